Context: an optimization exercise on an open-source flow, tuned for small area, a short achievable clock period and few clock cycles per item. The choices shown serve that exercise and are no tape-out recipe. Where RTL was checked, it was by simulation tests only, not by an equivalence proof against the original. The runs stand in the order in which they began. Some may have run side by side, so a run need not build on the results above it, and the first need not be the original design. The series may have gaps, and a smaller design here may also do less where the tests do not look. Function not checked in runs 2 to 9: the RTL went through the layout flow alone. Power and IR drop assume default switching activity.

`flow/run.sh`:
```
#!/bin/bash
# synth_recipe.tcl (not shown) runs the flow's synth.tcl, then flattens the netlist and writes it again
# the make line also repeats each setting of config.mk as NAME=value (left out here)
make -C /OpenROAD-flow-scripts/flow DESIGN_CONFIG=/design/flow/config.mk WORK_HOME=/design/flow/orfs CLKGATE_MAP_FILE= SYNTH_SCRIPT=/design/flow/synth_recipe.tcl finish
```
`flow/config.mk`:
```
export PLATFORM = sky130hd
export DESIGN_NAME = dcs_tx
export DESIGN_NICKNAME = dcs_tx
export VERILOG_FILES = /design/flow/design.v
export SDC_FILE = /design/flow/constraint.sdc
export NUM_CORES = 4
export LEC_CHECK = 0
export CAP_MARGIN = 20
export CORE_MARGIN = 2
export CORE_UTILIZATION = 40
export PLACE_DENSITY = 0.6
export SLEW_MARGIN = 20
```
`flow/constraint.sdc`:
```
create_clock -name core_clock -period 5.0 [get_ports {clk}]
set_input_delay 1.0000 -clock core_clock [delete_from_list [all_inputs] [get_ports {clk}]]
set_output_delay 1.0000 -clock core_clock [all_outputs]
set_load 0.01 [all_outputs]
```
`flow/design.v`:
```
module dcs_tx (
  input         clk,
  input         rst,
  input         start,
  input  [31:0] msg,
  output        ready,
  output        done,
  output [15:0] crc,
  output [95:0] frame
);
  reg [31:0] data;
  reg        done_r;
  always @(posedge clk)
    begin
      if (start)
        data <= msg;
      if (rst)
        done_r <= 1'b0;
      else if (start)
        done_r <= 1'b1;
    end
  function [15:0] crc16(input [31:0] m);
    reg [15:0] r;
    reg        fb;
    integer    k;
    begin
      r = 16'hFFFF;
      for (k = 31; k >= 0; k = k - 1)
        begin
          fb = r[15] ^ m[k];
          r  = {r[14:0], 1'b0} ^ (fb ? 16'h8005 : 16'h0000);
        end
      crc16 = r;
    end
  endfunction
  function [95:0] conv(input [47:0] s);
    reg [95:0] f;
    integer    n;
    reg        x0, x1, x2, x3;
    begin
      for (n = 0; n < 48; n = n + 1)
        begin
          x0 = s[47-n];
          x1 = (n >= 1) ? s[48-n] : 1'b0;
          x2 = (n >= 2) ? s[49-n] : 1'b0;
          x3 = (n >= 3) ? s[50-n] : 1'b0;
          f[2*(47-n)+1] = x0 ^ x2 ^ x3;
          f[2*(47-n)]   = x0 ^ x1 ^ x2 ^ x3;
        end
      conv = f;
    end
  endfunction
  function [95:0] ilv(input [95:0] f);
    reg [95:0] o;
    integer    g, j;
    begin
      for (g = 0; g < 3; g = g + 1)
        for (j = 0; j < 4; j = j + 1)
          o[32*g+8*j +: 8] = {f[32*g+24+2*j +: 2], f[32*g+16+2*j +: 2],
                              f[32*g+8+2*j +: 2],  f[32*g+2*j +: 2]};
      ilv = o;
    end
  endfunction
  wire [15:0] c = crc16(data);
  assign crc   = c;
  assign frame = ilv(conv({data, c}));
  assign ready = 1'b1;
  assign done  = done_r;
endmodule
```
==> results of run 1 <==
cell type report:
| class | count | area share |
|---|---|---|
| Clock buffer | 6 | 0.01531 |
| Sequential cell | 33 | 0.2069 |
| Multi-Input combinational cell | 205 | 0.4336 |
| Timing Repair Buffer | 149 | 0.3135 |
| Clock inverter | 2 | 0.002111 |
| Inverter | 2 | 0.001584 |
| Tap cell | 102 | 0.02692 |
flip-flops by register name (all words and copies together), names as in the netlist:
register,cells
done_r,1
data,32
Yosys cell counts (2+ instances only):
cell type | n | area [sq um]
sky130_fd_sc_hd__nor2_1 | 2 | 7.510
sky130_fd_sc_hd__xor2_2 | 4 | 65.06
sky130_fd_sc_hd__buf_4 | 6 | 45.04
sky130_fd_sc_hd__edfxtp_1 | 32 | 960.9
sky130_fd_sc_hd__buf_2 | 14 | 70.07
sky130_fd_sc_hd__inv_1 | 2 | 7.510
sky130_fd_sc_hd__xnor3_2 | 2 | 47.55
sky130_fd_sc_hd__xor3_2 | 2 | 50.05
sky130_fd_sc_hd__clkbuf_1 | 10 | 37.54
sky130_fd_sc_hd__xnor2_1 | 127 | 1112
sky130_fd_sc_hd__xnor3_1 | 9 | 202.7
sky130_fd_sc_hd__xor2_1 | 54 | 473.0
power by group through the flow:
stage	combinational [W]	sequential [W]	clock (W)
after floorplan	0.00151	0.000343	0
final	0.00296	0.000381	0.000197
after detailed placement	0.00298	0.000388	0
after global routing	0.00315	0.000386	0.000216
after CTS	0.00299	0.000382	0.000203
after global placement	0.00298	0.000387	0
how the worst max path moves through the flow:
stage,startpoint,end,slack (ps),depth (start not counted)
finish,data[25],frame[14],590,6
global route,data[25],frame[31],390,6
CTS,data[22],frame[15],580,6
detailed placement,data[25],frame[15],900,6
global placement,data[31],crc[15],970,6
floorplan,data[31],crc[15],1530,6
layer usage:
layer | GRT usage | up-vias | routed length (um)
met5 | 0 | - | 0
met4 | 0.04289 | 0 | 93
met3 | 0.04432 | 7 | 565
met2 | 0.3147 | 87 | 3951
met1 | 0.2636 | 1022 | 3817
li1 | - | 1077 | -
through the flow:
step                      total power [W]  hold slack (ps)  worst slack (ps)  std cells  utilization
final                            0.003541            486.8             592.2        499       0.6135
after detailed placement         0.003364            471.8             897.8        491       0.6028
after CTS                        0.003575            493.5             581.3        499       0.6135
after floorplan                  0.001856            502.8              1532        270            -
after global placement           0.003367            451.9             966.1        491       0.6028
after global routing             0.003755            532.8             386.8        499       0.6135
worst max-delay path: cells and delay by family (launching register included):
kind | cells | cell delay, ps
buffers and inverters | 1 | 550
DFF | 1 | 530
xor gates and xnor gates | 5 | 2040
logic make-up (layout without fill, tap and decap cells):
| kind of cell | Yosys count | after routing | synth area share |
|---|---|---|---|
| and+or+nand+nor | 2 | 2 | 0.002349 |
| other | 1 | 1 | 0.001173 |
| buffers and inverters | 32 | 159 | 0.05010 |
| xor gates and xnor gates | 202 | 202 | 0.6395 |
| DFF | 33 | 33 | 0.3068 |
==> flow_summary.json, run 1 <==
{
  "status": "no timing/DRC/antenna violations",
  "place_area_sq_um": 4658,
  "min_delay_path_class": "reg2reg",
  "grt.overflow.total": 0,
  "syn-num-nets": 305,
  "final-setup-viol-count": 0,
  "cts_setup_buffers": 0,
  "num-fill-cells": 650,
  "crit_path_start_kind": "register",
  "postRouteAntennaNets": 0,
  "layout.cells.most_common_list": "147 x sky130_fd_sc_hd__clkdlybuf4s50_1, 127 x sky130_fd_sc_hd__xnor2_1, 54 x sky130_fd_sc_hd__xor2_1, 32 x sky130_fd_sc_hd__edfxtp_1, 9 x sky130_fd_sc_hd__xnor3_1",
  "leakage_nw": 1.735,
  "critical_path.slowest_cell": "sky130_fd_sc_hd__xnor3_4",
  "count_of_max_cap_constraint_violations": 0,
  "layout-drive-gt1-share": 0.05038,
  "capture_point_of_the_worst_reg_to_reg_path": "done_r",
  "drt_first_pass_iters": 4,
  "worstPathCellList": "xnor2_1 -> xnor3_1 -> xor2_1 -> xnor3_4 -> xor2_1 -> clkdlybuf4s50_1",
  "worst-r2r-setup-slack_ps": 4440,
  "internal-power_w": 0.002189,
  "cts.sinks": 33,
  "total_negative_slack_for_setup_checks_ps": 0,
  "cts_made_buffers": 5,
  "r2r.worst_path.cells": 2,
  "port-buffer-count": 147,
  "cts-resized-gates": 0,
  "ys_seq_elements": 33,
  "max-slew-margin-rel": 0.5197,
  "worst_setup_path_end_kind": "output pin",
  "remaining_drc_errors": 0,
  "finish.instance_area_sq_um": 4741,
  "core_area_sq_um": 7727,
  "path_class": "reg2out",
  "combinationalPowerShare": 0.837,
  "via_per_inst": 4.395,
  "estimated_wirelength_of_the_detail_placed_design_um": 6856,
  "worst_skew_pair_later_pin_latency_ps": 280,
  "grt_max_degree": 34,
  "reg2reg_from": "done_r",
  "timing.hold.worst.start": "done_r",
  "antenna_cell_count": 0,
  "final.period_utilization": 0.8816,
  "synthesized_instance_count": 270,
  "yosys_warnings": 1,
  "register_area_sq_um": 980.9,
  "route.detailed.wl_per_inst_um": 16.89,
  "timing.clock.skew_ps": 0,
  "cp.arrival_ps": 3410,
  "p_seq_frac": 0.108,
  "critPathMaxStageDelay_ps": 560,
  "power.net_switching_w": 0.001352,
  "global_route_wire_length_before_repair_um": 12610,
  "grt_setup_unrepaired": "false",
  "grt_total_usage": 0.1936,
  "gp_congestion": 0.8150,
  "pin_count": 149,
  "min_delay_worst_endpoint": "done_r",
  "floorplan.die.height_um": 93.40,
  "post_synth.cell_area_avg_sq_um": 11.84,
  "cp_max_fo": 5,
  "worst_path_most_repeated_cell": "sky130_fd_sc_hd__xor2_1",
  "synth_top_flop_cell": "sky130_fd_sc_hd__edfxtp_1",
  "cellPowerDensity_nw_per_um2": 746.8,
  "vias": 2193,
  "design.die.area_sq_um": 8724,
  "holdBufCountCts": 0,
  "final_period_minus_worst_setup_slack_ps": 4408,
  "h-tree-depth": 2,
  "max_slew_violation_count": 0,
  "ys_seq_area_frac": 0.3068,
  "fp.dieW_um": 93.40,
  "dr.first_iter.drc_count": 55,
  "fmax_mhz": 226.9,
  "min_delay_path_depth": 2,
  "peakVddDrop_mv": 0.3394,
  "initial_utilization": 0.4137,
  "initial_antenna_violation_count": 0,
  "multi_input_area_sq_um": 2056,
  "power.share.switching": 0.3818,
  "hold_viol_final": 0,
  "synth_enable_flop_cells": 32,
  "first_global_vias": 2198,
  "synth_cell_types": 18,
  "wl_um": 8427,
  "ys_async_sr_fraction": 0,
  "cp_data_required_time_ps": 4000,
  "max_slew.worst_pin.slew_ps": 715.3,
  "row_count": 32,
  "cts_tree": "yes",
  "clk_path_buf_depth": 2,
  "power.share.clock": 0.056,
  "nets": 431,
  "clock-root-buffer": "sky130_fd_sc_hd__clkbuf_8",
  "clkSlewWorstSetupHoldPaths_ps": 70,
  "layout.cells.most_common": "sky130_fd_sc_hd__clkdlybuf4s50_1",
  "synthesis.area_sq_um": 3197,
  "area_added_between_synthesis_and_finish_pct": 48.30
}
Testbench counts, summed over its fixed seeds: cycles 512, items 512.
==> run 2: changes to the inputs <==
--- a/flow/design.v
+++ b/flow/design.v
@@ -11,2 +11,3 @@
   reg [31:0] data;
+  reg [15:0] crc_r;
   reg        done_r;
@@ -15,3 +16,6 @@
       if (start)
-        data <= msg;
+        begin
+          data  <= msg;
+          crc_r <= crc16(msg);
+        end
       if (rst)
@@ -63,5 +67,4 @@
   endfunction
-  wire [15:0] c = crc16(data);
-  assign crc   = c;
-  assign frame = ilv(conv({data, c}));
+  assign crc   = crc_r;
+  assign frame = ilv(conv({data, crc_r}));
   assign ready = 1'b1;
==> flow/flow/run.sh (new file) <==
#!/bin/bash
# Standard layout, but with the port buffers made from sky130_fd_sc_hd__buf_1
# instead of the buffer buffer_ports picks on its own.
set -euo pipefail
export BUFFER_PORTS_ARGS="-buffer_cell sky130_fd_sc_hd__buf_1"
bash standard.sh > standard.log 2>&1
==> flow/standard.sh (new file) <==
#!/bin/bash
# synth_recipe.tcl (not shown) runs the flow's synth.tcl, then flattens the netlist and writes it again
# the make line also repeats each setting of config.mk as NAME=value (left out here)
make -C /OpenROAD-flow-scripts/flow DESIGN_CONFIG=/design/flow/config.mk WORK_HOME=/design/flow/orfs CLKGATE_MAP_FILE= SYNTH_SCRIPT=/design/flow/synth_recipe.tcl "${@:-finish}"
removed: flow/run.sh
==> flow_summary.json, run 2 <==
{
  "status": "no timing/DRC/antenna violations",
  "antenna_cell_count": 0,
  "p_seq_frac": 0.329,
  "estimated_wirelength_of_the_detail_placed_design_um": 5932,
  "holdBufCountCts": 0,
  "initial_antenna_violation_count": 0,
  "design.die.area_sq_um": 9226,
  "layout.cells.most_common_list": "146 x sky130_fd_sc_hd__buf_1, 121 x sky130_fd_sc_hd__xnor2_1, 57 x sky130_fd_sc_hd__xor2_1, 48 x sky130_fd_sc_hd__edfxtp_1, 6 x sky130_fd_sc_hd__xnor3_1",
  "ys_seq_elements": 49,
  "total_negative_slack_for_setup_checks_ps": 0,
  "max_slew.worst_pin.slew_ps": 617.8,
  "floorplan.die.height_um": 96.05,
  "h-tree-depth": 2,
  "register_ranked_first_by_flip_flop_count": "data",
  "cts.sinks": 49,
  "synth_enable_flop_cells": 48,
  "grt_max_degree": 50,
  "max-slew-margin-rel": 0.5881,
  "total_power_w": 0.001893,
  "post_synth.cell_area_avg_sq_um": 13.61,
  "min_delay_path_class": "reg2reg",
  "reg_top3": "data x32, crc_r x16, done_r x1",
  "synthesis.area_sq_um": 3390,
  "worst-r2r-setup-slack_ps": 4440,
  "internal-power_w": 0.001117,
  "synth_cell_types": 14,
  "power.share.switching": 0.4098,
  "worst_skew_pair_later_pin_latency_ps": 290,
  "clk_path_buf_depth": 2,
  "synth_most_common_cell": "sky130_fd_sc_hd__xnor2_1",
  "power.share.clock": 0.118,
  "clkSlewWorstSetupHoldPaths_ps": 90,
  "crit_path_start_kind": "input pin",
  "yosys_warnings": 1,
  "fmax_mhz": 371.5,
  "route.detailed.wl_per_inst_um": 14.00,
  "core_area_sq_um": 8217,
  "first_global_vias": 1990,
  "worst_setup_path_end_kind": "register",
  "most_frequent_cells_after_synthesis": "121 x sky130_fd_sc_hd__xnor2_1, 57 x sky130_fd_sc_hd__xor2_1, 48 x sky130_fd_sc_hd__edfxtp_1",
  "register_area_sq_um": 1461,
  "leakage_nw": 1.406,
  "power.net_switching_w": 0.0007759,
  "dp_worst_setup_slack_ps": 1980,
  "yosys.area.top_type": "sky130_fd_sc_hd__edfxtp_1",
  "timing.clock.skew_ps": 0,
  "ys_seq_area_frac": 0.4312,
  "cp_data_required_time_ps": 5050,
  "netlist_top_cells_area": "sky130_fd_sc_hd__edfxtp_1 43%, sky130_fd_sc_hd__xnor2_1 31%, sky130_fd_sc_hd__xor2_1 15%",
  "drt_first_pass_iters": 4,
  "hold_viol_final": 0,
  "synthesized_instance_count": 249,
  "nets": 435,
  "grt.overflow.total": 0,
  "wl_um": 7083,
  "place_area_sq_um": 4051,
  "peakVddDrop_mv": 0.1757,
  "grt_setup_unrepaired": "false",
  "finish.instance_area_sq_um": 4135,
  "cts_tree": "yes",
  "via_per_inst": 4.417,
  "layout-drive-gt1-share": 0.03491,
  "synth_top_flop_cell": "sky130_fd_sc_hd__edfxtp_1",
  "postRouteAntennaNets": 0,
  "largest_reg_flops": 32,
  "final-setup-viol-count": 0,
  "layout.cells.most_common": "sky130_fd_sc_hd__buf_1",
  "dr.first_iter.drc_count": 62,
  "cellPowerDensity_nw_per_um2": 457.8,
  "synth_top_cell_area_share": 0.4252,
  "global_route_wire_length_before_repair_um": 10580,
  "gp_congestion": 0.7737,
  "pin_count": 149,
  "final_period_minus_worst_setup_slack_ps": 2692,
  "row_count": 33,
  "remaining_drc_errors": 0,
  "multi_input_area_sq_um": 1894,
  "area_added_between_synthesis_and_finish_pct": 22.00,
  "path_class": "in2reg",
  "vias": 2235,
  "combinationalPowerShare": 0.552,
  "cts_setup_buffers": 0,
  "final.period_utilization": 0.5384,
  "clock-root-buffer": "sky130_fd_sc_hd__clkbuf_8",
  "cts-resized-gates": 0,
  "port-buffer-count": 147,
  "initial_utilization": 0.4125,
  "cts_made_buffers": 5,
  "cp.arrival_ps": 2740,
  "num-fill-cells": 773,
  "cp_max_fo": 4,
  "max_slew_violation_count": 0,
  "syn-num-nets": 284,
  "timing.final.ws_setup_ps": 2308,
  "grt_total_usage": 0.1543,
  "ys_async_sr_fraction": 0,
  "fp.dieW_um": 96.05,
  "count_of_max_cap_constraint_violations": 0
}
-- run 2: power groups by stage --
stage | Clock [W] | Combinational, W | Sequential [W]
finish | 0.000224 | 0.00105 | 0.000623
global route | 0.000245 | 0.00117 | 0.000636
CTS | 0.000229 | 0.00107 | 0.000627
detailed placement | 0 | 0.00107 | 0.000635
global placement | 0 | 0.00106 | 0.000635
floorplan | 0 | 0.000727 | 0.000630
-- run 2: stage by stage --
step,cells,hold WS [ps],util
CTS,506,488.0,0.5033
detailed placement,498,468.1,0.4931
global placement,498,452.1,0.4931
finish,506,478.8,0.5033
floorplan,249,502.8,-
global route,506,532.6,0.5033
-- run 2: final timing paths --
| path | start | cells after the start | endpoint |
|---|---|---|---|
| hold reg to reg | done_r | 2 | done_r |
| hold / removal | done_r | 2 | done_r |
| setup reg to reg | done_r | 2 | done_r |
| setup / recovery | msg[19] | 5 | crc_r[0] |
-- run 2: metal layers --
layer	wire (um)	up-vias	track usage	part of all wire
met5	0	-	0	0
met4	57	0	0.04048	0.0080
met2	3603	73	0.2558	0.51
met3	382	7	0.02193	0.054
li1	-	1102	-	-
met1	3039	1053	0.2123	0.43
-- run 2: kinds of logic (layout without fill, tap and decap cells) --
logic type	after synthesis	in the layout	synth area share
xor gates and xnor gates	192	192	0.5556
DFF	49	49	0.4312
buffers and inverters	5	157	0.009966
and+or+nand+nor	2	2	0.002216
other	1	1	0.001106
-- run 2: cell type report --
type,instances,share of cell area
well taps,105,0.03177
inverters,1,0.0009077
repair buffers,148,0.1356
clock buffers,7,0.01846
flip-flops and latches,49,0.3534
multi-input cells,195,0.4581
clock inverters,1,0.001815
-- run 2: critical path, stage by stage --
cell                      delay (ps)
sky130_fd_sc_hd__buf_1           200
sky130_fd_sc_hd__xor3_2          510
sky130_fd_sc_hd__xnor3_1         350
sky130_fd_sc_hd__xnor3_2         260
sky130_fd_sc_hd__xor3_1          410
==> run 3: changes to the inputs <==
==> flow/run.sh (new file) <==
#!/bin/bash
# synth_recipe.tcl (not shown) runs the flow's synth.tcl, then flattens the netlist and writes it again
# the make line also repeats each setting of config.mk as NAME=value (left out here)
make -C /OpenROAD-flow-scripts/flow DESIGN_CONFIG=/design/flow/config.mk WORK_HOME=/design/flow/orfs CLKGATE_MAP_FILE= SYNTH_SCRIPT=/design/flow/synth_recipe.tcl finish
removed: flow/flow/run.sh
removed: flow/standard.sh
==> flow_summary.json, run 3 <==
{
  "holdBufCountCts": 0,
  "grt_total_usage": 0.1659,
  "vias": 2201,
  "initial_antenna_violation_count": 0,
  "clk_path_buf_depth": 2,
  "ys_async_sr_fraction": 0,
  "reg_top3": "data x32, crc_r x16, done_r x1",
  "layout-drive-gt1-share": 0.03250,
  "cts_tree": "yes",
  "h-tree-depth": 2,
  "dr.first_iter.drc_count": 66,
  "status": "no timing/DRC/antenna violations",
  "remaining_drc_errors": 0,
  "synthesized_instance_count": 249,
  "post_synth.cell_area_avg_sq_um": 13.61,
  "synth_most_common_cell": "sky130_fd_sc_hd__xnor2_1",
  "largest_reg_flops": 32,
  "max-slew-margin-rel": 0.2810,
  "cts_made_buffers": 5,
  "worst-r2r-setup-slack_ps": 4430,
  "netlist_top_cells_area": "sky130_fd_sc_hd__edfxtp_1 43%, sky130_fd_sc_hd__xnor2_1 31%, sky130_fd_sc_hd__xor2_1 15%",
  "fmax_mhz": 329.0,
  "layout.cells.most_common": "sky130_fd_sc_hd__clkdlybuf4s50_1",
  "layout.cells.most_common_list": "146 x sky130_fd_sc_hd__clkdlybuf4s50_1, 121 x sky130_fd_sc_hd__xnor2_1, 57 x sky130_fd_sc_hd__xor2_1, 48 x sky130_fd_sc_hd__edfxtp_1, 6 x sky130_fd_sc_hd__xnor3_1",
  "most_frequent_cells_after_synthesis": "121 x sky130_fd_sc_hd__xnor2_1, 57 x sky130_fd_sc_hd__xor2_1, 48 x sky130_fd_sc_hd__edfxtp_1",
  "synth_enable_flop_cells": 48,
  "clock-root-buffer": "sky130_fd_sc_hd__clkbuf_8",
  "cp_data_required_time_ps": 5050,
  "register_ranked_first_by_flip_flop_count": "data",
  "port-buffer-count": 147,
  "yosys.area.top_type": "sky130_fd_sc_hd__edfxtp_1",
  "total_negative_slack_for_setup_checks_ps": 0,
  "global_route_wire_length_before_repair_um": 11450,
  "peakVddDrop_mv": 0.2851,
  "worst_setup_path_end_kind": "register",
  "drt_first_pass_iters": 4,
  "syn-num-nets": 284,
  "synth_top_cell_area_share": 0.4252,
  "count_of_max_cap_constraint_violations": 0,
  "timing.clock.skew_ps": 0,
  "yosys_warnings": 1,
  "synthesis.area_sq_um": 3390,
  "estimated_wirelength_of_the_detail_placed_design_um": 6374,
  "pin_count": 149,
  "gp_congestion": 0.7353,
  "cp.arrival_ps": 3090,
  "row_count": 33,
  "floorplan.die.height_um": 96.05,
  "antenna_cell_count": 0,
  "ys_seq_area_frac": 0.4312,
  "core_area_sq_um": 8217,
  "crit_path_start_kind": "input pin",
  "via_per_inst": 4.358,
  "clkSlewWorstSetupHoldPaths_ps": 90,
  "fp.dieW_um": 96.05,
  "leakage_nw": 1.814,
  "synth_cell_types": 14,
  "hold_viol_final": 0,
  "final-setup-viol-count": 0,
  "path_class": "in2reg",
  "grt_max_degree": 50,
  "design.die.area_sq_um": 9226,
  "synth_top_flop_cell": "sky130_fd_sc_hd__edfxtp_1",
  "cp_max_fo": 4,
  "max_slew.worst_pin.slew_ps": 1078,
  "initial_utilization": 0.4125,
  "grt_setup_unrepaired": "false",
  "nets": 434,
  "wl_um": 7689,
  "postRouteAntennaNets": 0,
  "first_global_vias": 2169,
  "cellPowerDensity_nw_per_um2": 476.4,
  "final.period_utilization": 0.6080,
  "ys_seq_elements": 49,
  "cts_setup_buffers": 0,
  "max_slew_violation_count": 0,
  "worst_skew_pair_later_pin_latency_ps": 300,
  "cts-resized-gates": 0,
  "min_delay_path_class": "reg2reg",
  "area_added_between_synthesis_and_finish_pct": 49.39,
  "final_period_minus_worst_setup_slack_ps": 3040,
  "route.detailed.wl_per_inst_um": 15.23,
  "holdWs_ps": 488.5,
  "cts.sinks": 49,
  "grt.overflow.total": 0
}
-- run 3: per-layer routing --
metal,routed length (um),vias to the layer above,global-route usage
met5,0,-,0
met4,63,0,0.03571
met3,325,8,0.02271
met2,3796,66,0.2836
met1,3502,1020,0.2250
li1,-,1107,-
-- run 3: final timing paths --
path	start	end	cells past startpoint
min reg2reg	done_r	done_r	2
max	msg[19]	crc_r[0]	5
min	done_r	done_r	2
max reg2reg	done_r	done_r	2
-- run 3: kinds of logic (layout without fill, tap and decap cells) --
family / after synthesis / in the layout / share of synthesized area
xor+xnor: 192 / 192 / 0.5556
flops: 49 / 49 / 0.4312
buf+inv: 5 / 156 / 0.009966
simple gates: 2 / 2 / 0.002216
other cells: 1 / 1 / 0.001106
-- run 3: critical path, stage by stage --
cell and delay (ps):
sky130_fd_sc_hd__clkdlybuf4s50_1 560, sky130_fd_sc_hd__xor3_2 500, sky130_fd_sc_hd__xnor3_1 360, sky130_fd_sc_hd__xnor3_2 270, sky130_fd_sc_hd__xor3_1 410
-- run 3: per-stage QoR --
stage	power, W	util	area (sq um)	cells	setup slack, ps
floorplan	0.001357	-	3390	249	2311
detailed placement	0.002165	0.6033	4957	497	1644
finish	0.002412	0.6163	5064	505	1960
global route	0.002560	0.6163	5064	505	1884
global placement	0.002163	0.6033	4957	497	1670
CTS	0.002445	0.6163	5064	505	1954
-- run 3: layout make-up --
| class | count | area (sq um) |
|---|---|---|
| clock buffers | 6 | 72.57 |
| flip-flops and latches | 49 | 1461 |
| well taps | 105 | 131.4 |
| multi-input cells | 195 | 1894 |
| fillers | 695 | 3153 |
| inverters | 1 | 3.754 |
| clock inverters | 2 | 33.78 |
| repair buffers | 147 | 1466 |
-- run 3: report_power, final --
part / total (W) / switching, W / internal [W] / leakage [nW]
combinational: 0.00151 / 0.000579 / 0.000933 / 1.28
clock: 0.000276 / 0.000128 / 0.000148 / 0.0528
sequential: 0.000626 / 0.0000905 / 0.000535 / 0.478
total: 0.00241 / 0.000797 / 0.00162 / 1.81
==> run 4: changes to the inputs <==
==> flow/flow/run.sh (new file) <==
#!/bin/bash
# Standard layout, but with the port buffers made from sky130_fd_sc_hd__buf_1
# instead of the buffer buffer_ports picks on its own.
set -euo pipefail
export BUFFER_PORTS_ARGS="-buffer_cell sky130_fd_sc_hd__buf_1"
bash standard.sh > standard.log 2>&1
==> flow/standard.sh (new file) <==
#!/bin/bash
# synth_recipe.tcl (not shown) runs the flow's synth.tcl, then flattens the netlist and writes it again
# the make line also repeats each setting of config.mk as NAME=value (left out here)
make -C /OpenROAD-flow-scripts/flow DESIGN_CONFIG=/design/flow/config.mk WORK_HOME=/design/flow/orfs CLKGATE_MAP_FILE= SYNTH_SCRIPT=/design/flow/synth_recipe.tcl "${@:-finish}"
--- a/flow/config.mk
+++ b/flow/config.mk
@@ -7,2 +7,3 @@
 export LEC_CHECK = 0
+export ABC_AREA = 1
 export CAP_MARGIN = 20
removed: flow/run.sh
==> flow_summary.json, run 4 <==
{
  "synth-compound-area-share": 0,
  "synth_most_common_cell": "sky130_fd_sc_hd__xnor2_1",
  "cts-resized-gates": 0,
  "h-tree-depth": 2,
  "min_delay_path_class": "reg2reg",
  "reg_top3": "data x32, crc_r x16, done_r x1",
  "drt_first_pass_iters": 4,
  "ys_seq_area_frac": 0.3748,
  "synth_top_cell_area_share": 0.3697,
  "dp.cells": 676,
  "status": "no timing/DRC/antenna violations",
  "max-slew-margin-rel": 0.5720,
  "count_of_max_cap_constraint_violations": 0,
  "layout-drive-gt1-share": 0.07260,
  "synth_top_flop_cell": "sky130_fd_sc_hd__edfxtp_1",
  "clk_path_buf_depth": 2,
  "cp.arrival_ps": 4030,
  "largest_family_of_logic_cells_by_synthesized_area": "XOR/XNOR gates",
  "core_area_sq_um": 9594,
  "cellPowerDensity_nw_per_um2": 543.7,
  "place_area_sq_um": 4592,
  "register_ranked_first_by_flip_flop_count": "data",
  "total_power_w": 0.002542,
  "antenna_cell_count": 0,
  "worst_skew_pair_later_pin_latency_ps": 300,
  "synth_xor_xnor_area_share": 0.4169,
  "max_slew.worst_pin.slew_ps": 642.0,
  "via_per_inst": 4.474,
  "cts_setup_buffers": 0,
  "cts_made_buffers": 5,
  "worst-r2r-setup-slack_ps": 4440,
  "leakage_nw": 1.826,
  "vias": 3060,
  "row_count": 36,
  "grt_setup_unrepaired": "false",
  "layout.cells.most_common": "sky130_fd_sc_hd__buf_1",
  "dr.first_iter.drc_count": 101,
  "grt.overflow.total": 0,
  "num-fill-cells": 966,
  "synth_cell_types": 19,
  "finish.instance_area_sq_um": 4676,
  "most_frequent_cells_after_synthesis": "105 x sky130_fd_sc_hd__xnor2_1, 75 x sky130_fd_sc_hd__xor2_1, 74 x sky130_fd_sc_hd__nand2_1",
  "internal-power_w": 0.001316,
  "grt_total_usage": 0.1591,
  "final-setup-viol-count": 0,
  "postRouteAntennaNets": 0,
  "gp_congestion": 0.8742,
  "p_seq_frac": 0.277,
  "combinationalPowerShare": 0.633,
  "yosys.area_share.adder": 0,
  "port-buffer-count": 147,
  "capture_point_of_the_worst_reg_to_reg_path": "done_r",
  "layout.cells.most_common_list": "146 x sky130_fd_sc_hd__buf_1, 105 x sky130_fd_sc_hd__xnor2_1, 75 x sky130_fd_sc_hd__xor2_1, 74 x sky130_fd_sc_hd__nand2_1, 48 x sky130_fd_sc_hd__edfxtp_1",
  "worst_setup_path_end_kind": "register",
  "floorplan.die.height_um": 102.7,
  "r2r.worst_path.cells": 2,
  "crit_path_start_kind": "input pin",
  "layout.cells.non_filler": 684,
  "nets": 585,
  "syn-num-nets": 435,
  "grt_max_degree": 50,
  "postLayoutCoreUtil": 0.4874,
  "route.detailed.wl_per_inst_um": 12.62,
  "clock-root-buffer": "sky130_fd_sc_hd__clkbuf_8",
  "wl_um": 8629,
  "cts.sinks": 49,
  "reg2reg_from": "done_r",
  "max_slew_violation_count": 0,
  "yosys_warnings": 1,
  "ys_async_sr_fraction": 0,
  "multiplexer_share_of_the_synthesized_area": 0,
  "initial_utilization": 0.4064,
  "synthesized_instance_count": 400,
  "cp_data_required_time_ps": 5070,
  "fp.dieW_um": 102.7,
  "design.die.area_sq_um": 10550,
  "cts_tree": "yes",
  "timing.clock.skew_ps": 0,
  "netlist_top_cells_area": "sky130_fd_sc_hd__edfxtp_1 37%, sky130_fd_sc_hd__xnor2_1 24%, sky130_fd_sc_hd__xor2_1 17%",
  "post_synth.cell_area_avg_sq_um": 9.747,
  "remaining_drc_errors": 0,
  "largest_reg_flops": 32,
  "ys_seq_elements": 49,
  "power.net_switching_w": 0.001226,
  "estimated_wirelength_of_the_detail_placed_design_um": 7248,
  "power.share.switching": 0.4824,
  "first_global_vias": 2635,
  "hold_viol_final": 0,
  "synth_enable_flop_cells": 48,
  "area_fraction_in_and_or_nand_and_nor_cells_after_synthesis": 0.1640,
  "pin_count": 149,
  "fmax_mhz": 252.3,
  "timing.hold.worst.start": "done_r",
  "yosys.area.top_type": "sky130_fd_sc_hd__edfxtp_1",
  "initial_antenna_violation_count": 0,
  "final_period_minus_worst_setup_slack_ps": 3964,
  "path_class": "in2reg",
  "global_route_wire_length_before_repair_um": 12850,
  "area_added_between_synthesis_and_finish_pct": 19.93,
  "min_delay_worst_endpoint": "done_r",
  "final.period_utilization": 0.7928,
  "peakVddDrop_mv": 0.3135,
  "power.share.clock": 0.090,
  "synthesis.area_sq_um": 3899,
  "clkSlewWorstSetupHoldPaths_ps": 90,
  "min_delay_path_depth": 2,
  "holdBufCountCts": 0,
  "total_negative_slack_for_setup_checks_ps": 0,
  "cp_max_fo": 5
}
## run 4: cell count changes after synthesis, sizes merged, moves of 4 or more
cell / delta
inv: +35
nand2: +87
nand3: +36
xnor2: -16
xnor3: -8
xor2: +19
xor3: -4
## run 4: kinds of logic after synthesis
family	Yosys count
simple gates	126
xor+xnor	183
buf+inv	41
flops	49
other cells	1
## run 4: power groups by stage
stage | sequential, W | clock (W) | combinational, W
after global placement | 0.000712 | 0 | 0.00161
after CTS | 0.000707 | 0.000237 | 0.00164
after detailed placement | 0.000716 | 0 | 0.00163
after global routing | 0.000719 | 0.000252 | 0.00184
after floorplan | 0.000714 | 0 | 0.00113
final | 0.000704 | 0.000228 | 0.00161
## run 4: how the worst max path moves through the flow
stage            start   endpoint  slack (ps)
2_1_floorplan  msg[30]  crc_r[15]        1370
3_3_place_gp   msg[29]  crc_r[15]         810
3_5_place_dp   msg[29]  crc_r[15]         710
4_1_cts        msg[29]  crc_r[15]        1020
5_1_grt        msg[24]  crc_r[15]         570
6_report       msg[29]  crc_r[15]        1040
## run 4: routing by layer
metal  track usage  part of all wire  wire length (um)
met1        0.2140              0.46              4002
met3       0.02169             0.051               438
met4       0.04718             0.014               120
met5             0                 0                 0
met2        0.2680              0.47              4068
## run 4: per-stage QoR
stage | hold slack (ps) | setup WS (ps)
floorplan | 502.8 | 1365
global placement | 461.5 | 812.0
detailed placement | 466.0 | 710.5
CTS | 488.0 | 1024
global route | 502.9 | 570.1
finish | 485.5 | 1036
## run 4: critical path, stage by stage
cell,delay (ps)
sky130_fd_sc_hd__buf_1,220
sky130_fd_sc_hd__xnor2_1,170
sky130_fd_sc_hd__xor2_1,300
sky130_fd_sc_hd__xor2_1,330
sky130_fd_sc_hd__inv_1,90
sky130_fd_sc_hd__nand3_2,100
sky130_fd_sc_hd__nand2_1,70
sky130_fd_sc_hd__nand2_2,80
sky130_fd_sc_hd__nand2_2,50
sky130_fd_sc_hd__nand2_1,80
sky130_fd_sc_hd__nand3_2,90
sky130_fd_sc_hd__nand2_2,100
sky130_fd_sc_hd__nand2_1,70
sky130_fd_sc_hd__nand3_1,120
sky130_fd_sc_hd__nand3_2,150
sky130_fd_sc_hd__nand2_4,120
sky130_fd_sc_hd__nand2_2,60
sky130_fd_sc_hd__nand2_1,80
sky130_fd_sc_hd__nand2_1,70
sky130_fd_sc_hd__nand3_2,120
sky130_fd_sc_hd__nand2_4,80
sky130_fd_sc_hd__nand2_1,70
sky130_fd_sc_hd__nand3_2,90
sky130_fd_sc_hd__nand2_2,100
sky130_fd_sc_hd__nand2_1,70
sky130_fd_sc_hd__nand3_1,70
sky130_fd_sc_hd__nand2_1,50
## run 4: area by class of cell
type	instances	area (sq um)	area share
sequential	49	1461	0.3126
clock buffer	7	76.32	0.01632
inverter	36	135.1	0.02890
multi-input combinational	310	2268	0.4851
timing repair buffer	148	560.5	0.1199
clock inverter	1	7.507	0.001606
tap	133	166.4	0.03559
==> run 5: changes to the inputs <==
--- a/flow/config.mk
+++ b/flow/config.mk
@@ -7,3 +7,2 @@
 export LEC_CHECK = 0
-export ABC_AREA = 1
 export CAP_MARGIN = 20
@@ -12,2 +11,3 @@
 export PLACE_DENSITY = 0.6
+export SETUP_SLACK_MARGIN = 2.6
 export SLEW_MARGIN = 20
==> flow_summary.json, run 5 <==
{
  "status": "no timing/DRC/antenna violations",
  "leakage_nw": 2.553,
  "cts_made_buffers": 5,
  "timing.clock.skew_ps": 0,
  "cp.arrival_ps": 1620,
  "grt.overflow.total": 0,
  "synth_cell_types": 14,
  "power.share.clock": 0.107,
  "vias": 2663,
  "ys_seq_area_frac": 0.4312,
  "total_power_w": 0.002594,
  "internal-power_w": 0.001641,
  "cp_data_required_time_ps": 4000,
  "register_ranked_first_by_flip_flop_count": "data",
  "min_delay_path_class": "reg2reg",
  "hold_viol_final": 0,
  "num-fill-cells": 588,
  "r2r.worst_path.cells": 2,
  "port-buffer-count": 147,
  "p_seq_frac": 0.246,
  "synth_top_flop_cell": "sky130_fd_sc_hd__edfxtp_1",
  "grt_total_usage": 0.1821,
  "yosys_warnings": 1,
  "cellPowerDensity_nw_per_um2": 446.3,
  "combinationalPowerShare": 0.647,
  "power.net_switching_w": 0.0009531,
  "gp_congestion": 0.7899,
  "postLayoutCoreUtil": 0.7073,
  "route.detailed.wl_per_inst_um": 15.22,
  "max_slew.worst_pin.slew_ps": 627.3,
  "most_frequent_cells_after_synthesis": "121 x sky130_fd_sc_hd__xnor2_1, 57 x sky130_fd_sc_hd__xor2_1, 48 x sky130_fd_sc_hd__edfxtp_1",
  "ys_seq_elements": 49,
  "fp.dieW_um": 96.05,
  "synth_most_common_cell": "sky130_fd_sc_hd__xnor2_1",
  "via_per_inst": 4.491,
  "max_slew_violation_count": 0,
  "floorplan.die.height_um": 96.05,
  "final-setup-viol-count": 0,
  "antenna_cell_count": 0,
  "largest_reg_flops": 32,
  "grt_setup_unrepaired": "true",
  "ys_async_sr_fraction": 0,
  "nets": 523,
  "worst_setup_path_end_kind": "output pin",
  "clkSlewWorstSetupHoldPaths_ps": 90,
  "min_delay_path_depth": 2,
  "grt_max_degree": 50,
  "cts.sinks": 49,
  "peakVddDrop_mv": 0.2448,
  "layout.cells.most_common": "sky130_fd_sc_hd__buf_2",
  "yosys.area.top_type": "sky130_fd_sc_hd__edfxtp_1",
  "netlist_top_cells_area": "sky130_fd_sc_hd__edfxtp_1 43%, sky130_fd_sc_hd__xnor2_1 31%, sky130_fd_sc_hd__xor2_1 15%",
  "first_global_vias": 2556,
  "core_area_sq_um": 8217,
  "estimated_wirelength_of_the_detail_placed_design_um": 5999,
  "cp_max_fo": 4,
  "power.share.switching": 0.3675,
  "layout-drive-gt1-share": 0.5430,
  "synth_top_cell_area_share": 0.4252,
  "syn-num-nets": 284,
  "holdWs_ps": 473.7,
  "layout.cells.most_common_list": "76 x sky130_fd_sc_hd__buf_2, 65 x sky130_fd_sc_hd__buf_4, 61 x sky130_fd_sc_hd__xnor2_1, 56 x sky130_fd_sc_hd__xor2_1, 48 x sky130_fd_sc_hd__edfxtp_1",
  "final.period_utilization": 0.5231,
  "synthesis.area_sq_um": 3390,
  "clk_path_buf_depth": 2,
  "max-slew-margin-rel": 0.5818,
  "reg_top3": "data x32, crc_r x16, done_r x1",
  "worst_skew_pair_later_pin_latency_ps": 300,
  "initial_utilization": 0.4125,
  "fmax_mhz": 382.4,
  "global_route_wire_length_before_repair_um": 12340,
  "clock-root-buffer": "sky130_fd_sc_hd__clkbuf_8",
  "layout.cells.non_filler": 593,
  "crit_path_start_kind": "register",
  "post_synth.cell_area_avg_sq_um": 13.61,
  "remaining_drc_errors": 0,
  "synthesized_instance_count": 249,
  "h-tree-depth": 2,
  "dr.first_iter.drc_count": 139,
  "count_of_max_cap_constraint_violations": 0,
  "wl_um": 9024,
  "cts_tree": "yes",
  "area_added_between_synthesis_and_finish_pct": 71.47,
  "pin_count": 149,
  "dp.cells": 498,
  "path_class": "reg2out",
  "synth_enable_flop_cells": 48,
  "design.die.area_sq_um": 9226,
  "postRouteAntennaNets": 0,
  "drt_first_pass_iters": 4,
  "initial_antenna_violation_count": 0,
  "final_period_minus_worst_setup_slack_ps": 2615,
  "row_count": 33,
  "total_negative_slack_for_setup_checks_ps": 0
}
[run 5: changes by cell type in the layout (fill, tap and decap cells not counted), moves of 43 or more]
cell	delta
sky130_fd_sc_hd__buf_1	-99
sky130_fd_sc_hd__buf_2	+76
sky130_fd_sc_hd__buf_4	+64
sky130_fd_sc_hd__buf_6	+43
sky130_fd_sc_hd__nand2_1	-74
sky130_fd_sc_hd__xnor2_1	-44
[run 5: worst max-delay path: stages, from the launching register on]
cell	delay, ps
sky130_fd_sc_hd__edfxtp_1	530
sky130_fd_sc_hd__xnor2_2	290
sky130_fd_sc_hd__xnor2_2	160
sky130_fd_sc_hd__xor2_1	170
sky130_fd_sc_hd__buf_2	150
[run 5: final timing paths]
path | startpoint | endpoint | slack (ps)
worst max-delay path | crc_r[13] | frame[20] | 2380
worst max register to register | done_r | done_r | 4450
worst min-delay path | done_r | done_r | 470
worst min register to register | done_r | done_r | 470
[run 5: power groups by stage]
stage / clock (W) / combinational, W / sequential, W
floorplan: 0 / 0.000719 / 0.000630
global placement: 0 / 0.00104 / 0.000634
detailed placement: 0 / 0.00106 / 0.000636
CTS: 0.000279 / 0.00145 / 0.000618
global route: 0.000298 / 0.00182 / 0.000648
finish: 0.000277 / 0.00168 / 0.000639
[run 5: logic make-up after synthesis]
group	synth area share
XOR/XNOR	0.5556
buffers and inverters	0.009966
flip-flops	0.4312
other	0.001106
AND/OR/NAND/NOR	0.002216
[run 5: what timing repair did]
action,4_1_cts,5_1_grt
hold buffers,0,0
pin swaps,67,63
buffers inserted,77,11
gates resized for setup,117,134
endpoints found under the setup margin,79,92
[run 5: layer usage]
metal | routed length, um | vias to the layer above | GRT usage
met5 | 0 | - | 0
met1 | 3453 | 1275 | 0.2160
met4 | 112 | 0 | 0.04881
met3 | 425 | 11 | 0.02349
li1 | - | 1285 | -
met2 | 5032 | 92 | 0.3432
[run 5: area by class of cell]
class | count | area (sq um) | area share
Clock buffer | 5 | 68.82 | 0.01184
Clock inverter | 2 | 35.03 | 0.006028
Inverter | 1 | 3.754 | 0.0006459
Multi-Input combinational cell | 195 | 2557 | 0.4400
Sequential cell | 49 | 1461 | 0.2515
Tap cell | 105 | 131.4 | 0.02260
Timing Repair Buffer | 236 | 1554 | 0.2674
[run 5: through the flow]
step,instance area [sq um],setup slack [ps]
floorplan,3397,2401
global placement,4059,2108
detailed placement,4059,2087
CTS,5167,2435
global route,5812,2319
finish,5812,2385
==> run 6: changes to the inputs <==
--- a/flow/config.mk
+++ b/flow/config.mk
@@ -7,2 +7,3 @@
 export LEC_CHECK = 0
+export ABC_CLOCK_PERIOD_IN_PS = 1000
 export CAP_MARGIN = 20
@@ -11,3 +12,2 @@
 export PLACE_DENSITY = 0.6
-export SETUP_SLACK_MARGIN = 2.6
 export SLEW_MARGIN = 20
==> flow_summary.json, run 6 <==
{
  "synth_top_cell_area_share": 0.4252,
  "min_delay_path_class": "reg2reg",
  "initial_utilization": 0.4125,
  "grt.overflow.total": 0,
  "multi_input_area_sq_um": 1894,
  "h-tree-depth": 2,
  "postRouteAntennaNets": 0,
  "ys_seq_area_frac": 0.4312,
  "clk_path_buf_depth": 2,
  "area_added_between_synthesis_and_finish_pct": 22.00,
  "ys_seq_elements": 49,
  "critical_path.slowest_cell": "sky130_fd_sc_hd__xor3_2",
  "register_ranked_first_by_flip_flop_count": "data",
  "via_per_inst": 4.417,
  "fp.dieW_um": 96.05,
  "grt_total_usage": 0.1543,
  "crit_path_start_kind": "input pin",
  "worst_setup_path_end_kind": "register",
  "design.die.area_sq_um": 9226,
  "layout.cells.most_common_list": "146 x sky130_fd_sc_hd__buf_1, 121 x sky130_fd_sc_hd__xnor2_1, 57 x sky130_fd_sc_hd__xor2_1, 48 x sky130_fd_sc_hd__edfxtp_1, 6 x sky130_fd_sc_hd__xnor3_1",
  "status": "no timing/DRC/antenna violations",
  "final_period_minus_worst_setup_slack_ps": 2692,
  "worst_path_dominant_cell_family": "XOR/XNOR gates",
  "cp_data_required_time_ps": 5050,
  "most_frequent_cells_after_synthesis": "121 x sky130_fd_sc_hd__xnor2_1, 57 x sky130_fd_sc_hd__xor2_1, 48 x sky130_fd_sc_hd__edfxtp_1",
  "row_count": 33,
  "cts.sinks": 49,
  "synth_top_flop_cell": "sky130_fd_sc_hd__edfxtp_1",
  "layout-drive-gt1-share": 0.03491,
  "register_area_sq_um": 1461,
  "cp_max_fo": 4,
  "hold_viol_final": 0,
  "leakage_nw": 1.406,
  "first_global_vias": 1990,
  "max_slew.worst_pin.slew_ps": 617.8,
  "peakVddDrop_mv": 0.1757,
  "syn-num-nets": 284,
  "cts-resized-gates": 0,
  "nets": 435,
  "wl_um": 7083,
  "timing.clock.skew_ps": 0,
  "port-buffer-count": 147,
  "gp_congestion": 0.7737,
  "core_area_sq_um": 8217,
  "remaining_drc_errors": 0,
  "synthesized_instance_count": 249,
  "estimated_wirelength_of_the_detail_placed_design_um": 5932,
  "largest_reg_flops": 32,
  "count_of_max_cap_constraint_violations": 0,
  "yosys.area.top_type": "sky130_fd_sc_hd__edfxtp_1",
  "critPathMaxStageDelay_ps": 510,
  "final-setup-viol-count": 0,
  "worst-path-buf-inv": 1,
  "post_synth.cell_area_avg_sq_um": 13.61,
  "holdBufCountCts": 0,
  "synth_most_common_cell": "sky130_fd_sc_hd__xnor2_1",
  "max_slew_violation_count": 0,
  "route.detailed.wl_per_inst_um": 14.00,
  "vias": 2235,
  "drt_first_pass_iters": 4,
  "cts_made_buffers": 5,
  "clock-root-buffer": "sky130_fd_sc_hd__clkbuf_8",
  "place_area_sq_um": 4051,
  "layout.cells.most_common": "sky130_fd_sc_hd__buf_1",
  "path_class": "in2reg",
  "dr.first_iter.drc_count": 62,
  "synth_enable_flop_cells": 48,
  "max-slew-margin-rel": 0.5881,
  "cts_setup_buffers": 0,
  "reg_top3": "data x32, crc_r x16, done_r x1",
  "global_route_wire_length_before_repair_um": 10580,
  "grt_max_degree": 50,
  "synthesis.area_sq_um": 3390,
  "num-fill-cells": 773,
  "synth_cell_types": 14,
  "antenna_cell_count": 0,
  "worst_skew_pair_later_pin_latency_ps": 290,
  "pin_count": 149,
  "initial_antenna_violation_count": 0,
  "total_negative_slack_for_setup_checks_ps": 0,
  "clkSlewWorstSetupHoldPaths_ps": 90,
  "finish.instance_area_sq_um": 4135,
  "netlist_top_cells_area": "sky130_fd_sc_hd__edfxtp_1 43%, sky130_fd_sc_hd__xnor2_1 31%, sky130_fd_sc_hd__xor2_1 15%",
  "cts_tree": "yes",
  "fmax_mhz": 371.5,
  "final.period_utilization": 0.5384,
  "yosys_warnings": 1,
  "cp.arrival_ps": 2740,
  "total_power_w": 0.001893,
  "floorplan.die.height_um": 96.05,
  "ys_async_sr_fraction": 0,
  "worstPathCellList": "buf_1 -> xor3_2 -> xnor3_1 -> xnor3_2 -> xor3_1",
  "grt_setup_unrepaired": "false",
  "cellPowerDensity_nw_per_um2": 457.8
}
-- run 6: cells by family after synthesis --
logic type | count (synthesis) | synth area share
and+or+nand+nor | 2 | 0.002216
other | 1 | 0.001106
DFF | 49 | 0.4312
buffers and inverters | 5 | 0.009966
xor gates and xnor gates | 192 | 0.5556
-- run 6: per-layer routing --
layer	vias to the layer above	routed length, um	track usage
met4	0	57	0.04048
met1	1053	3039	0.2123
met5	-	0	0
met3	7	382	0.02193
met2	73	3603	0.2558
li1	1102	-	-
-- run 6: path summary, 6_finish.rpt --
path              slack (ps)       end     from  cells after the start
setup / recovery        2310  crc_r[0]  msg[19]                      5
hold / removal           480    done_r   done_r                      2
setup reg to reg        4440    done_r   done_r                      2
hold reg to reg          480    done_r   done_r                      2
-- run 6: worst register-to-register path: stages (launching register included) --
cell,delay [ps]
sky130_fd_sc_hd__dfxtp_1,320
sky130_fd_sc_hd__nor2_1,100
sky130_fd_sc_hd__nor2_1,50
-- run 6: per-stage QoR --
| step | hold slack, ps | worst slack, ps | instances | utilization |
|---|---|---|---|---|
| 5_1_grt | 532.6 | 2242 | 506 | 0.5033 |
| 3_5_place_dp | 468.1 | 1980 | 498 | 0.4931 |
| 3_3_place_gp | 452.1 | 2041 | 498 | 0.4931 |
| 2_1_floorplan | 502.8 | 2311 | 249 | - |
| 4_1_cts | 488.0 | 2321 | 506 | 0.5033 |
| 6_report | 478.8 | 2308 | 506 | 0.5033 |
-- run 6: cell type report --
cell class | instances | share of cell area
Timing Repair Buffer | 148 | 0.1356
Tap cell | 105 | 0.03177
Multi-Input combinational cell | 195 | 0.4581
Clock inverter | 1 | 0.001815
Sequential cell | 49 | 0.3534
Inverter | 1 | 0.0009077
Clock buffer | 7 | 0.01846
-- run 6: power by group --
part | leakage, nW | internal [W] | switching [W]
Clock | 0.0385 | 0.0000991 | 0.000125
Combinational | 0.889 | 0.000483 | 0.000562
Sequential | 0.478 | 0.000535 | 0.0000886
Total | 1.41 | 0.00112 | 0.000776
==> run 7: changes to the inputs <==
--- a/flow/config.mk
+++ b/flow/config.mk
@@ -7,3 +7,3 @@
 export LEC_CHECK = 0
-export ABC_CLOCK_PERIOD_IN_PS = 1000
+export ABC_CLOCK_PERIOD_IN_PS = 2500
 export CAP_MARGIN = 20
==> flow_summary.json, run 7 <==
{
  "postLayoutCoreUtil": 0.5033,
  "remaining_drc_errors": 0,
  "layout-drive-gt1-share": 0.03491,
  "synth_cell_types": 14,
  "cp_data_required_time_ps": 5050,
  "nets": 435,
  "synth_top_flop_cell": "sky130_fd_sc_hd__edfxtp_1",
  "via_per_inst": 4.417,
  "max_slew_violation_count": 0,
  "estimated_wirelength_of_the_detail_placed_design_um": 5932,
  "ys_seq_area_frac": 0.4312,
  "pin_count": 149,
  "fmax_mhz": 371.5,
  "gp_congestion": 0.7737,
  "worst_setup_path_end_kind": "register",
  "final-setup-viol-count": 0,
  "postRouteAntennaNets": 0,
  "row_count": 33,
  "min_delay_path_class": "reg2reg",
  "wl_um": 7083,
  "cts-resized-gates": 0,
  "status": "no timing/DRC/antenna violations",
  "antenna_cell_count": 0,
  "post_synth.cell_area_avg_sq_um": 13.61,
  "timing.clock.skew_ps": 0,
  "floorplan.die.height_um": 96.05,
  "cts_made_buffers": 5,
  "port-buffer-count": 147,
  "cellPowerDensity_nw_per_um2": 457.8,
  "max_slew.worst_pin.slew_ps": 617.8,
  "reg_top3": "data x32, crc_r x16, done_r x1",
  "holdWs_ps": 478.8,
  "global_route_wire_length_before_repair_um": 10580,
  "dr.first_iter.drc_count": 62,
  "holdBufCountCts": 0,
  "layout.cells.most_common_list": "146 x sky130_fd_sc_hd__buf_1, 121 x sky130_fd_sc_hd__xnor2_1, 57 x sky130_fd_sc_hd__xor2_1, 48 x sky130_fd_sc_hd__edfxtp_1, 6 x sky130_fd_sc_hd__xnor3_1",
  "leakage_nw": 1.406,
  "final.period_utilization": 0.5384,
  "clk_path_buf_depth": 2,
  "clock-root-buffer": "sky130_fd_sc_hd__clkbuf_8",
  "crit_path_start_kind": "input pin",
  "route.detailed.wl_per_inst_um": 14.00,
  "place_area_sq_um": 4051,
  "grt_total_usage": 0.1543,
  "initial_antenna_violation_count": 0,
  "cp_max_fo": 4,
  "multiplexer_share_of_the_synthesized_area": 0,
  "yosys_warnings": 1,
  "first_global_vias": 1990,
  "netlist_top_cells_area": "sky130_fd_sc_hd__edfxtp_1 43%, sky130_fd_sc_hd__xnor2_1 31%, sky130_fd_sc_hd__xor2_1 15%",
  "initial_utilization": 0.4125,
  "design.die.area_sq_um": 9226,
  "register_ranked_first_by_flip_flop_count": "data",
  "synth_top_cell_area_share": 0.4252,
  "count_of_max_cap_constraint_violations": 0,
  "largest_reg_flops": 32,
  "yosys.area.top_type": "sky130_fd_sc_hd__edfxtp_1",
  "vias": 2235,
  "ys_seq_elements": 49,
  "clkSlewWorstSetupHoldPaths_ps": 90,
  "cts_setup_buffers": 0,
  "yosys.area_share.adder": 0,
  "grt_max_degree": 50,
  "largest_family_of_logic_cells_by_synthesized_area": "XOR/XNOR gates",
  "area_added_between_synthesis_and_finish_pct": 22.00,
  "synth_enable_flop_cells": 48,
  "cts_tree": "yes",
  "final_period_minus_worst_setup_slack_ps": 2692,
  "synthesis.area_sq_um": 3390,
  "fp.dieW_um": 96.05,
  "total_negative_slack_for_setup_checks_ps": 0,
  "worst_skew_pair_later_pin_latency_ps": 290,
  "syn-num-nets": 284,
  "dp_worst_setup_slack_ps": 1980,
  "grt.overflow.total": 0,
  "timing.final.ws_setup_ps": 2308,
  "synth-compound-area-share": 0,
  "cts.sinks": 49,
  "grt_setup_unrepaired": "false",
  "synth_most_common_cell": "sky130_fd_sc_hd__xnor2_1",
  "h-tree-depth": 2,
  "synth_xor_xnor_area_share": 0.5556,
  "finish.instance_area_sq_um": 4135,
  "layout.cells.most_common": "sky130_fd_sc_hd__buf_1",
  "peakVddDrop_mv": 0.1757,
  "most_frequent_cells_after_synthesis": "121 x sky130_fd_sc_hd__xnor2_1, 57 x sky130_fd_sc_hd__xor2_1, 48 x sky130_fd_sc_hd__edfxtp_1",
  "drt_first_pass_iters": 4,
  "ys_async_sr_fraction": 0,
  "cp.arrival_ps": 2740,
  "path_class": "in2reg",
  "area_fraction_in_and_or_nand_and_nor_cells_after_synthesis": 0.002215,
  "synthesized_instance_count": 249,
  "core_area_sq_um": 8217,
  "max-slew-margin-rel": 0.5881,
  "hold_viol_final": 0
}
[run 7: logic make-up after synthesis]
| logic type | Yosys count |
|---|---|
| buffers and inverters | 5 |
| XOR/XNOR | 192 |
| other | 1 |
| flip-flops | 49 |
| AND/OR/NAND/NOR | 2 |
[run 7: critical path, cell delays in order]
cell                      delay, ps
sky130_fd_sc_hd__buf_1          200
sky130_fd_sc_hd__xor3_2         510
sky130_fd_sc_hd__xnor3_1        350
sky130_fd_sc_hd__xnor3_2        260
sky130_fd_sc_hd__xor3_1         410
[run 7: path summary, 6_finish.rpt]
kind	slack [ps]	startpoint	end	cells past startpoint
worst min register to register	480	done_r	done_r	2
worst min-delay path	480	done_r	done_r	2
worst max register to register	4440	done_r	done_r	2
worst max-delay path	2310	msg[19]	crc_r[0]	5
[run 7: layout make-up]
cell class,count,area [sq um]
Multi-Input combinational cell,195,1894
Clock buffer,7,76.32
Clock inverter,1,7.507
Sequential cell,49,1461
Inverter,1,3.754
Tap cell,105,131.4
Fill cell,773,4081
Timing Repair Buffer,148,560.5
[run 7: power by group]
part | total (W) | switching, W | internal, W
registers | 0.000623 | 0.0000886 | 0.000535
logic | 0.00105 | 0.000562 | 0.000483
clock network | 0.000224 | 0.000125 | 0.0000991
total | 0.00189 | 0.000776 | 0.00112
[run 7: layer usage]
metal  GRT usage  up-vias  wire, um
met3     0.02193        7       382
met5           0        -         0
li1            -     1102         -
met1      0.2123     1053      3039
met2      0.2558       73      3603
met4     0.04048        0        57
[run 7: metrics by stage]
step,power (W),instances
5_1_grt,0.002055,506
4_1_cts,0.001921,506
3_3_place_gp,0.001690,498
3_5_place_dp,0.001702,498
2_1_floorplan,0.001357,249
6_report,0.001893,506
==> run 8: changes to the inputs <==
--- a/flow/design.v
+++ b/flow/design.v
@@ -26,13 +26,19 @@
   function [15:0] crc16(input [31:0] m);
-    reg [15:0] r;
-    reg        fb;
-    integer    k;
     begin
-      r = 16'hFFFF;
-      for (k = 31; k >= 0; k = k - 1)
-        begin
-          fb = r[15] ^ m[k];
-          r  = {r[14:0], 1'b0} ^ (fb ? 16'h8005 : 16'h0000);
-        end
-      crc16 = r;
+      crc16[ 0] = ^(m & 32'hcfffbfff);
+      crc16[ 1] = ^(m & 32'h9fff7ffe);
+      crc16[ 2] = ^(m & 32'hf0014003) ^ 1;
+      crc16[ 3] = ^(m & 32'he0028006);
+      crc16[ 4] = ^(m & 32'hc005000c);
+      crc16[ 5] = ^(m & 32'h800a0018) ^ 1;
+      crc16[ 6] = ^(m & 32'h00140030);
+      crc16[ 7] = ^(m & 32'h00280060);
+      crc16[ 8] = ^(m & 32'h005000c0);
+      crc16[ 9] = ^(m & 32'h00a00180);
+      crc16[10] = ^(m & 32'h01400300);
+      crc16[11] = ^(m & 32'h02800600);
+      crc16[12] = ^(m & 32'h05000c00);
+      crc16[13] = ^(m & 32'h0a001800);
+      crc16[14] = ^(m & 32'h14003000);
+      crc16[15] = ^(m & 32'he7ffdfff);
     end
@@ -41,13 +47,18 @@
     reg [95:0] f;
+    reg [47:0] x, b;
     integer    n;
-    reg        x0, x1, x2, x3;
     begin
       for (n = 0; n < 48; n = n + 1)
+        x[n] = s[47-n];
+      b[0] = x[0];
+      for (n = 1; n < 48; n = n + 1)
+        b[n] = x[n] ^ x[n-1];
+      f[95] = x[0];
+      f[94] = x[0];
+      f[93] = x[1];
+      f[92] = b[1];
+      for (n = 2; n < 48; n = n + 1)
         begin
-          x0 = s[47-n];
-          x1 = (n >= 1) ? s[48-n] : 1'b0;
-          x2 = (n >= 2) ? s[49-n] : 1'b0;
-          x3 = (n >= 3) ? s[50-n] : 1'b0;
-          f[2*(47-n)+1] = x0 ^ x2 ^ x3;
-          f[2*(47-n)]   = x0 ^ x1 ^ x2 ^ x3;
+          f[2*(47-n)+1] = x[n] ^ b[n-2];
+          f[2*(47-n)]   = b[n] ^ b[n-2];
         end
--- a/flow/config.mk
+++ b/flow/config.mk
@@ -7,3 +7,2 @@
 export LEC_CHECK = 0
-export ABC_CLOCK_PERIOD_IN_PS = 2500
 export CAP_MARGIN = 20
==> flow_summary.json, run 8 <==
{
  "status": "no timing/DRC/antenna violations",
  "cts.sinks": 49,
  "ys_async_sr_fraction": 0,
  "timing.hold.worst.start": "done_r",
  "path_class": "reg2out",
  "grt_total_usage": 0.1542,
  "worst_skew_pair_later_pin_latency_ps": 290,
  "estimated_wirelength_of_the_detail_placed_design_um": 6046,
  "yosys_warnings": 1,
  "top_layer": "met4",
  "antenna_cell_count": 0,
  "pin_count": 149,
  "vias": 2205,
  "reg2reg_from": "done_r",
  "core_area_sq_um": 8134,
  "cellPowerDensity_nw_per_um2": 451.3,
  "leakage_nw": 1.338,
  "grt_max_degree": 50,
  "drt_first_pass_iters": 4,
  "max_slew_violation_count": 0,
  "final.period_utilization": 0.5275,
  "clk_path_buf_depth": 2,
  "synth_top_cell_area_share": 0.4341,
  "grt_setup_unrepaired": "false",
  "reg_top3": "data x32, crc_r x16, done_r x1",
  "min_delay_path_class": "reg2reg",
  "route.detailed.wl_per_inst_um": 14.07,
  "ys_seq_area_frac": 0.4401,
  "cts_setup_buffers": 0,
  "area_added_between_synthesis_and_finish_pct": 22.34,
  "r2r.worst_path.cells": 2,
  "synthesis.area_sq_um": 3321,
  "postLayoutCoreUtil": 0.4995,
  "h-tree-depth": 2,
  "hold_viol_final": 0,
  "gp_congestion": 0.7915,
  "worst_setup_path_end_kind": "output pin",
  "fp.dieW_um": 95.12,
  "synthesized_instance_count": 255,
  "dr.first_iter.drc_count": 74,
  "count_of_max_cap_constraint_violations": 0,
  "postRouteAntennaNets": 0,
  "netlist_top_cells_area": "sky130_fd_sc_hd__edfxtp_1 43%, sky130_fd_sc_hd__xnor2_1 34%, sky130_fd_sc_hd__xor2_1 16%",
  "synth_enable_flop_cells": 48,
  "synth_cell_types": 11,
  "clock-root-buffer": "sky130_fd_sc_hd__clkbuf_8",
  "grt.overflow.total": 0,
  "via_per_inst": 4.307,
  "port-buffer-count": 147,
  "layout.cells.most_common": "sky130_fd_sc_hd__buf_1",
  "total_negative_slack_for_setup_checks_ps": 0,
  "capture_point_of_the_worst_reg_to_reg_path": "done_r",
  "nets": 441,
  "dr_wl_met3_um": 411,
  "min_delay_worst_endpoint": "done_r",
  "fmax_mhz": 379.1,
  "yosys.area.top_type": "sky130_fd_sc_hd__edfxtp_1",
  "cp_data_required_time_ps": 4000,
  "design.die.area_sq_um": 9047,
  "synth_most_common_cell": "sky130_fd_sc_hd__xnor2_1",
  "max_slew.worst_pin.slew_ps": 623.8,
  "cts_made_buffers": 5,
  "most_frequent_cells_after_synthesis": "129 x sky130_fd_sc_hd__xnor2_1, 61 x sky130_fd_sc_hd__xor2_1, 48 x sky130_fd_sc_hd__edfxtp_1",
  "worst-r2r-setup-slack_ps": 4430,
  "final-setup-viol-count": 0,
  "clkSlewWorstSetupHoldPaths_ps": 80,
  "wl_met2_um": 3512,
  "post_synth.cell_area_avg_sq_um": 13.02,
  "peakVddDrop_mv": 0.1392,
  "first_global_vias": 2059,
  "timing.clock.skew_ps": 0,
  "cts-resized-gates": 0,
  "routed_metal_1_wirelength_um": 3172,
  "min_delay_path_depth": 2,
  "register_ranked_first_by_flip_flop_count": "data",
  "crit_path_start_kind": "register",
  "synth_top_flop_cell": "sky130_fd_sc_hd__edfxtp_1",
  "max-slew-margin-rel": 0.5841,
  "row_count": 33,
  "global_route_wire_length_before_repair_um": 10440,
  "layout-drive-gt1-share": 0.02457,
  "wl_um": 7205,
  "initial_utilization": 0.4082,
  "cp_max_fo": 4,
  "holdBufCountCts": 0,
  "largest_reg_flops": 32,
  "cts_tree": "yes",
  "initial_antenna_violation_count": 0,
  "ys_seq_elements": 49,
  "final_period_minus_worst_setup_slack_ps": 2638,
  "floorplan.die.height_um": 95.12,
  "remaining_drc_errors": 0,
  "layout.cells.most_common_list": "146 x sky130_fd_sc_hd__buf_1, 129 x sky130_fd_sc_hd__xnor2_1, 61 x sky130_fd_sc_hd__xor2_1, 48 x sky130_fd_sc_hd__edfxtp_1, 5 x sky130_fd_sc_hd__clkbuf_8",
  "syn-num-nets": 290,
  "cp.arrival_ps": 1640
}
==> run 8: cell count changes in the layout (fill, tap and decap cells not counted), moves of 2 or more <==
cell / delta
sky130_fd_sc_hd__xnor3_1: -2
sky130_fd_sc_hd__xor3_2: -2
sky130_fd_sc_hd__xor2_1: +4
sky130_fd_sc_hd__xnor2_2: +2
sky130_fd_sc_hd__xnor2_1: +8
sky130_fd_sc_hd__xor3_1: -2
==> run 8: how the worst max path moves through the flow <==
stage / from / to / slack (ps) / cells after the start
floorplan: msg[9] / crc_r[0] / 2440 / 5
global placement: msg[9] / crc_r[0] / 2210 / 6
detailed placement: msg[9] / crc_r[0] / 2180 / 6
CTS: crc_r[15] / frame[6] / 2340 / 4
global route: crc_r[15] / frame[6] / 2210 / 4
finish: crc_r[15] / frame[6] / 2360 / 4
==> run 8: power by group <==
part	switching, W	internal (W)
Clock	0.000118	0.0000995
Sequential	0.0000810	0.000530
Combinational	0.000571	0.000434
Total	0.000769	0.00106
==> run 8: area by class of cell <==
| cell class | instances | area (sq um) |
|---|---|---|
| Sequential cell | 49 | 1461 |
| Inverter | 2 | 7.507 |
| Timing Repair Buffer | 148 | 560.5 |
| Clock buffer | 8 | 80.08 |
| Fill cell | 785 | 4071 |
| Multi-Input combinational cell | 200 | 1822 |
| Tap cell | 105 | 131.4 |
==> run 8: per-layer routing <==
metal	vias up	global-route usage
met5	-	0
met3	9	0.02846
met2	76	0.2612
met4	0	0.04227
li1	1118	-
met1	1002	0.2028
==> run 8: stage by stage <==
step           power, W  setup WS (ps)  hold slack (ps)  area, sq um  std cells
2_1_floorplan  0.001307           2444            502.8         3321        255
3_3_place_gp   0.001635           2210            452.7         3983        504
3_5_place_dp   0.001643           2180            474.6         3983        504
4_1_cts        0.001859           2335            495.0         4063        512
5_1_grt        0.001976           2205            515.7         4063        512
6_report       0.001833           2362            494.7         4063        512
==> run 8: kinds of logic after synthesis <==
family | share of synthesized area
buf+inv | 0.01130
xor+xnor | 0.5452
simple gates | 0.002262
flops | 0.4401
other cells | 0.001129
==> run 8: worst max-delay path: stages, from the launching register on <==
cell,delay (ps)
sky130_fd_sc_hd__edfxtp_1,510
sky130_fd_sc_hd__xnor2_1,300
sky130_fd_sc_hd__xnor2_1,200
sky130_fd_sc_hd__xor2_1,170
sky130_fd_sc_hd__buf_1,160
==> run 9: changes to the inputs <==
==> flow/design.v (replaced) <==
module dcs_tx_xor2 (input a, input b, output y);
  assign y = a ^ b;
endmodule
module dcs_tx_mux2 (input s, input a1, input a0, output y);
  assign y = s ? a1 : a0;
endmodule
module dcs_tx_xnor2 (input a, input b, output y);
  assign y = ~(a ^ b);
endmodule
module dcs_tx (
  input         clk,
  input         rst,
  input         start,
  input  [31:0] msg,
  output        ready,
  output        done,
  output [15:0] crc,
  output [95:0] frame
);
  reg [31:0] data;
  reg [15:0] crc_r;
  reg        done_r;
  wire [31:0] data_d;
  wire [15:0] crc_in;
  genvar i;
  generate
    for (i = 0; i < 32; i = i + 1) begin : hold
      dcs_tx_mux2 m (.s(start), .a1(msg[i]), .a0(data[i]), .y(data_d[i]));
    end
  endgenerate
  always @(posedge clk)
    begin
      data  <= data_d;
      crc_r <= crc_in;
      if (rst)
        done_r <= 1'b0;
      else if (start)
        done_r <= 1'b1;
    end
  wire [64:0] t;
  dcs_tx_xor2 ct0 (.a(data_d[3]), .b(data_d[31]), .y(t[0]));
  dcs_tx_xor2 ct1 (.a(data_d[16]), .b(data_d[30]), .y(t[1]));
  dcs_tx_xor2 ct2 (.a(data_d[4]), .b(data_d[17]), .y(t[2]));
  dcs_tx_xor2 ct3 (.a(data_d[8]), .b(data_d[24]), .y(t[3]));
  dcs_tx_xor2 ct4 (.a(data_d[10]), .b(data_d[23]), .y(t[4]));
  dcs_tx_xor2 ct5 (.a(data_d[19]), .b(data_d[21]), .y(t[5]));
  dcs_tx_xor2 ct6 (.a(data_d[20]), .b(data_d[22]), .y(t[6]));
  dcs_tx_xor2 ct7 (.a(data_d[5]), .b(data_d[18]), .y(t[7]));
  dcs_tx_xor2 ct8 (.a(data_d[6]), .b(data_d[7]), .y(t[8]));
  dcs_tx_xor2 ct9 (.a(data_d[1]), .b(data_d[2]), .y(t[9]));
  dcs_tx_xor2 ct10 (.a(data_d[11]), .b(data_d[12]), .y(t[10]));
  dcs_tx_xor2 ct11 (.a(data_d[9]), .b(data_d[25]), .y(t[11]));
  dcs_tx_xor2 ct12 (.a(t[4]), .b(t[11]), .y(t[12]));
  dcs_tx_xor2 ct13 (.a(t[0]), .b(t[2]), .y(t[13]));
  dcs_tx_xor2 ct14 (.a(t[6]), .b(t[8]), .y(t[14]));
  dcs_tx_xor2 ct15 (.a(data_d[13]), .b(data_d[26]), .y(t[15]));
  dcs_tx_xor2 ct16 (.a(t[5]), .b(t[7]), .y(t[16]));
  dcs_tx_xor2 ct17 (.a(data_d[27]), .b(t[10]), .y(t[17]));
  dcs_tx_xor2 ct18 (.a(data_d[15]), .b(t[9]), .y(t[18]));
  dcs_tx_xor2 ct19 (.a(data_d[0]), .b(t[1]), .y(t[19]));
  dcs_tx_xor2 ct20 (.a(t[12]), .b(t[13]), .y(t[20]));
  dcs_tx_xor2 ct21 (.a(t[14]), .b(t[16]), .y(t[21]));
  dcs_tx_xor2 ct22 (.a(t[20]), .b(t[21]), .y(t[22]));
  dcs_tx_xor2 ct23 (.a(data_d[14]), .b(data_d[28]), .y(t[23]));
  dcs_tx_xor2 ct24 (.a(data_d[29]), .b(data_d[31]), .y(t[24]));
  dcs_tx_xor2 ct25 (.a(t[3]), .b(t[15]), .y(t[25]));
  dcs_tx_xor2 ct26 (.a(t[18]), .b(t[19]), .y(t[26]));
  dcs_tx_xor2 ct27 (.a(t[17]), .b(t[25]), .y(t[27]));
  dcs_tx_xor2 ct28 (.a(data_d[5]), .b(data_d[6]), .y(t[28]));
  dcs_tx_xor2 ct29 (.a(data_d[8]), .b(data_d[21]), .y(t[29]));
  dcs_tx_xor2 ct30 (.a(data_d[26]), .b(data_d[29]), .y(t[30]));
  dcs_tx_xor2 ct31 (.a(data_d[24]), .b(data_d[26]), .y(t[31]));
  dcs_tx_xor2 ct32 (.a(data_d[9]), .b(data_d[22]), .y(t[32]));
  dcs_tx_xor2 ct33 (.a(data_d[4]), .b(data_d[20]), .y(t[33]));
  dcs_tx_xor2 ct34 (.a(data_d[12]), .b(data_d[28]), .y(t[34]));
  dcs_tx_xor2 ct35 (.a(data_d[2]), .b(data_d[18]), .y(t[35]));
  dcs_tx_xor2 ct36 (.a(data_d[7]), .b(data_d[23]), .y(t[36]));
  dcs_tx_xor2 ct37 (.a(data_d[17]), .b(data_d[30]), .y(t[37]));
  dcs_tx_xor2 ct38 (.a(data_d[10]), .b(data_d[11]), .y(t[38]));
  dcs_tx_xor2 ct39 (.a(data_d[1]), .b(t[23]), .y(t[39]));
  dcs_tx_xor2 ct40 (.a(t[10]), .b(t[30]), .y(t[40]));
  dcs_tx_xor2 ct41 (.a(t[5]), .b(t[28]), .y(t[41]));
  dcs_tx_xor2 ct42 (.a(t[0]), .b(t[1]), .y(t[42]));
  dcs_tx_xor2 ct43 (.a(data_d[14]), .b(t[3]), .y(t[43]));
  dcs_tx_xor2 ct44 (.a(t[24]), .b(t[37]), .y(t[44]));
  dcs_tx_xor2 ct45 (.a(t[15]), .b(t[34]), .y(t[45]));
  dcs_tx_xor2 ct46 (.a(t[9]), .b(t[23]), .y(t[46]));
  dcs_tx_xor2 ct47 (.a(t[29]), .b(t[36]), .y(t[47]));
  dcs_tx_xor2 ct48 (.a(t[3]), .b(t[32]), .y(t[48]));
  dcs_tx_xor2 ct49 (.a(t[31]), .b(t[38]), .y(t[49]));
  dcs_tx_xor2 ct50 (.a(t[7]), .b(t[33]), .y(t[50]));
  dcs_tx_xor2 ct51 (.a(t[24]), .b(t[39]), .y(t[51]));
  dcs_tx_xor2 ct52 (.a(t[18]), .b(t[44]), .y(t[52]));
  dcs_tx_xor2 ct53 (.a(t[35]), .b(t[42]), .y(t[53]));
  dcs_tx_xor2 ct54 (.a(t[40]), .b(t[43]), .y(t[54]));
  dcs_tx_xor2 ct55 (.a(data_d[19]), .b(t[13]), .y(t[55]));
  dcs_tx_xor2 ct56 (.a(data_d[16]), .b(t[46]), .y(t[56]));
  dcs_tx_xor2 ct57 (.a(data_d[25]), .b(t[17]), .y(t[57]));
  dcs_tx_xor2 ct58 (.a(t[26]), .b(t[27]), .y(t[58]));
  dcs_tx_xor2 ct59 (.a(t[19]), .b(t[51]), .y(t[59]));
  dcs_tx_xor2 ct60 (.a(t[26]), .b(t[54]), .y(t[60]));
  dcs_tx_xor2 ct61 (.a(t[27]), .b(t[56]), .y(t[61]));
  dcs_tx_xor2 ct62 (.a(t[22]), .b(t[58]), .y(t[62]));
  dcs_tx_xor2 ct63 (.a(t[22]), .b(t[61]), .y(t[63]));
  dcs_tx_xor2 ct64 (.a(t[22]), .b(t[60]), .y(t[64]));
  assign crc_in[0] = t[62];
  assign crc_in[1] = t[63];
  dcs_tx_xnor2 cn2 (.a(t[19]), .b(t[51]), .y(crc_in[2]));
  assign crc_in[3] = t[52];
  assign crc_in[4] = t[53];
  dcs_tx_xnor2 cn5 (.a(data_d[19]), .b(t[13]), .y(crc_in[5]));
  assign crc_in[6] = t[50];
  assign crc_in[7] = t[41];
  assign crc_in[8] = t[14];
  assign crc_in[9] = t[47];
  assign crc_in[10] = t[48];
  assign crc_in[11] = t[12];
  assign crc_in[12] = t[49];
  assign crc_in[13] = t[57];
  assign crc_in[14] = t[45];
  assign crc_in[15] = t[64];
  wire [47:0] s = {data, crc_r};
  wire [47:0] x, b, p0, p1;
  genvar n;
  generate
    for (n = 0; n < 48; n = n + 1) begin : stream
      assign x[n] = s[47-n];
    end
  endgenerate
  assign b[0]  = x[0];
  assign p0[0] = x[0];
  assign p1[0] = x[0];
  assign p0[1] = b[1];
  assign p1[1] = x[1];
  generate
    for (n = 1; n < 48; n = n + 1) begin : pair
      dcs_tx_xor2 gb (.a(x[n]), .b(x[n-1]), .y(b[n]));
    end
    for (n = 2; n < 48; n = n + 1) begin : enc
      dcs_tx_xor2 g1 (.a(x[n]), .b(b[n-2]), .y(p1[n]));
      dcs_tx_xor2 g0 (.a(b[n]), .b(b[n-2]), .y(p0[n]));
    end
  endgenerate
  wire [95:0] f;
  genvar g, j;
  generate
    for (n = 0; n < 48; n = n + 1) begin : place
      assign f[2*(47-n)+1] = p1[n];
      assign f[2*(47-n)]   = p0[n];
    end
    for (g = 0; g < 3; g = g + 1) begin : grp
      for (j = 0; j < 4; j = j + 1) begin : byt
        assign frame[32*g+8*j +: 8] = {f[32*g+24+2*j +: 2], f[32*g+16+2*j +: 2],
                                       f[32*g+8+2*j +: 2],  f[32*g+2*j +: 2]};
      end
    end
  endgenerate
  assign crc   = crc_r;
  assign ready = 1'b1;
  assign done  = done_r;
endmodule
--- a/flow/config.mk
+++ b/flow/config.mk
@@ -12 +12,2 @@
 export SLEW_MARGIN = 20
+export SYNTH_HIERARCHICAL = 1
==> flow_summary.json, run 9 <==
{
  "cp.arrival_ps": 3640,
  "total_negative_slack_for_setup_checks_ps": 0,
  "cp_max_fo": 20,
  "max_slew_violation_count": 0,
  "status": "no timing/DRC/antenna violations",
  "fmax_mhz": 293.0,
  "ys_seq_area_frac": 0.2973,
  "area_fraction_in_and_or_nand_and_nor_cells_after_synthesis": 0,
  "global_route_wire_length_before_repair_um": 11850,
  "clkSlewWorstSetupHoldPaths_ps": 100,
  "dp.cells": 540,
  "count_of_max_cap_constraint_violations": 0,
  "wl_um": 7924,
  "fp.dieW_um": 94.82,
  "worst_skew_pair_later_pin_latency_ps": 300,
  "antenna_cell_count": 0,
  "worstSetupStartpoint": "start",
  "register_ranked_first_by_flip_flop_count": "data",
  "row_count": 33,
  "first_global_vias": 2281,
  "min_delay_path_class": "reg2reg",
  "gr-usage-met2": 0.2843,
  "synthesis.area_sq_um": 3299,
  "design.die.area_sq_um": 8991,
  "synth_cell_types": 7,
  "cts.sinks": 49,
  "final.period_utilization": 0.6826,
  "remaining_drc_errors": 0,
  "grt_max_degree": 21,
  "synth_top_flop_cell": "sky130_fd_sc_hd__dfxtp_1",
  "grt_setup_unrepaired": "false",
  "capture_point_of_the_worst_reg_to_reg_path": "crc_r[1]",
  "area_added_between_synthesis_and_finish_pct": 22.72,
  "max-slew-margin-rel": 0.5096,
  "grt_total_usage": 0.1705,
  "finish.instance_area_sq_um": 4049,
  "multiplexer_share_of_the_synthesized_area": 0.1456,
  "post_synth.cell_area_avg_sq_um": 11.30,
  "route.detailed.wl_per_inst_um": 14.46,
  "pin_count": 149,
  "port-buffer-count": 147,
  "postRouteAntennaNets": 0,
  "r2r.worst_path.cells": 6,
  "layout.cells.most_common_list": "202 x sky130_fd_sc_hd__xor2_1, 146 x sky130_fd_sc_hd__buf_1, 49 x sky130_fd_sc_hd__dfxtp_1, 32 x sky130_fd_sc_hd__mux2_4, 5 x sky130_fd_sc_hd__clkbuf_8",
  "gp_congestion": 0.7368,
  "total_power_w": 0.002558,
  "netlist_top_cells_area": "sky130_fd_sc_hd__xor2_1 54%, sky130_fd_sc_hd__dfxtp_1 30%, sky130_fd_sc_hd__mux2_4 15%",
  "initial_antenna_violation_count": 0,
  "layout.cells.most_common": "sky130_fd_sc_hd__xor2_1",
  "synth_top_cell_area_share": 0.5362,
  "cts_made_buffers": 5,
  "final_period_minus_worst_setup_slack_ps": 3413,
  "path_class": "in2reg",
  "core_area_sq_um": 8093,
  "ys_seq_elements": 49,
  "cellPowerDensity_nw_per_um2": 631.8,
  "groute.layer.met3.usage": 0.04310,
  "via_per_inst": 4.403,
  "globalRouteMet1Util": 0.2273,
  "cts_setup_buffers": 0,
  "max_slew.worst_pin.slew_ps": 735.7,
  "floorplan.die.height_um": 94.82,
  "cts-resized-gates": 0,
  "yosys.area_share.adder": 0,
  "worst-r2r-setup-slack_ps": 2910,
  "place_area_sq_um": 3954,
  "layout.cells.non_filler": 548,
  "timing.clock.skew_ps": 6.682,
  "synth_xor_xnor_area_share": 0.5415,
  "dr.first_iter.drc_count": 40,
  "crit_path_start_kind": "input pin",
  "crit_path_end": "crc_r[1]",
  "final-setup-viol-count": 0,
  "drt_first_pass_iters": 4,
  "vias": 2413,
  "layout-drive-gt1-share": 0.09481,
  "estimated_wirelength_of_the_detail_placed_design_um": 6601,
  "hold_viol_final": 0,
  "cp_data_required_time_ps": 5230,
  "highest_utilization_routing_layer_at_the_global_route_stage": "met2",
  "largest_family_of_logic_cells_by_synthesized_area": "XOR/XNOR gates",
  "grt.overflow.total": 0,
  "most_frequent_cells_after_synthesis": "202 x sky130_fd_sc_hd__xor2_1, 49 x sky130_fd_sc_hd__dfxtp_1, 32 x sky130_fd_sc_hd__mux2_4",
  "cts_tree": "yes",
  "synthesized_instance_count": 292,
  "h-tree-depth": 2,
  "peakVddDrop_mv": 0.2025,
  "synth_most_common_cell": "sky130_fd_sc_hd__xor2_1",
  "clk_path_buf_depth": 2,
  "dp_worst_setup_slack_ps": 1259,
  "holdBufCountCts": 0,
  "worst_setup_path_end_kind": "register",
  "leakage_nw": 1.783,
  "initial_utilization": 0.4077,
  "nets": 477,
  "syn-num-nets": 327,
  "yosys_warnings": 7,
  "timing.final.ws_setup_ps": 1587,
  "largest_reg_flops": 32,
  "synth-compound-area-share": 0.003034,
  "yosys.area.top_type": "sky130_fd_sc_hd__xor2_1",
  "clock-root-buffer": "sky130_fd_sc_hd__clkbuf_8",
  "synth_enable_flop_cells": 0,
  "ys_async_sr_fraction": 0,
  "reg_top3": "data x32, crc_r x16, done_r x1",
  "reg2reg_from": "data[31]"
}
run 9: worst min path at each step:
stage | from | endpoint | depth (start not counted) | slack (ps)
final | done_r | done_r | 1 | 490
after global routing | done_r | done_r | 1 | 530
after CTS | done_r | done_r | 1 | 500
after detailed placement | done_r | done_r | 1 | 470
after global placement | done_r | done_r | 1 | 460
after floorplan | done_r | done_r | 1 | 520
run 9: cell type report:
class,instances,area (sq um)
timing repair buffer,148,560.5
multi-input combinational,238,2281
sequential,49,980.9
clock inverter,3,26.28
fill,790,4044
clock buffer,5,68.82
tap,105,131.4
run 9: per-module statistics from Yosys, one instance, submodules excluded:
module,times used,cells,flip-flops and latches
dcs_tx_xor2,202,1,0
dcs_tx_mux2,32,1,0
dcs_tx_xnor2,2,1,0
dcs_tx,1,56,49
run 9: logic make-up (layout without fill, tap and decap cells):
kind of cell / count (synthesis) / in the layout
muxes: 32 / 32
DFF: 49 / 49
AOI/OAI and AO/OA: 1 / 1
other: 1 / 1
buffers and inverters: 5 / 156
xor gates and xnor gates: 204 / 204
run 9: critical path, stage by stage:
cell and delay, ps:
sky130_fd_sc_hd__clkbuf_2 560, sky130_fd_sc_hd__buf_4 410, sky130_fd_sc_hd__mux2_4 360, sky130_fd_sc_hd__xor2_1 270, sky130_fd_sc_hd__xor2_1 300, sky130_fd_sc_hd__xor2_1 200, sky130_fd_sc_hd__xor2_1 330, sky130_fd_sc_hd__xor2_1 200
run 9: power breakdown:
group          internal (W)  switching (W)
registers          0.000487       0.000142
clock network      0.000102       0.000143
logic              0.000649        0.00104
total               0.00124        0.00132
run 9: per-stage QoR:
step / util / hold WS [ps]
final: 0.5003 / 491.7
after global routing: 0.5003 / 525.9
after CTS: 0.5003 / 496.1
after detailed placement: 0.4886 / 470.5
after global placement: 0.4886 / 457.4
after floorplan: - / 515.9
run 9: per-layer routing:
metal | up-vias | part of all wire
met5 | - | 0
met4 | 0 | 0.00088
met3 | 2 | 0.081
met2 | 116 | 0.45
met1 | 1084 | 0.47
li1 | 1211 | -
==> run 10: changes to the inputs <==
--- a/flow/design.v
+++ b/flow/design.v
@@ -2,5 +2,2 @@
   assign y = a ^ b;
-endmodule
-module dcs_tx_mux2 (input s, input a1, input a0, output y);
-  assign y = s ? a1 : a0;
 endmodule
@@ -22,14 +19,10 @@
   reg        done_r;
-  wire [31:0] data_d;
   wire [15:0] crc_in;
-  genvar i;
-  generate
-    for (i = 0; i < 32; i = i + 1) begin : hold
-      dcs_tx_mux2 m (.s(start), .a1(msg[i]), .a0(data[i]), .y(data_d[i]));
-    end
-  endgenerate
   always @(posedge clk)
     begin
-      data  <= data_d;
-      crc_r <= crc_in;
+      if (start)
+        begin
+          data  <= msg;
+          crc_r <= crc_in;
+        end
       if (rst)
@@ -40,14 +33,14 @@
   wire [64:0] t;
-  dcs_tx_xor2 ct0 (.a(data_d[3]), .b(data_d[31]), .y(t[0]));
-  dcs_tx_xor2 ct1 (.a(data_d[16]), .b(data_d[30]), .y(t[1]));
-  dcs_tx_xor2 ct2 (.a(data_d[4]), .b(data_d[17]), .y(t[2]));
-  dcs_tx_xor2 ct3 (.a(data_d[8]), .b(data_d[24]), .y(t[3]));
-  dcs_tx_xor2 ct4 (.a(data_d[10]), .b(data_d[23]), .y(t[4]));
-  dcs_tx_xor2 ct5 (.a(data_d[19]), .b(data_d[21]), .y(t[5]));
-  dcs_tx_xor2 ct6 (.a(data_d[20]), .b(data_d[22]), .y(t[6]));
-  dcs_tx_xor2 ct7 (.a(data_d[5]), .b(data_d[18]), .y(t[7]));
-  dcs_tx_xor2 ct8 (.a(data_d[6]), .b(data_d[7]), .y(t[8]));
-  dcs_tx_xor2 ct9 (.a(data_d[1]), .b(data_d[2]), .y(t[9]));
-  dcs_tx_xor2 ct10 (.a(data_d[11]), .b(data_d[12]), .y(t[10]));
-  dcs_tx_xor2 ct11 (.a(data_d[9]), .b(data_d[25]), .y(t[11]));
+  dcs_tx_xor2 ct0 (.a(msg[3]), .b(msg[31]), .y(t[0]));
+  dcs_tx_xor2 ct1 (.a(msg[16]), .b(msg[30]), .y(t[1]));
+  dcs_tx_xor2 ct2 (.a(msg[4]), .b(msg[17]), .y(t[2]));
+  dcs_tx_xor2 ct3 (.a(msg[8]), .b(msg[24]), .y(t[3]));
+  dcs_tx_xor2 ct4 (.a(msg[10]), .b(msg[23]), .y(t[4]));
+  dcs_tx_xor2 ct5 (.a(msg[19]), .b(msg[21]), .y(t[5]));
+  dcs_tx_xor2 ct6 (.a(msg[20]), .b(msg[22]), .y(t[6]));
+  dcs_tx_xor2 ct7 (.a(msg[5]), .b(msg[18]), .y(t[7]));
+  dcs_tx_xor2 ct8 (.a(msg[6]), .b(msg[7]), .y(t[8]));
+  dcs_tx_xor2 ct9 (.a(msg[1]), .b(msg[2]), .y(t[9]));
+  dcs_tx_xor2 ct10 (.a(msg[11]), .b(msg[12]), .y(t[10]));
+  dcs_tx_xor2 ct11 (.a(msg[9]), .b(msg[25]), .y(t[11]));
   dcs_tx_xor2 ct12 (.a(t[4]), .b(t[11]), .y(t[12]));
@@ -55,7 +48,7 @@
   dcs_tx_xor2 ct14 (.a(t[6]), .b(t[8]), .y(t[14]));
-  dcs_tx_xor2 ct15 (.a(data_d[13]), .b(data_d[26]), .y(t[15]));
+  dcs_tx_xor2 ct15 (.a(msg[13]), .b(msg[26]), .y(t[15]));
   dcs_tx_xor2 ct16 (.a(t[5]), .b(t[7]), .y(t[16]));
-  dcs_tx_xor2 ct17 (.a(data_d[27]), .b(t[10]), .y(t[17]));
-  dcs_tx_xor2 ct18 (.a(data_d[15]), .b(t[9]), .y(t[18]));
-  dcs_tx_xor2 ct19 (.a(data_d[0]), .b(t[1]), .y(t[19]));
+  dcs_tx_xor2 ct17 (.a(msg[27]), .b(t[10]), .y(t[17]));
+  dcs_tx_xor2 ct18 (.a(msg[15]), .b(t[9]), .y(t[18]));
+  dcs_tx_xor2 ct19 (.a(msg[0]), .b(t[1]), .y(t[19]));
   dcs_tx_xor2 ct20 (.a(t[12]), .b(t[13]), .y(t[20]));
@@ -63,4 +56,4 @@
   dcs_tx_xor2 ct22 (.a(t[20]), .b(t[21]), .y(t[22]));
-  dcs_tx_xor2 ct23 (.a(data_d[14]), .b(data_d[28]), .y(t[23]));
-  dcs_tx_xor2 ct24 (.a(data_d[29]), .b(data_d[31]), .y(t[24]));
+  dcs_tx_xor2 ct23 (.a(msg[14]), .b(msg[28]), .y(t[23]));
+  dcs_tx_xor2 ct24 (.a(msg[29]), .b(msg[31]), .y(t[24]));
   dcs_tx_xor2 ct25 (.a(t[3]), .b(t[15]), .y(t[25]));
@@ -68,14 +61,14 @@
   dcs_tx_xor2 ct27 (.a(t[17]), .b(t[25]), .y(t[27]));
-  dcs_tx_xor2 ct28 (.a(data_d[5]), .b(data_d[6]), .y(t[28]));
-  dcs_tx_xor2 ct29 (.a(data_d[8]), .b(data_d[21]), .y(t[29]));
-  dcs_tx_xor2 ct30 (.a(data_d[26]), .b(data_d[29]), .y(t[30]));
-  dcs_tx_xor2 ct31 (.a(data_d[24]), .b(data_d[26]), .y(t[31]));
-  dcs_tx_xor2 ct32 (.a(data_d[9]), .b(data_d[22]), .y(t[32]));
-  dcs_tx_xor2 ct33 (.a(data_d[4]), .b(data_d[20]), .y(t[33]));
-  dcs_tx_xor2 ct34 (.a(data_d[12]), .b(data_d[28]), .y(t[34]));
-  dcs_tx_xor2 ct35 (.a(data_d[2]), .b(data_d[18]), .y(t[35]));
-  dcs_tx_xor2 ct36 (.a(data_d[7]), .b(data_d[23]), .y(t[36]));
-  dcs_tx_xor2 ct37 (.a(data_d[17]), .b(data_d[30]), .y(t[37]));
-  dcs_tx_xor2 ct38 (.a(data_d[10]), .b(data_d[11]), .y(t[38]));
-  dcs_tx_xor2 ct39 (.a(data_d[1]), .b(t[23]), .y(t[39]));
+  dcs_tx_xor2 ct28 (.a(msg[5]), .b(msg[6]), .y(t[28]));
+  dcs_tx_xor2 ct29 (.a(msg[8]), .b(msg[21]), .y(t[29]));
+  dcs_tx_xor2 ct30 (.a(msg[26]), .b(msg[29]), .y(t[30]));
+  dcs_tx_xor2 ct31 (.a(msg[24]), .b(msg[26]), .y(t[31]));
+  dcs_tx_xor2 ct32 (.a(msg[9]), .b(msg[22]), .y(t[32]));
+  dcs_tx_xor2 ct33 (.a(msg[4]), .b(msg[20]), .y(t[33]));
+  dcs_tx_xor2 ct34 (.a(msg[12]), .b(msg[28]), .y(t[34]));
+  dcs_tx_xor2 ct35 (.a(msg[2]), .b(msg[18]), .y(t[35]));
+  dcs_tx_xor2 ct36 (.a(msg[7]), .b(msg[23]), .y(t[36]));
+  dcs_tx_xor2 ct37 (.a(msg[17]), .b(msg[30]), .y(t[37]));
+  dcs_tx_xor2 ct38 (.a(msg[10]), .b(msg[11]), .y(t[38]));
+  dcs_tx_xor2 ct39 (.a(msg[1]), .b(t[23]), .y(t[39]));
   dcs_tx_xor2 ct40 (.a(t[10]), .b(t[30]), .y(t[40]));
@@ -83,3 +76,3 @@
   dcs_tx_xor2 ct42 (.a(t[0]), .b(t[1]), .y(t[42]));
-  dcs_tx_xor2 ct43 (.a(data_d[14]), .b(t[3]), .y(t[43]));
+  dcs_tx_xor2 ct43 (.a(msg[14]), .b(t[3]), .y(t[43]));
   dcs_tx_xor2 ct44 (.a(t[24]), .b(t[37]), .y(t[44]));
@@ -95,5 +88,5 @@
   dcs_tx_xor2 ct54 (.a(t[40]), .b(t[43]), .y(t[54]));
-  dcs_tx_xor2 ct55 (.a(data_d[19]), .b(t[13]), .y(t[55]));
-  dcs_tx_xor2 ct56 (.a(data_d[16]), .b(t[46]), .y(t[56]));
-  dcs_tx_xor2 ct57 (.a(data_d[25]), .b(t[17]), .y(t[57]));
+  dcs_tx_xor2 ct55 (.a(msg[19]), .b(t[13]), .y(t[55]));
+  dcs_tx_xor2 ct56 (.a(msg[16]), .b(t[46]), .y(t[56]));
+  dcs_tx_xor2 ct57 (.a(msg[25]), .b(t[17]), .y(t[57]));
   dcs_tx_xor2 ct58 (.a(t[26]), .b(t[27]), .y(t[58]));
@@ -110,3 +103,3 @@
   assign crc_in[4] = t[53];
-  dcs_tx_xnor2 cn5 (.a(data_d[19]), .b(t[13]), .y(crc_in[5]));
+  dcs_tx_xnor2 cn5 (.a(msg[19]), .b(t[13]), .y(crc_in[5]));
   assign crc_in[6] = t[50];
--- a/flow/config.mk
+++ b/flow/config.mk
@@ -11,2 +11,3 @@
 export PLACE_DENSITY = 0.6
+export SETUP_SLACK_MARGIN = 2.55
 export SLEW_MARGIN = 20
==> flow_summary.json, run 10 <==
{
  "num-fill-cells": 703,
  "layout.cells.most_common_list": "154 x sky130_fd_sc_hd__xor2_1, 82 x sky130_fd_sc_hd__buf_2, 58 x sky130_fd_sc_hd__buf_1, 48 x sky130_fd_sc_hd__xor2_2, 48 x sky130_fd_sc_hd__edfxtp_1",
  "final-setup-viol-count": 0,
  "ys_async_sr_fraction": 0,
  "cp.arrival_ps": 1500,
  "worst_skew_pair_later_pin_latency_ps": 290,
  "dp_worst_setup_slack_ps": 2316,
  "cts_made_buffers": 5,
  "final.period_utilization": 0.4994,
  "worst_setup_path_end_kind": "output pin",
  "count_of_max_cap_constraint_violations": 0,
  "clock-root-buffer": "sky130_fd_sc_hd__clkbuf_8",
  "power.share.clock": 0.119,
  "yosys_warnings": 7,
  "holdBufCountCts": 0,
  "floorplan.die.height_um": 94.82,
  "syn-num-nets": 295,
  "fmax_mhz": 400.5,
  "final_period_minus_worst_setup_slack_ps": 2497,
  "wl_um": 7918,
  "total_negative_slack_for_setup_checks_ps": 0,
  "finish.instance_area_sq_um": 4830,
  "grt_setup_unrepaired": "true",
  "h-tree-depth": 2,
  "multiplexer_share_of_the_synthesized_area": 0,
  "cts.sinks": 49,
  "synth_top_flop_cell": "sky130_fd_sc_hd__edfxtp_1",
  "grt_total_usage": 0.1673,
  "cp_max_fo": 3,
  "synth_enable_flop_cells": 48,
  "register_ranked_first_by_flip_flop_count": "data",
  "synth_most_common_cell": "sky130_fd_sc_hd__xor2_1",
  "fp.dieW_um": 94.82,
  "status": "no timing/DRC/antenna violations",
  "place_area_sq_um": 3954,
  "synthesized_instance_count": 260,
  "holdWs_ps": 482.5,
  "nets": 487,
  "gp_congestion": 0.7904,
  "cts_tree": "yes",
  "antenna_cell_count": 0,
  "layout.cells.most_common": "sky130_fd_sc_hd__xor2_1",
  "p_seq_frac": 0.319,
  "largest_family_of_logic_cells_by_synthesized_area": "XOR/XNOR gates",
  "synth_cell_types": 7,
  "design.die.area_sq_um": 8991,
  "grt.overflow.total": 0,
  "synth_top_cell_area_share": 0.5362,
  "largest_reg_flops": 32,
  "timing.clock.skew_ps": 0,
  "netlist_top_cells_area": "sky130_fd_sc_hd__xor2_1 54%, sky130_fd_sc_hd__edfxtp_1 44%, sky130_fd_sc_hd__buf_4 1.1%",
  "drt_first_pass_iters": 4,
  "dr.first_iter.drc_count": 73,
  "leakage_nw": 2.092,
  "layout-drive-gt1-share": 0.4150,
  "route.detailed.wl_per_inst_um": 14.19,
  "synthesis.area_sq_um": 3299,
  "critPathMaxStageDelay_ps": 530,
  "worstPathCellList": "xor2_2 -> xor2_1 -> buf_2",
  "ys_seq_area_frac": 0.4429,
  "vias": 2456,
  "initial_antenna_violation_count": 0,
  "min_delay_path_class": "reg2reg",
  "reg_top3": "data x32, crc_r x16, done_r x1",
  "power.share.switching": 0.4246,
  "port-buffer-count": 147,
  "peakVddDrop_mv": 0.2156,
  "clkSlewWorstSetupHoldPaths_ps": 90,
  "critical_path.slowest_cell": "sky130_fd_sc_hd__edfxtp_1",
  "estimated_wirelength_of_the_detail_placed_design_um": 5845,
  "postLayoutCoreUtil": 0.5968,
  "crit_path_start_kind": "register",
  "first_global_vias": 2260,
  "ys_seq_elements": 49,
  "path_class": "reg2out",
  "max_slew_violation_count": 0,
  "yosys.area.top_type": "sky130_fd_sc_hd__xor2_1",
  "area_fraction_in_and_or_nand_and_nor_cells_after_synthesis": 0,
  "internal-power_w": 0.001132,
  "synth_xor_xnor_area_share": 0.5415,
  "grt_max_degree": 50,
  "core_area_sq_um": 8093,
  "post_synth.cell_area_avg_sq_um": 12.69,
  "global_route_wire_length_before_repair_um": 11210,
  "hold_viol_final": 0,
  "most_frequent_cells_after_synthesis": "202 x sky130_fd_sc_hd__xor2_1, 48 x sky130_fd_sc_hd__edfxtp_1, 5 x sky130_fd_sc_hd__buf_4",
  "synth-compound-area-share": 0.003034,
  "initial_utilization": 0.4077,
  "power.net_switching_w": 0.0008353,
  "cellPowerDensity_nw_per_um2": 407.3,
  "max_slew.worst_pin.slew_ps": 614.5,
  "clk_path_buf_depth": 2,
  "via_per_inst": 4.401,
  "postRouteAntennaNets": 0,
  "max-slew-margin-rel": 0.5904,
  "remaining_drc_errors": 0,
  "pin_count": 149,
  "cp_data_required_time_ps": 4000,
  "row_count": 33,
  "yosys.area_share.adder": 0,
  "area_added_between_synthesis_and_finish_pct": 46.38,
  "combinationalPowerShare": 0.561,
  "timing.final.ws_setup_ps": 2503
}
## run 10: cell types whose count changed after synthesis, sizes merged
cell / delta
dfxtp: -48
mux2: -32
edfxtp: +48
## run 10: cell type report
type | count | area, sq um | area share
Clock buffer | 5 | 68.82 | 0.01425
Multi-Input combinational cell | 206 | 2161 | 0.4474
Sequential cell | 49 | 1461 | 0.3026
Timing Repair Buffer | 190 | 985.9 | 0.2041
Tap cell | 105 | 131.4 | 0.02720
Clock inverter | 3 | 21.27 | 0.004404
## run 10: logic make-up after synthesis
| family | Yosys count |
|---|---|
| AO/OA/AOI/OAI | 1 |
| XOR/XNOR | 204 |
| other | 1 |
| flip-flops | 49 |
| buffers and inverters | 5 |
## run 10: modules after synthesis (local to each module, per instance)
module,copies in the design,flops+latches
dcs_tx,1,49
dcs_tx_xnor2,2,0
dcs_tx_xor2,202,0
## run 10: power groups by stage
stage	Clock, W	Sequential [W]	Combinational (W)
floorplan	0	0.000617	0.000599
global placement	0	0.000622	0.000922
detailed placement	0	0.000619	0.000933
CTS	0.000241	0.000628	0.00101
global route	0.000257	0.000639	0.00122
finish	0.000235	0.000628	0.00110
## run 10: repair_timing
item                                    in CTS  in global routing
endpoints found under the setup margin      91                 94
setup buffers                               20                 22
gates resized for setup                     57                140
pin swaps                                   17                100
## run 10: stage by stage
step	instances	total power, W
floorplan	260	0.001217
global placement	508	0.001544
finish	558	0.001967
global route	558	0.002116
detailed placement	508	0.001553
CTS	536	0.001882
## run 10: path summary, 6_finish.rpt
path	startpoint	end	slack (ps)	depth (start not counted)
worst max-delay path	data[2]	frame[30]	2500	3
worst min-delay path	done_r	done_r	480	1
worst max register to register	done_r	done_r	4420	1
worst min register to register	done_r	done_r	480	1
## run 10: critical path: cells and delay by family (launching register included)
family,cells,cell delay (ps)
buffers and inverters,1,160
XOR/XNOR,2,510
flip-flops,1,530
## run 10: layer usage
metal  part of all wire  track usage
met1               0.42       0.2221
met2               0.52       0.2890
met3              0.052      0.02474
met4             0.0067      0.03986
met5                  0            0
Testbench counts for the RTL of run 10, summed over its fixed seeds: cycles 512, items 512.
==> run 11: changes to the inputs <==
--- a/flow/config.mk
+++ b/flow/config.mk
@@ -9,5 +9,4 @@
 export CORE_MARGIN = 2
-export CORE_UTILIZATION = 40
-export PLACE_DENSITY = 0.6
-export SETUP_SLACK_MARGIN = 2.55
+export CORE_UTILIZATION = 65
+export PLACE_DENSITY = 0.8
 export SLEW_MARGIN = 20
==> flow_summary.json, run 11 <==
{
  "global_route_wire_length_before_repair_um": 9804,
  "final_period_minus_worst_setup_slack_ps": 2613,
  "worst_setup_path_end_kind": "output pin",
  "area_added_between_synthesis_and_finish_pct": 22.22,
  "critPathMaxStageDelay_ps": 490,
  "total_negative_slack_for_setup_checks_ps": 0,
  "grt_total_usage": 0.2421,
  "cts_made_buffers": 5,
  "largest_reg_flops": 32,
  "grt_setup_unrepaired": "false",
  "synth_top_cell_area_share": 0.5362,
  "yosys.area.top_type": "sky130_fd_sc_hd__xor2_1",
  "worst_path_most_repeated_cell": "sky130_fd_sc_hd__xor2_1",
  "peakVddDrop_mv": 0.3404,
  "register_ranked_first_by_flip_flop_count": "data",
  "fmax_mhz": 382.7,
  "final.period_utilization": 0.5225,
  "layout.cells.most_common": "sky130_fd_sc_hd__xor2_1",
  "max-slew-margin-rel": 0.2710,
  "worst_skew_pair_later_pin_latency_ps": 300,
  "gp_congestion": 0.8812,
  "cts_tree": "yes",
  "ys_seq_elements": 49,
  "num-fill-cells": 321,
  "fp.dieW_um": 75.25,
  "initial_utilization": 0.6849,
  "dr.first_iter.drc_count": 79,
  "layout-drive-gt1-share": 0.02195,
  "crit_path_start_kind": "register",
  "cts_setup_buffers": 0,
  "cp_max_fo": 4,
  "cts-resized-gates": 0,
  "ys_async_sr_fraction": 0,
  "ys_seq_area_frac": 0.4429,
  "cts.sinks": 49,
  "max_slew.worst_pin.slew_ps": 1093,
  "netlist_top_cells_area": "sky130_fd_sc_hd__xor2_1 54%, sky130_fd_sc_hd__edfxtp_1 44%, sky130_fd_sc_hd__buf_4 1.1%",
  "max_slew_violation_count": 0,
  "estimated_wirelength_of_the_detail_placed_design_um": 5668,
  "clock-root-buffer": "sky130_fd_sc_hd__clkbuf_8",
  "grt.overflow.total": 0,
  "wl_um": 7105,
  "remaining_drc_errors": 0,
  "worstPathCellList": "xor2_1 -> xor2_1 -> buf_1",
  "clkSlewWorstSetupHoldPaths_ps": 90,
  "critical_path.slowest_cell": "sky130_fd_sc_hd__edfxtp_1",
  "leakage_nw": 1.602,
  "synthesis.area_sq_um": 3299,
  "hold_viol_final": 0,
  "postLayoutCoreUtil": 0.8371,
  "count_of_max_cap_constraint_violations": 0,
  "cp.arrival_ps": 1610,
  "core_area_sq_um": 4817,
  "synth_most_common_cell": "sky130_fd_sc_hd__xor2_1",
  "design.die.area_sq_um": 5662,
  "synthesized_instance_count": 260,
  "syn-num-nets": 295,
  "dp.cells": 469,
  "synth_cell_types": 7,
  "via_per_inst": 4.765,
  "initial_antenna_violation_count": 0,
  "yosys_warnings": 7,
  "post_synth.cell_area_avg_sq_um": 12.69,
  "layout.cells.non_filler": 477,
  "nets": 444,
  "cp_data_required_time_ps": 4000,
  "row_count": 25,
  "layout.cells.most_common_list": "202 x sky130_fd_sc_hd__xor2_1, 146 x sky130_fd_sc_hd__buf_1, 48 x sky130_fd_sc_hd__edfxtp_1, 5 x sky130_fd_sc_hd__clkbuf_8",
  "cellPowerDensity_nw_per_um2": 464.0,
  "h-tree-depth": 2,
  "path_class": "reg2out",
  "min_delay_path_class": "reg2reg",
  "postRouteAntennaNets": 0,
  "dp_worst_setup_slack_ps": 2297,
  "final-setup-viol-count": 0,
  "floorplan.die.height_um": 75.25,
  "drt_first_pass_iters": 4,
  "reg_top3": "data x32, crc_r x16, done_r x1",
  "timing.clock.skew_ps": 0,
  "timing.final.ws_setup_ps": 2387,
  "pin_count": 149,
  "grt_max_degree": 50,
  "antenna_cell_count": 0,
  "status": "no timing/DRC/antenna violations",
  "port-buffer-count": 147,
  "route.detailed.wl_per_inst_um": 14.90,
  "holdBufCountCts": 0,
  "synth_enable_flop_cells": 48,
  "first_global_vias": 2035,
  "vias": 2273,
  "clk_path_buf_depth": 2,
  "synth_top_flop_cell": "sky130_fd_sc_hd__edfxtp_1",
  "most_frequent_cells_after_synthesis": "202 x sky130_fd_sc_hd__xor2_1, 48 x sky130_fd_sc_hd__edfxtp_1, 5 x sky130_fd_sc_hd__buf_4"
}
## run 11: worst max-delay path, delay by kind of cell (launching register included)
family                 cells  cell delay, ps
XOR/XNOR                   2             650
flip-flops                 1             490
buffers and inverters      1             180
## run 11: cell type report
type / count / area [sq um] / area share
multi-input combinational: 206 / 1800 / 0.4465
sequential: 49 / 1461 / 0.3624
timing repair buffer: 147 / 553.0 / 0.1371
tap: 67 / 83.83 / 0.02079
clock buffer: 5 / 68.82 / 0.01706
clock inverter: 3 / 65.06 / 0.01613
## run 11: final timing paths
kind | startpoint | to | slack (ps) | cells past startpoint
min reg2reg | done_r | done_r | 480 | 1
min | done_r | done_r | 480 | 1
max reg2reg | done_r | done_r | 4420 | 1
max | crc_r[8] | frame[19] | 2390 | 3
## run 11: kinds of logic (layout without fill, tap and decap cells)
kind of cell,Yosys count,after routing,share of synthesized area
other,1,1,0.001137
buffers and inverters,5,155,0.01138
xor gates and xnor gates,204,204,0.5415
AOI/OAI and AO/OA,1,1,0.003034
DFF,49,49,0.4429
## run 11: modules after synthesis, one instance, submodules excluded
module        flops+latches  cells inside  times used
dcs_tx                   49            56           1
dcs_tx_xnor2              0             1           2
dcs_tx_xor2               0             1         202
## run 11: through the flow
step | hold slack, ps | power (W) | cell area (sq um)
3_3_place_gp | 457.9 | 0.001520 | 3899
5_1_grt | 504.3 | 0.001998 | 4033
6_report | 481.3 | 0.001871 | 4033
2_1_floorplan | 515.9 | 0.001217 | 3299
4_1_cts | 480.8 | 0.001882 | 4033
3_5_place_dp | 459.5 | 0.001552 | 3899
## run 11: power by group
part / internal [W] / switching, W / leakage, nW
Sequential: 0.000531 / 0.0000774 / 0.478
Combinational: 0.000344 / 0.000591 / 1.06
Clock: 0.000199 / 0.000129 / 0.0681
Total: 0.00107 / 0.000798 / 1.60
## run 11: per-layer routing
layer / wire length (um) / global-route usage
met5: 0 / 0
met2: 3783 / 0.4464
met3: 419 / 0.03481
met4: 85 / 0.06823
met1: 2817 / 0.2957
==> run 12: changes to the inputs <==
--- a/flow/config.mk
+++ b/flow/config.mk
@@ -9,4 +9,6 @@
 export CORE_MARGIN = 2
-export CORE_UTILIZATION = 65
-export PLACE_DENSITY = 0.8
+export CORE_UTILIZATION = 40
+export CTS_CLUSTER_DIAMETER = 200
+export CTS_CLUSTER_SIZE = 50
+export PLACE_DENSITY = 0.6
 export SLEW_MARGIN = 20
==> flow_summary.json, run 12 <==
{
  "dr.first_iter.drc_count": 57,
  "core_area_sq_um": 8093,
  "fp.dieW_um": 94.82,
  "cts_setup_buffers": 0,
  "area_added_between_synthesis_and_finish_pct": 22.56,
  "clk_path_buf_depth": 2,
  "path_class": "reg2out",
  "largest_reg_flops": 32,
  "cts_tree": "yes",
  "capture_point_of_the_worst_reg_to_reg_path": "done_r",
  "internal-power_w": 0.0009742,
  "cts-resized-gates": 0,
  "total_negative_slack_for_setup_checks_ps": 0,
  "post_synth.cell_area_avg_sq_um": 12.69,
  "reg2reg_from": "done_r",
  "drt_first_pass_iters": 4,
  "timing.hold.worst.start": "done_r",
  "power.share.switching": 0.4468,
  "min_delay_path_class": "reg2reg",
  "via_per_inst": 4.395,
  "grt_setup_unrepaired": "false",
  "yosys_warnings": 7,
  "holdBufCountCts": 0,
  "synthesized_instance_count": 260,
  "combinationalPowerShare": 0.521,
  "min_delay_worst_endpoint": "done_r",
  "grt_max_degree": 50,
  "final_period_minus_worst_setup_slack_ps": 2556,
  "most_frequent_cells_after_synthesis": "202 x sky130_fd_sc_hd__xor2_1, 48 x sky130_fd_sc_hd__edfxtp_1, 5 x sky130_fd_sc_hd__buf_4",
  "peakVddDrop_mv": 0.2122,
  "gp_congestion": 0.7904,
  "timing.clock.skew_ps": 0,
  "remaining_drc_errors": 0,
  "layout.cells.most_common": "sky130_fd_sc_hd__xor2_1",
  "first_global_vias": 2070,
  "status": "no timing/DRC/antenna violations",
  "netlist_top_cells_area": "sky130_fd_sc_hd__xor2_1 54%, sky130_fd_sc_hd__edfxtp_1 44%, sky130_fd_sc_hd__buf_4 1.1%",
  "cts.sinks": 49,
  "reg_top3": "data x32, crc_r x16, done_r x1",
  "num-fill-cells": 792,
  "fmax_mhz": 391.2,
  "synth_enable_flop_cells": 48,
  "cp_data_required_time_ps": 4000,
  "grt_total_usage": 0.1549,
  "nets": 445,
  "p_seq_frac": 0.345,
  "pin_count": 149,
  "min_delay_path_depth": 1,
  "worst-r2r-setup-slack_ps": 4420,
  "route.detailed.wl_per_inst_um": 13.80,
  "layout.cells.most_common_list": "202 x sky130_fd_sc_hd__xor2_1, 146 x sky130_fd_sc_hd__buf_1, 48 x sky130_fd_sc_hd__edfxtp_1, 5 x sky130_fd_sc_hd__clkbuf_8, 2 x sky130_fd_sc_hd__xnor2_1",
  "synth_top_cell_area_share": 0.5362,
  "cts_made_buffers": 5,
  "hold_viol_final": 0,
  "worst_setup_path_end_kind": "output pin",
  "count_of_max_cap_constraint_violations": 0,
  "postRouteAntennaNets": 0,
  "synthesis.area_sq_um": 3299,
  "layout-drive-gt1-share": 0.02433,
  "estimated_wirelength_of_the_detail_placed_design_um": 5845,
  "initial_utilization": 0.4077,
  "grt.overflow.total": 0,
  "worst_skew_pair_later_pin_latency_ps": 290,
  "floorplan.die.height_um": 94.82,
  "power.share.clock": 0.133,
  "ys_seq_elements": 49,
  "register_ranked_first_by_flip_flop_count": "data",
  "synth_most_common_cell": "sky130_fd_sc_hd__xor2_1",
  "cp_max_fo": 3,
  "power.net_switching_w": 0.0007869,
  "final-setup-viol-count": 0,
  "syn-num-nets": 295,
  "yosys.area.top_type": "sky130_fd_sc_hd__xor2_1",
  "clkSlewWorstSetupHoldPaths_ps": 90,
  "port-buffer-count": 147,
  "total_power_w": 0.001761,
  "global_route_wire_length_before_repair_um": 10410,
  "cp.arrival_ps": 1560,
  "design.die.area_sq_um": 8991,
  "leakage_nw": 1.584,
  "max_slew.worst_pin.slew_ps": 619.5,
  "synth_top_flop_cell": "sky130_fd_sc_hd__edfxtp_1",
  "cellPowerDensity_nw_per_um2": 435.5,
  "max_slew_violation_count": 0,
  "row_count": 33,
  "max-slew-margin-rel": 0.5870,
  "r2r.worst_path.cells": 1,
  "h-tree-depth": 2,
  "clock-root-buffer": "sky130_fd_sc_hd__clkbuf_8",
  "wl_um": 7119,
  "initial_antenna_violation_count": 0,
  "ys_async_sr_fraction": 0,
  "vias": 2268,
  "crit_path_start_kind": "register",
  "ys_seq_area_frac": 0.4429,
  "final.period_utilization": 0.5112,
  "synth_cell_types": 7,
  "antenna_cell_count": 0
}
==> run 12: cell count changes in the layout (fill, tap and decap cells not counted), sizes merged <==
cell,before,now
inv,0,1
bufinv,2,0
clkinvlp,0,1
clkbuf,5,6
==> run 12: layout make-up <==
cell class / instances / area [sq um] / share of cell area
multi-input combinational: 206 / 1800 / 0.4452
sequential: 49 / 1461 / 0.3614
timing repair buffer: 148 / 560.5 / 0.1386
tap: 105 / 131.4 / 0.03249
clock buffer: 5 / 68.82 / 0.01702
clock inverter: 3 / 21.27 / 0.005260
==> run 12: power groups by stage <==
stage	clock network (W)	registers (W)	logic, W
2_1_floorplan	0	0.000617	0.000599
3_3_place_gp	0	0.000622	0.000922
3_5_place_dp	0	0.000619	0.000933
4_1_cts	0.000241	0.000611	0.000936
5_1_grt	0.000257	0.000619	0.00103
6_report	0.000235	0.000608	0.000918
==> run 12: worst max-delay path: stages, from the launching register on <==
cell	delay [ps]
sky130_fd_sc_hd__edfxtp_1	510
sky130_fd_sc_hd__xor2_1	380
sky130_fd_sc_hd__xor2_1	210
sky130_fd_sc_hd__buf_1	170
==> run 12: worst max path at each step <==
stage	start	endpoint	cells after the start
after floorplan	msg[31]	crc_r[0]	5
after global placement	msg[12]	crc_r[1]	6
after detailed placement	msg[12]	crc_r[1]	6
after CTS	crc_r[11]	frame[5]	3
after global routing	crc_r[11]	frame[5]	3
final	data[1]	frame[30]	3
==> run 12: metal layers <==
layer  global-route usage  routed length (um)
met5                    0                   0
met4              0.03986                  53
met3              0.02474                 404
met2               0.2494                3392
met1               0.2182                3269
==> run 12: cells by family after synthesis <==
family / Yosys count / share of synthesized area
other: 1 / 0.001137
XOR/XNOR: 204 / 0.5415
flip-flops: 49 / 0.4429
AO/OA/AOI/OAI: 1 / 0.003034
buffers and inverters: 5 / 0.01138
==> run 12: per-module statistics from Yosys, one instance, submodules excluded <==
module / cells inside / area [sq um] / copies in the design / flops+latches
dcs_tx_xor2: 1 / 8.758 / 202 / 0
dcs_tx_xnor2: 1 / 8.758 / 2 / 0
dcs_tx: 56 / 1513 / 1 / 49
==> run 12: per-stage QoR <==
step	cell area, sq um	hold slack (ps)	instances	util	setup slack (ps)
after CTS	4044	487.7	516	0.4997	2433
after floorplan	3299	515.9	260	-	2683
after global placement	3954	455.5	508	0.4886	2324
after detailed placement	3954	465.8	508	0.4886	2316
final	4044	482.5	516	0.4997	2444
after global routing	4044	516.5	516	0.4997	2332
==> run 13: changes to the inputs <==
--- a/flow/config.mk
+++ b/flow/config.mk
@@ -10,4 +10,2 @@
 export CORE_UTILIZATION = 40
-export CTS_CLUSTER_DIAMETER = 200
-export CTS_CLUSTER_SIZE = 50
 export PLACE_DENSITY = 0.6
==> flow_summary.json, run 13 <==
{
  "cp.arrival_ps": 1560,
  "max_slew.worst_pin.slew_ps": 619.5,
  "vias": 2268,
  "reg_top3": "data x32, crc_r x16, done_r x1",
  "max-slew-margin-rel": 0.5870,
  "register_ranked_first_by_flip_flop_count": "data",
  "final.period_utilization": 0.5112,
  "estimated_wirelength_of_the_detail_placed_design_um": 5845,
  "synth_most_common_cell": "sky130_fd_sc_hd__xor2_1",
  "peakVddDrop_mv": 0.2122,
  "initial_antenna_violation_count": 0,
  "synth_top_flop_cell": "sky130_fd_sc_hd__edfxtp_1",
  "layout.cells.most_common": "sky130_fd_sc_hd__xor2_1",
  "most_frequent_cells_after_synthesis": "202 x sky130_fd_sc_hd__xor2_1, 48 x sky130_fd_sc_hd__edfxtp_1, 5 x sky130_fd_sc_hd__buf_4",
  "cts.sinks": 49,
  "area_added_between_synthesis_and_finish_pct": 22.56,
  "initial_utilization": 0.4077,
  "pin_count": 149,
  "worst_skew_pair_later_pin_latency_ps": 290,
  "timing.clock.skew_ps": 0,
  "antenna_cell_count": 0,
  "synthesized_instance_count": 260,
  "design.die.area_sq_um": 8991,
  "holdBufCountCts": 0,
  "reg2reg_from": "done_r",
  "worst_path_dominant_cell_family": "XOR/XNOR gates",
  "via_per_inst": 4.395,
  "synth_enable_flop_cells": 48,
  "path_class": "reg2out",
  "clk_path_buf_depth": 2,
  "max_slew_violation_count": 0,
  "critPathMaxStageDelay_ps": 510,
  "cp_data_required_time_ps": 4000,
  "min_delay_path_class": "reg2reg",
  "total_negative_slack_for_setup_checks_ps": 0,
  "cellPowerDensity_nw_per_um2": 435.5,
  "postRouteAntennaNets": 0,
  "dr.first_iter.drc_count": 57,
  "count_of_max_cap_constraint_violations": 0,
  "row_count": 33,
  "post_synth.cell_area_avg_sq_um": 12.69,
  "clock-root-buffer": "sky130_fd_sc_hd__clkbuf_8",
  "synth_top_cell_area_share": 0.5362,
  "layout.cells.most_common_list": "202 x sky130_fd_sc_hd__xor2_1, 146 x sky130_fd_sc_hd__buf_1, 48 x sky130_fd_sc_hd__edfxtp_1, 5 x sky130_fd_sc_hd__clkbuf_8, 2 x sky130_fd_sc_hd__xnor2_1",
  "final-setup-viol-count": 0,
  "port-buffer-count": 147,
  "critical_path.slowest_cell": "sky130_fd_sc_hd__edfxtp_1",
  "yosys_warnings": 7,
  "timing.hold.worst.start": "done_r",
  "total_power_w": 0.001761,
  "synth_cell_types": 7,
  "path_depth": 3,
  "h-tree-depth": 2,
  "worstSetupStartpoint": "data[1]",
  "fp.dieW_um": 94.82,
  "cts_tree": "yes",
  "floorplan.die.height_um": 94.82,
  "nets": 445,
  "ys_seq_elements": 49,
  "gp_congestion": 0.7904,
  "ys_async_sr_fraction": 0,
  "layout-drive-gt1-share": 0.02433,
  "remaining_drc_errors": 0,
  "cp_max_fo": 3,
  "first_global_vias": 2070,
  "final_period_minus_worst_setup_slack_ps": 2556,
  "hold_viol_final": 0,
  "core_area_sq_um": 8093,
  "worst_path_most_repeated_cell": "sky130_fd_sc_hd__xor2_1",
  "status": "no timing/DRC/antenna violations",
  "worst_setup_path_end_kind": "output pin",
  "grt_setup_unrepaired": "false",
  "synthesis.area_sq_um": 3299,
  "worstPathCellList": "xor2_1 -> xor2_1 -> buf_1",
  "worst-path-buf-inv": 1,
  "grt_total_usage": 0.1549,
  "netlist_top_cells_area": "sky130_fd_sc_hd__xor2_1 54%, sky130_fd_sc_hd__edfxtp_1 44%, sky130_fd_sc_hd__buf_4 1.1%",
  "yosys.area.top_type": "sky130_fd_sc_hd__xor2_1",
  "clkSlewWorstSetupHoldPaths_ps": 90,
  "largest_reg_flops": 32,
  "leakage_nw": 1.584,
  "r2r.worst_path.cells": 1,
  "wl_um": 7119,
  "drt_first_pass_iters": 4,
  "ys_seq_area_frac": 0.4429,
  "syn-num-nets": 295,
  "cts-resized-gates": 0,
  "grt.overflow.total": 0,
  "cts_setup_buffers": 0,
  "min_delay_path_depth": 1,
  "grt_max_degree": 50,
  "fmax_mhz": 391.2,
  "cts_made_buffers": 5,
  "crit_path_start_kind": "register",
  "route.detailed.wl_per_inst_um": 13.80,
  "global_route_wire_length_before_repair_um": 10410
}
[run 13: through the flow]
step / std cells / worst slack, ps / utilization / hold slack, ps / cell area, sq um
3_3_place_gp: 508 / 2324 / 0.4886 / 455.5 / 3954
4_1_cts: 516 / 2433 / 0.4997 / 487.7 / 4044
5_1_grt: 516 / 2332 / 0.4997 / 516.5 / 4044
2_1_floorplan: 260 / 2683 / - / 515.9 / 3299
3_5_place_dp: 508 / 2316 / 0.4886 / 465.8 / 3954
6_report: 516 / 2444 / 0.4997 / 482.5 / 4044
[run 13: layout make-up]
| class | count | area (sq um) |
|---|---|---|
| Clock buffer | 5 | 68.82 |
| Clock inverter | 3 | 21.27 |
| Fill cell | 792 | 4049 |
| Multi-Input combinational cell | 206 | 1800 |
| Sequential cell | 49 | 1461 |
| Tap cell | 105 | 131.4 |
| Timing Repair Buffer | 148 | 560.5 |
[run 13: cells by family after synthesis]
| logic type | after synthesis | synth area share |
|---|---|---|
| other cells | 1 | 0.001137 |
| compound gates | 1 | 0.003034 |
| xor+xnor | 204 | 0.5415 |
| flops | 49 | 0.4429 |
| buf+inv | 5 | 0.01138 |
[run 13: path summary, 6_finish.rpt]
check / end / slack, ps
max: frame[30] / 2440
min: done_r / 480
max reg2reg: done_r / 4420
min reg2reg: done_r / 480
[run 13: metal layers]
| metal | up-vias | GRT usage | share of wire |
|---|---|---|---|
| met5 | - | 0 | 0 |
| met4 | 0 | 0.03986 | 0.0074 |
| met3 | 5 | 0.02474 | 0.057 |
| met2 | 83 | 0.2494 | 0.48 |
| met1 | 1052 | 0.2182 | 0.46 |
| li1 | 1128 | - | - |
[run 13: modules after synthesis (local to each module, per instance)]
module / cells inside / cell area (sq um) / flops+latches
dcs_tx_xnor2: 1 / 8.758 / 0
dcs_tx_xor2: 1 / 8.758 / 0
dcs_tx: 56 / 1513 / 49
[run 13: power breakdown]
| group | switching, W | internal, W | leakage, nW |
|---|---|---|---|
| Clock | 0.000136 | 0.0000994 | 0.0445 |
| Combinational | 0.000574 | 0.000344 | 1.06 |
| Sequential | 0.0000775 | 0.000530 | 0.478 |
| Total | 0.000787 | 0.000974 | 1.58 |
==> run 14: changes to the inputs <==
==> flow/flow/run.sh (replaced) <==
#!/bin/bash
set -euo pipefail
export BUFFER_PORTS_ARGS="-buffer_cell sky130_fd_sc_hd__buf_1"
export CTS_ARGS="-sink_clustering_enable -repair_clock_nets -sink_clustering_size 50 -sink_clustering_max_diameter 500 -root_buf sky130_fd_sc_hd__clkbuf_16 -buf_list sky130_fd_sc_hd__clkbuf_16"
bash standard.sh > standard.log 2>&1
==> flow_summary.json, run 14 <==
{
  "status": "no timing/DRC/antenna violations",
  "cp_max_fo": 3,
  "cp_data_required_time_ps": 4000,
  "leakage_nw": 1.609,
  "yosys.area.top_type": "sky130_fd_sc_hd__xor2_1",
  "synth_top_flop_cell": "sky130_fd_sc_hd__edfxtp_1",
  "register_ranked_first_by_flip_flop_count": "data",
  "internal-power_w": 0.001062,
  "final_period_minus_worst_setup_slack_ps": 2534,
  "route.detailed.wl_per_inst_um": 13.69,
  "finish.instance_area_sq_um": 4100,
  "largest_reg_flops": 32,
  "wl_um": 7062,
  "cts-resized-gates": 0,
  "floorplan.die.height_um": 94.82,
  "count_of_max_cap_constraint_violations": 0,
  "grt_max_degree": 50,
  "timing.final.ws_setup_ps": 2466,
  "postRouteAntennaNets": 0,
  "clock-root-buffer": "sky130_fd_sc_hd__clkbuf_16",
  "reg_top3": "data x32, crc_r x16, done_r x1",
  "ys_seq_area_frac": 0.4429,
  "hold_viol_final": 0,
  "port-buffer-count": 147,
  "min_delay_path_class": "reg2reg",
  "power.share.clock": 0.178,
  "synthesized_instance_count": 260,
  "grt.overflow.total": 0,
  "antenna_cell_count": 0,
  "ys_async_sr_fraction": 0,
  "h-tree-depth": 2,
  "cp.arrival_ps": 1530,
  "synth_enable_flop_cells": 48,
  "place_area_sq_um": 3954,
  "final.period_utilization": 0.5068,
  "worstPathCellList": "xor2_1 -> xor2_1 -> buf_1",
  "timing.clock.skew_ps": 0,
  "synthesis.area_sq_um": 3299,
  "global_route_wire_length_before_repair_um": 10370,
  "layout.cells.non_filler": 516,
  "nets": 445,
  "area_added_between_synthesis_and_finish_pct": 24.27,
  "p_seq_frac": 0.328,
  "clkSlewWorstSetupHoldPaths_ps": 60,
  "path_class": "reg2out",
  "grt_setup_unrepaired": "false",
  "yosys_warnings": 7,
  "holdBufCountCts": 0,
  "first_global_vias": 2071,
  "via_per_inst": 4.401,
  "vias": 2271,
  "gp_congestion": 0.7904,
  "estimated_wirelength_of_the_detail_placed_design_um": 5845,
  "post_synth.cell_area_avg_sq_um": 12.69,
  "initial_utilization": 0.4077,
  "remaining_drc_errors": 0,
  "cts_made_buffers": 5,
  "grt_total_usage": 0.1534,
  "crit_path_start_kind": "register",
  "cts.sinks": 49,
  "layout.cells.most_common": "sky130_fd_sc_hd__xor2_1",
  "syn-num-nets": 295,
  "power.share.switching": 0.4287,
  "register_area_sq_um": 1461,
  "dr.first_iter.drc_count": 53,
  "cts_setup_buffers": 0,
  "design.die.area_sq_um": 8991,
  "combinationalPowerShare": 0.495,
  "clk_path_buf_depth": 2,
  "multi_input_area_sq_um": 1800,
  "dp.cells": 508,
  "core_area_sq_um": 8093,
  "critPathMaxStageDelay_ps": 500,
  "worst_setup_path_end_kind": "output pin",
  "layout.cells.most_common_list": "202 x sky130_fd_sc_hd__xor2_1, 146 x sky130_fd_sc_hd__buf_1, 48 x sky130_fd_sc_hd__edfxtp_1, 5 x sky130_fd_sc_hd__clkbuf_16, 2 x sky130_fd_sc_hd__xnor2_1",
  "fp.dieW_um": 94.82,
  "max_slew_violation_count": 0,
  "most_frequent_cells_after_synthesis": "202 x sky130_fd_sc_hd__xor2_1, 48 x sky130_fd_sc_hd__edfxtp_1, 5 x sky130_fd_sc_hd__buf_4",
  "pin_count": 149,
  "synth_top_cell_area_share": 0.5362,
  "synth_cell_types": 7,
  "synth_most_common_cell": "sky130_fd_sc_hd__xor2_1",
  "max_slew.worst_pin.slew_ps": 625.1,
  "cts_tree": "yes",
  "critical_path.slowest_cell": "sky130_fd_sc_hd__edfxtp_1",
  "max-slew-margin-rel": 0.5832,
  "drt_first_pass_iters": 4,
  "row_count": 33,
  "dp_worst_setup_slack_ps": 2316,
  "total_negative_slack_for_setup_checks_ps": 0,
  "final-setup-viol-count": 0,
  "peakVddDrop_mv": 0.1773,
  "cellPowerDensity_nw_per_um2": 453.2,
  "netlist_top_cells_area": "sky130_fd_sc_hd__xor2_1 54%, sky130_fd_sc_hd__edfxtp_1 44%, sky130_fd_sc_hd__buf_4 1.1%",
  "worst_path_most_repeated_cell": "sky130_fd_sc_hd__xor2_1",
  "fmax_mhz": 394.6,
  "ys_seq_elements": 49,
  "num-fill-cells": 784,
  "layout-drive-gt1-share": 0.02433,
  "power.net_switching_w": 0.0007966,
  "initial_antenna_violation_count": 0,
  "worst_skew_pair_later_pin_latency_ps": 280
}
-- run 14: cell counts after synthesis --
No cell type changed its count.
-- run 14: area by class of cell --
cell class              instances  share of cell area
flip-flops and latches         49              0.3564
well taps                     105             0.03204
clock inverters                 3            0.005188
multi-input cells             206              0.4391
repair buffers                148              0.1367
clock buffers                   5             0.03052
-- run 14: per-stage QoR --
stage	utilization	hold slack, ps	total power [W]
3_3_place_gp	0.4886	455.5	0.001544
2_1_floorplan	-	515.9	0.001217
3_5_place_dp	0.4886	465.8	0.001553
6_report	0.5066	476.4	0.001858
5_1_grt	0.5066	509.9	0.002005
4_1_cts	0.5066	481.9	0.001885
-- run 14: critical path, delay by kind of cell (launching register included) --
kind / cells / cell delay [ps]
xor+xnor: 2 / 590
flops: 1 / 500
buf+inv: 1 / 170
-- run 14: power by group through the flow --
stage	clock network, W	registers, W	logic, W
final	0.000330	0.000609	0.000919
after global routing	0.000354	0.000620	0.00103
after CTS	0.000337	0.000612	0.000936
after detailed placement	0	0.000619	0.000933
after global placement	0	0.000622	0.000922
after floorplan	0	0.000617	0.000599
-- run 14: final timing paths --
check / slack (ps) / cells after the start / start / end
worst max-delay path: 2470 / 3 / data[1] / frame[30]
worst min-delay path: 480 / 1 / done_r / done_r
worst max register to register: 4420 / 1 / done_r / done_r
worst min register to register: 480 / 1 / done_r / done_r
-- run 14: cells by family (layout without fill, tap and decap cells) --
logic type / count (synthesis) / in the layout / synth area share
AO/OA/AOI/OAI: 1 / 1 / 0.003034
XOR/XNOR: 204 / 204 / 0.5415
flip-flops: 49 / 49 / 0.4429
buffers and inverters: 5 / 156 / 0.01138
other: 1 / 1 / 0.001137
-- run 14: Yosys stat by module (local to each module, per instance) --
module | cells inside | area [sq um] | flip-flops and latches
dcs_tx_xnor2 | 1 | 8.758 | 0
dcs_tx_xor2 | 1 | 8.758 | 0
dcs_tx | 56 | 1513 | 49
-- run 14: metal layers --
metal	GRT usage	vias to the layer above	wire [um]	part of all wire
met5	0	-	0	0
met3	0.02713	3	387	0.055
met2	0.2488	81	3393	0.48
li1	-	1131	-	-
met4	0.02899	0	20	0.0028
met1	0.2172	1056	3261	0.46

[port drivers added, routing unchanged]
How much do the figures lean on ideal ports? The routed layouts below were timed once more, with nothing changed but the port constraints. Step 1 sets driving cells, clkbuf_16 on the clock port and buf_2 on the other inputs (assumed; they add their load-dependent delay and slew). Step 2 also shifts input and output timing later by t, the mid clock arrival at the registers, as if the neighbouring blocks saw the same clock. a / b / c = no drivers / after step 1 / after step 2; a / b = the first two.
run	t (ns)	setup slack, ns	slew at the worst register clock pin (ns)	pins driven straight from the clock port
run 1	0.310	0.592 / 0.561 / 0.872	0.07 / 0.07	1
run 2	0.322	2.308 / 2.310 / 1.988	0.09 / 0.09	1
run 3	0.322	1.960 / 1.960 / 1.640	0.09 / 0.09	1
run 4	0.329	1.036 / 1.043 / 0.714	0.09 / 0.09	1
run 5	0.327	2.385 / 2.359 / 2.247	0.09 / 0.09	1
run 6	0.322	2.308 / 2.310 / 1.988	0.09 / 0.09	1
run 7	0.322	2.308 / 2.310 / 1.988	0.09 / 0.09	1
run 8	0.316	2.362 / 2.334 / 2.149	0.08 / 0.08	1
run 9	0.323	1.587 / 1.592 / 1.269	0.10 / 0.10	1
run 10	0.325	2.503 / 2.475 / 2.339	0.09 / 0.09	1
run 11	0.325	2.387 / 2.360 / 2.154	0.09 / 0.09	1
run 12	0.324	2.444 / 2.416 / 2.322	0.09 / 0.09	1
run 13	0.324	2.444 / 2.416 / 2.322	0.09 / 0.09	1
run 14	0.310	2.466 / 2.437 / 2.311	0.07 / 0.07	1
After both steps setup and hold are still met in every run listed. For run 4, which loses most, drivers alone change the setup slack by +0.007 ns; drivers and shift together by -0.322 ns.
